This design comes from an exercise in tuning for small area and a short achievable clock period on the open sky130 flow, not from production work. At most, simulation tests tie the RTL to the original design; equivalence was not proved. Order is by start time. A run may have started before the one above it ended, and the first run may already hold edits. Some runs may be left out. An edit can pass the tests and still lose a function that they never use. The RTL of run 2 was laid out without a check of its function. Power is estimated from default activity; no workload was simulated.

==> flow/design.v <==
module register_wen #(parameter W=8) (clock, rst, enable, reg_in, reg_out);
	input clock, rst, enable;
	input [W-1:0] reg_in;
	output reg [W-1:0] reg_out;
	always @(posedge clock)
	begin
		if (~rst) 
		begin
			if (enable) 
			begin
				reg_out <= reg_in;
			end 
		end
		else 
		begin
			reg_out <= 0;
		end
	end
endmodule
module DECODER4_16(
input wire [3:0] dec_in,
output [15:0] dec_out
);
assign dec_out[15] = dec_in[3] & dec_in[2] & dec_in[1] & dec_in[0],
		 dec_out[14] = dec_in[3] & dec_in[2] & dec_in[1] & ~dec_in[0],
		 dec_out[13] = dec_in[3] & dec_in[2] & ~dec_in[1] & dec_in[0],
		 dec_out[12] = dec_in[3] & dec_in[2] & ~dec_in[1] & ~dec_in[0],
		 dec_out[11] = dec_in[3] & ~dec_in[2] & dec_in[1] & dec_in[0],
		 dec_out[10] = dec_in[3] & ~dec_in[2] & dec_in[1] & ~dec_in[0],
		 dec_out[9] = dec_in[3] & ~dec_in[2] & ~dec_in[1] & dec_in[0],
		 dec_out[8] = dec_in[3] & ~dec_in[2] & ~dec_in[1] & ~dec_in[0],
		 dec_out[7] = ~dec_in[3] & dec_in[2] & dec_in[1] & dec_in[0],
		 dec_out[6] = ~dec_in[3] & dec_in[2] & dec_in[1] & ~dec_in[0],
		 dec_out[5] = ~dec_in[3] & dec_in[2] & ~dec_in[1] & dec_in[0],
		 dec_out[4] = ~dec_in[3] & dec_in[2] & ~dec_in[1] & ~dec_in[0],
		 dec_out[3] = ~dec_in[3] & ~dec_in[2] & dec_in[1] & dec_in[0],
		 dec_out[2] = ~dec_in[3] & ~dec_in[2] & dec_in[1] & ~dec_in[0],
		 dec_out[1] = ~dec_in[3] & ~dec_in[2] & ~dec_in[1] & dec_in[0],
		 dec_out[0] = ~dec_in[3] & ~dec_in[2] & ~dec_in[1] & ~dec_in[0];
endmodule
module MUX16to1 #(parameter W = 32)(
input [3:0] select,
input wire [W-1:0] mux_in_0,
input wire [W-1:0] mux_in_1,
input wire [W-1:0] mux_in_2,
input wire [W-1:0] mux_in_3,
input wire [W-1:0] mux_in_4,
input wire [W-1:0] mux_in_5,
input wire [W-1:0] mux_in_6,
input wire [W-1:0] mux_in_7,
input wire [W-1:0] mux_in_8,
input wire [W-1:0] mux_in_9,
input wire [W-1:0] mux_in_10,
input wire [W-1:0] mux_in_11,
input wire [W-1:0] mux_in_12,
input wire [W-1:0] mux_in_13,
input wire [W-1:0] mux_in_14,
input wire [W-1:0] mux_in_15,
output [W-1:0] mux_out
);
reg [W-1:0] mux_sel;
always @*
begin
case(select)
4'b0000: mux_sel = mux_in_0;
4'b0001: mux_sel = mux_in_1;
4'b0010: mux_sel = mux_in_2;
4'b0011: mux_sel = mux_in_3;
4'b0100: mux_sel = mux_in_4;
4'b0101: mux_sel = mux_in_5;
4'b0110: mux_sel = mux_in_6;
4'b0111: mux_sel = mux_in_7;
4'b1000: mux_sel = mux_in_8;
4'b1001: mux_sel = mux_in_9;
4'b1010: mux_sel = mux_in_10;
4'b1011: mux_sel = mux_in_11;
4'b1100: mux_sel = mux_in_12;
4'b1101: mux_sel = mux_in_13;
4'b1110: mux_sel = mux_in_14;
default: mux_sel = mux_in_15;
endcase
end
assign mux_out = mux_sel;
endmodule
module register_file #(parameter W=32)(
input clock,
input rst,
input [3:0] A3,
input [3:0] A2,
input [3:0] A1,
input [W-1:0] WD3,
input [W-1:0] R15,
input enable,
output [W-1:0] RD1,
output [W-1:0] RD2
); 
wire [15:0] decoder_out;
wire wen_0,wen_1,wen_2,wen_3,wen_4,wen_5,wen_6,wen_7,wen_8,wen_9,wen_10,wen_11,wen_12,wen_13,wen_14,wen_15;
wire [W-1:0] register0,register1,register2,register3,register4,register5,register6,register7,register8,register9,register10,register11,register12,register13,register14,register15;
assign wen_0 = decoder_out[0] & enable,
		 wen_1 = decoder_out[1] & enable,
		 wen_2 = decoder_out[2] & enable,
		 wen_3 = decoder_out[3] & enable,
		 wen_4 = decoder_out[4] & enable,
		 wen_5 = decoder_out[5] & enable,
		 wen_6 = decoder_out[6] & enable,
		 wen_7 = decoder_out[7] & enable,
		 wen_8 = decoder_out[8] & enable,
		 wen_9 = decoder_out[9] & enable,
		 wen_10 = decoder_out[10] & enable,
		 wen_11 = decoder_out[11] & enable,
		 wen_12 = decoder_out[12] & enable,
		 wen_13 = decoder_out[13] & enable,
		 wen_14 = decoder_out[14] & enable,
		 wen_15 = decoder_out[15] & enable;
MUX16to1 mux1(A1,register0,register1,register2,register3,register4,register5,register6,register7,register8,register9,register10,register11,register12,register13,register14,register15,RD1);
MUX16to1 mux2(A2,register0,register1,register2,register3,register4,register5,register6,register7,register8,register9,register10,register11,register12,register13,register14,register15,RD2);
register_wen  #(W) register_0(clock,rst,wen_0,WD3,register0);
register_wen  #(W) register_1(clock,rst,wen_1,WD3,register1);
register_wen  #(W) register_2(clock,rst,wen_2,WD3,register2);
register_wen  #(W) register_3(clock,rst,wen_3,WD3,register3);
register_wen  #(W) register_4(clock,rst,wen_4,WD3,register4);
register_wen  #(W) register_5(clock,rst,wen_5,WD3,register5);
register_wen  #(W) register_6(clock,rst,wen_6,WD3,register6);
register_wen  #(W) register_7(clock,rst,wen_7,WD3,register7);
register_wen  #(W) register_8(clock,rst,wen_8,WD3,register8);
register_wen  #(W) register_9(clock,rst,wen_9,WD3,register9);
register_wen  #(W) register_10(clock,rst,wen_10,WD3,register10);
register_wen  #(W) register_11(clock,rst,wen_11,WD3,register11);
register_wen  #(W) register_12(clock,rst,wen_12,WD3,register12);
register_wen  #(W) register_13(clock,rst,wen_13,WD3,register13);
register_wen  #(W) register_14(clock,rst,wen_14,WD3,register14);
assign register15 = R15;  
DECODER4_16 dec(A3,decoder_out);
endmodule
module ADDER_FOUR(
input [31:0] ADDER_FOUR_IN,
output [31:0] ADDER_FOUR_OUT
);
assign  ADDER_FOUR_OUT = ADDER_FOUR_IN + 4;
endmodule
module EXTEND(
input [23:0] ext_in,
input [1:0] imm_src,
output reg [31:0] ext_out
);
always @*
begin
case(imm_src)
2'b00: ext_out = {24'b0, ext_in[7:0]};
2'b01: ext_out = {20'b0, ext_in[11:0]};
default: ext_out = {24'b0, ext_in[7:0]};
endcase
end
endmodule
module ALU #(parameter W = 3)(A, B, I, F, C_out, OVF, Z, N);
	input [W-1:0] A;
	input [W-1:0] B;
	input [2:0] I;
	output reg C_out, OVF, Z, N;
	output reg [W-1:0] F;
always @(A, B, I)
	begin
	case(I)
		3'b000:	begin						 
					{C_out, F} = A + B;
					if (A[W-1] ~^ B[W-1])
						OVF = F[W-1] ^ A[W-1];
					else
						OVF = 0;
					end
		3'b001:	begin						 
					{C_out, F} = A - B;
					if ((A[W-1] ^ B[W-1]))
						OVF = F[W-1] ^ A[W-1];
					else
						OVF = 0;
					end
		3'b010:	begin						 
					{C_out, F} = B - A;
					if ((A[W-1] ^ B[W-1]))
						OVF = F[W-1] ^ B[W-1];
					else
						OVF = 0;
					end
		3'b011:	begin					 
					F = A & ~B;
					C_out = 0;
					OVF = 0;
					end
		3'b100:	begin					 
					F = A & B;
					C_out = 0;
					OVF = 0;
					end
		3'b101:	begin					 
					F = A | B;
					C_out = 0;
					OVF = 0;
					end
		3'b110:	begin					 
					F = A ^ B;
					C_out = 0;
					OVF = 0;				
					end
		3'b111:	begin					 
					F = A ~^ B;
					C_out = 0;
					OVF = 0;
					end
	endcase			
	N = F[W-1];
	Z = (F == 0);
	end
endmodule
module MUX2to1 #(parameter W = 2)(
input wire [W-1:0] mux_in_1,
input select,
input wire [W-1:0] mux_in_0,
output reg [W-1:0] mux_out
);
always@(mux_in_1 or mux_in_0 or select)
begin
	if(select)
		mux_out[W-1:0] = mux_in_1[W-1:0];
	else
		mux_out[W-1:0] = mux_in_0[W-1:0];
end
endmodule
module MUX4to1 #(parameter W = 2)(
input [1:0] select,
input wire [W-1:0] mux_in_0,
input wire [W-1:0] mux_in_1,
input wire [W-1:0] mux_in_2,
input wire [W-1:0] mux_in_3,
output reg [W-1:0] mux_out
);
always @*
begin
	case (select)
	2'b00: mux_out[W-1:0] = mux_in_0[W-1:0];
	2'b01: mux_out[W-1:0] = mux_in_1[W-1:0];
	2'b10: mux_out[W-1:0] = mux_in_2[W-1:0];
	default: mux_out[W-1:0] = mux_in_3[W-1:0];
	endcase
end
endmodule
module SHIFTER(
input [31:0] data_in, 
input [31:0] shift_amount, 
input shift_direction, 
output reg [31:0] shifter_output 
);
always @*
begin
if(shift_direction) 
	shifter_output = data_in >> shift_amount;
else
	shifter_output = data_in << shift_amount;
end
endmodule
module MAIN_DECODER(
input [5:0] FUNCT,
input [1:0] Op,
output reg [1:0] Result_Src,
output reg  Reg_Write, Mem_Write, ALU_Src, Reg_Src, ALU_Op, Shift_Dir
);
always @ (FUNCT, Op)
	begin
		Result_Src = 2'b00;
		Reg_Write = 0;
		Mem_Write = 0;
		ALU_Src = 0;
		Reg_Src = 0;
		ALU_Op = 0;
		Shift_Dir = 0;
		if(Op[1:0] == 2'b00) begin
			if(FUNCT[5] == 0 & (FUNCT[4:1] == 4'b0100 | FUNCT[4:1] == 4'b0010 | FUNCT[4:1] == 4'b0000 | FUNCT[4:1] == 4'b1100)) 
			begin
				Result_Src = 2'b01;
				Mem_Write = 0;
				ALU_Src = 0; 
				Reg_Write = 1;
				Reg_Src = 0;
				ALU_Op = 1;
			end 
			else if(FUNCT[5] == 1 & FUNCT[4:1] == 4'b0001) 
			begin
				Result_Src = 2'b10;
				Mem_Write = 0; 
				Reg_Write = 1;
				ALU_Op = 0;
				Shift_Dir = 1;
			end 
			else if(FUNCT[5] == 1 & FUNCT[4:1] == 4'b0011) 
			begin
				Result_Src = 2'b10;
				Mem_Write = 0; 
				Reg_Write = 1;
				ALU_Op = 0;
				Shift_Dir = 0;
			end else if(FUNCT[5] == 0 & FUNCT[4:1] == 4'b1010) 
			begin
				Mem_Write = 0;
				ALU_Src = 0;
				Reg_Write = 0;
				Reg_Src = 0;
				ALU_Op = 1;
			end
		end 
		else if(Op[1:0] == 2'b01) 
		begin
			if(FUNCT[0] == 1 & FUNCT[5] == 0) 
			begin
				Result_Src = 2'b00;
				Mem_Write = 0;
				ALU_Src = 1; 
				Reg_Write = 1;
				ALU_Op = 0;
			end 
			else if(FUNCT[0] == 0 & FUNCT[5] == 0) 
			begin
				Mem_Write = 1;
				ALU_Src = 1; 
				Reg_Write = 0;
				Reg_Src = 1;
				ALU_Op = 0;
			end
		end
	end
endmodule
module ALU_DECODER(
input [4:0] FUNCT,
input ALU_Op,
output reg [2:0] 	ALU_Ctrl,
output reg [1:0] 	Flag_Write,
output reg 	No_Write
);
always @ (FUNCT or ALU_Op)
	begin
		ALU_Ctrl = 3'b000;
		No_Write = 0;
		Flag_Write = 2'b00;
		if(!ALU_Op)  
		begin
			ALU_Ctrl = 3'b000;
			No_Write = 0;
			Flag_Write = 2'b00;
		end 
		else 
		begin
			if(FUNCT[4:1] == 4'b0100) 
			begin
				ALU_Ctrl = 3'b000;
				No_Write = 0;
				Flag_Write = FUNCT[0] ? 2'b11 : 2'b00;
			end 
			else if(FUNCT[4:1] == 4'b0010) 
			begin
				ALU_Ctrl = 3'b001;
				No_Write = 0;
				Flag_Write = FUNCT[0] ? 2'b11 : 2'b00;
			end 
			else if(FUNCT[4:1] == 4'b0000) 
			begin
				ALU_Ctrl = 3'b100;
				No_Write = 0;
				Flag_Write = FUNCT[0] ? 2'b10 : 2'b00;
			end 
			else if(FUNCT[4:1] == 4'b1100) 
			begin
				ALU_Ctrl = 3'b101;
				No_Write = 0;
				Flag_Write = FUNCT[0] ? 2'b10 : 2'b00;
			end 
			else if(FUNCT[4:1] == 4'b1010) 
			begin
				ALU_Ctrl = 3'b001;
				No_Write = 1;
				Flag_Write = 2'b11;
			end
		end
	end	
endmodule
module CONDITION_LOGIC(
input [3:0] cond, 
input [3:0] ALU_Flags,
input [1:0] FlagW,
input clk, rst, Memory_Wr, NoWrite, PCS, Register_Wr, 
output wire PCSrc, Register_Write, Memory_Write
);
wire [1:0] Flags_NZ, Flags_CV, FW;
reg CondEx;
always @ (cond or Flags_NZ[1]) 
begin
	if(cond[3:0] == 4'b1110) 
	begin
		CondEx = 1;
	end 
	else if((cond[3:0] == 4'b0000) & Flags_NZ[1] == 1) 
	begin
		CondEx = 1;
		end 
		else 
		begin
		CondEx = 0;
	end
end
and a1(FW[1], FlagW[1], CondEx);
and a2(FW[0], FlagW[0], CondEx);
register_wen #(2) Flags_NZ_reg(clk, rst, FW[1], ALU_Flags[3:2], Flags_NZ[1:0]);
register_wen #(2) Flags_CV_reg(clk, rst, FW[0], ALU_Flags[1:0], Flags_CV[1:0]);
and a3(PCSrc, PCS, CondEx);
and a4(Memory_Write, Memory_Wr, CondEx);
and a5(Register_Write, ~NoWrite, Register_Wr, CondEx);
endmodule
module Single_Cycle_Datapath(
input clock,
input reset,
input Reg_Src,
input [2:0] ALU_Ctrl,
input Mem_Write,
input Reg_Write,
input [1:0] Result_Src,
input [1:0] Imm_Src,
input shift_dir,
input ALU_Source,
output [3:0] Cond,
output [1:0] Op,
output [5:0] Funct,
output [3:0] R,
output [31:0] Instr,
output [3:0] ALU_FLAGS,
output [31:0] PC_out,
input [31:0] instr_in,
output [31:0] DataAdr,
output [31:0] WriteData,
output MemWrite,
input [31:0] ReadData
);
wire [31:0] instr;
wire [31:0] pc, pc_plus4, pc_plus8, pc_next;
wire [31:0] rd1, rd2, ext_imm, src_b, alu_result, shift_result, result;
wire [3:0] ra2;
wire [3:0] alu_flag;
assign instr = instr_in;
assign Cond = instr[31:28];
assign Op = instr[27:26];
assign Funct = instr[25:20];
assign R = instr[15:12];
assign Instr = instr;
assign ALU_FLAGS = alu_flag;
assign PC_out = pc;
assign DataAdr = alu_result;
assign WriteData = rd2;
assign MemWrite = Mem_Write;
register_wen #(32) PC(clock, reset, 1'b1, pc_next, pc);
ADDER_FOUR inst2(pc, pc_plus4);
ADDER_FOUR inst3(pc_plus4, pc_plus8);
MUX2to1 #(32) PCMUX(result, 1'b0, pc_plus4, pc_next);
MUX2to1 #(4) inst13(instr[15:12], Reg_Src, instr[3:0], ra2);
register_file #(32) inst9(clock, reset, instr[15:12], ra2, instr[19:16], result, pc_plus8, Reg_Write, rd1, rd2);
EXTEND inst7(instr[23:0], Imm_Src, ext_imm);
MUX2to1 #(32) inst11(ext_imm, ALU_Source, rd2, src_b);
ALU #(32) inst5(rd1, src_b, ALU_Ctrl, alu_result, alu_flag[1], alu_flag[0], alu_flag[3], alu_flag[2]);
SHIFTER inst14(rd1, ext_imm, shift_dir, shift_result);
MUX4to1 #(32) inst15(Result_Src, ReadData, alu_result, shift_result, 32'b0, result);
endmodule
module Single_Cycle_CPU(
input clock,
input reset,
output [31:0] pc,
input [31:0] instr,
output [31:0] dmem_addr,
output [31:0] dmem_wdata,
output dmem_we,
input [31:0] dmem_rdata
);
wire [3:0] cond;
wire [1:0] op;
wire [5:0] funct;
wire [3:0] r;
wire [31:0] instr_unused;
wire [3:0] alu_flags;
wire alu_op, no_write, reg_write_d, mem_write_d, alu_src, reg_src, shift_dir;
wire [2:0] alu_ctrl;
wire [1:0] flag_write, result_src;
wire pc_src, register_write, memory_write;
ALU_DECODER inst(funct[4:0], alu_op, alu_ctrl, flag_write, no_write);
CONDITION_LOGIC inst1(cond, alu_flags, flag_write, clock, reset, mem_write_d, no_write, 1'b0, reg_write_d,
                      pc_src, register_write, memory_write);
MAIN_DECODER inst2(funct, op, result_src, reg_write_d, mem_write_d, alu_src, reg_src, alu_op, shift_dir);
Single_Cycle_Datapath inst4(clock, reset, reg_src, alu_ctrl, memory_write, register_write, result_src, 2'b00,
                            shift_dir, alu_src, cond, op, funct, r, instr_unused, alu_flags,
                            pc, instr, dmem_addr, dmem_wdata, dmem_we, dmem_rdata);
endmodule
==> flow/run.sh <==
#!/bin/bash
# synth_recipe.tcl (not shown) runs the flow's synth.tcl, then flattens the netlist and writes it again
# the make line also repeats each setting of config.mk as NAME=value (left out here)
make -C /OpenROAD-flow-scripts/flow DESIGN_CONFIG=/design/flow/config.mk WORK_HOME=/design/flow/orfs CLKGATE_MAP_FILE= SYNTH_SCRIPT=/design/flow/synth_recipe.tcl finish
==> flow/config.mk <==
export PLATFORM = sky130hd
export DESIGN_NAME = Single_Cycle_CPU
export DESIGN_NICKNAME = Single_Cycle_CPU
export VERILOG_FILES = /design/flow/design.v
export SDC_FILE = /design/flow/constraint.sdc
export NUM_CORES = 4
export LEC_CHECK = 0
export CAP_MARGIN = 20
export CORE_MARGIN = 2
export CORE_UTILIZATION = 30
export SLEW_MARGIN = 20
==> flow/constraint.sdc <==
create_clock -name core_clock -period 14.0 [get_ports {clock}]
set_input_delay 2.8000 -clock core_clock [delete_from_list [all_inputs] [get_ports {clock}]]
set_output_delay 2.8000 -clock core_clock [all_outputs]
set_load 0.01 [all_outputs]
==> results.sh, run 1 <==
export IMPL_clock_sinks=511
export IMPL_seq_power_share_pct=33.3
export IMPL_track_usage_pct=36.8
export IMPL_drc_errors=0
export IMPL_core_mm2=0.131
export IMPL_tritoncts="built"
export IMPL_die_area_mm2=0.135
export IMPL_ir_drop_uv=113
export IMPL_arrival_ns=10.82
export IMPL_clk_path_buf_depth=3
export IMPL_hold_viol=0
export IMPL_p_leak_nw=16.5
export IMPL_power_per_cell_area_mw_per_mm2=92.1
export IMPL_die_w_um=367
export IMPL_io_buffers=156
export IMPL_min_period_over_period_pct=97.3
export IMPL_gp_congestion=1.10
export IMPL_ctsRootBufferMaster="clkbuf_16"
export IMPL_min_from="inst4.inst9.register_4.reg_out[24]"
export IMPL_finalSetupViolations=0
export IMPL_path_max_fanout=18
export IMPL_critPathRequiredTime_ns=11.20
export IMPL_p_clk_share_pct=44.1
export IMPL_switchingPower_mw=1.44
export IMPL_grt_pass1_wl_um=356000
export IMPL_worstSetupStartpointType="primary input"
export IMPL_avgSynthCellArea_um2=7.56
export IMPL_p_int_mw=2.94
export IMPL_critPathKind="in -> out"
export IMPL_synth_cells=5236
export IMPL_final_nets=5546
export IMPL_drive_above_1_share_pct=14.7
export IMPL_num_rows=133
export IMPL_synth_async_reset_ratio_pct=0
export IMPL_cts_max_level=2
export IMPL_worstSkewPairLatency_ns=0.75
export IMPL_cap_violations=0
export IMPL_finClkSkew_ns=0.0792
export IMPL_fillers=13900
export IMPL_overflow=0
export IMPL_drt_vias_per_instance=6.77
export IMPL_ys_ff_latch=511
export IMPL_drt_iter0_markers=8830
export IMPL_fin_area_mm2=0.0475
export IMPL_antenna_found_initial=17
export IMPL_switching_share_pct=32.8
export IMPL_min_path_type="reg -> reg"
export IMPL_start_util_pct=30.2
export IMPL_dp_hpwl_um=190000
export IMPL_wl_per_cell_um=36.2
export IMPL_wirelength_um=261000
export IMPL_reg2reg_from="inst4.PC.reg_out[4]"
export IMPL_ant_nets=0
export IMPL_r2r_slack_ns=4.90
export IMPL_maxSlewHeadroom_pct=11.0
export IMPL_max_freq_mhz=73.4
export IMPL_status="timing/DRC/antenna clean"
export IMPL_worst_slew_pin_slew_ns=1.33
export IMPL_min_path_cells=2
export IMPL_synth_area_mm2=0.0396
export IMPL_ys_warn_count=12
export IMPL_timing_rr_end="inst4.inst9.register_3.reg_out[25]"
export IMPL_grt_pass1_vias=44200
export IMPL_cts_hold_buf=0
export IMPL_crit_path_end_kind="output port"
export IMPL_synth_main_ff_cell="dfxtp_1"
export IMPL_clk_pin_slew_ns=0.06
export IMPL_io_pins=163
export IMPL_final_cell_mix="nor2_1 (651), dfxtp_1 (511), nand2_1 (439)"
export IMPL_grt_max_degree=168
export IMPL_rsz0062_at_grt="no"
export IMPL_place_area_mm2=0.0450
export IMPL_synth_seq_area_share_pct=25.9
export IMPL_min_period_ns=13.62
export IMPL_tns_ns=0
export IMPL_hold_end="inst4.inst9.register_4.reg_out[24]"
export IMPL_tritoncts_num_buffers=61
export IMPL_synthDistinctLibCells=115
export IMPL_r2r_cells=27
export IMPL_drtPass1Iterations=12
export IMPL_synth_edf_count=0
export IMPL_vias=48800
export IMPL_syn_to_final_growth_pct=20.1
export IMPL_die_height_um=367
export IMPL_final_common_cell="nor2_1"
export IMPL_maxSlewViolCount=0
export IMPL_combPwrFrac_pct=22.6
## cell families after synthesis
kind of cell | share of synthesized area, %
AO/OA/AOI/OAI | 31.2
XOR/XNOR | 2.43
adder cells (fa/ha/maj) | 3.20
buffers and inverters | 6.29
flip-flops | 25.9
multiplexers | 5.98
other | 0.00948
AND/OR/NAND/NOR | 25.0
## power by group through the flow
| stage | Combinational (mW) | Sequential, mW | Clock [mW] |
|---|---|---|---|
| finish | 0.987 | 1.46 | 1.93 |
| global route | 0.987 | 1.46 | 1.98 |
| CTS | 0.922 | 1.46 | 1.92 |
| detailed placement | 0.918 | 1.49 | 0 |
| global placement | 0.920 | 1.49 | 0 |
| floorplan | 0.451 | 1.49 | 0 |
## synthesized netlist by cell type, types with 70 or more instances
cell type / count / share of area [%]
nor2_1: 670 / 6.4
dfxtp_1: 511 / 26
nand2_1: 440 / 4.2
clkbuf_1: 357 / 3.4
a211oi_1: 293 / 5.6
a21oi_1: 260 / 3.3
o21ai_0: 234 / 3.0
a22oi_1: 174 / 3.3
nand3_1: 157 / 2.0
nand3b_1: 124 / 2.4
inv_1: 103 / 0.98
ha_1: 98 / 3.1
mux2i_1: 98 / 2.5
nor3_1: 90 / 1.1
xnor2_1: 78 / 1.7
buf_2: 75 / 0.95
o31ai_1: 74 / 1.4
a221oi_1: 71 / 1.6
mux2_2: 70 / 2.0
## how the worst max path moves through the flow
stage                          from            end  slack [ns]  cells after the start
after floorplan           instr[19]  dmem_addr[31]        2.73                     32
after global placement    instr[27]  dmem_addr[31]        0.05                     29
after detailed placement  instr[27]  dmem_addr[31]        0.31                     29
after CTS                 instr[27]  dmem_addr[31]        0.26                     29
after global routing      instr[14]  dmem_addr[31]        0.28                     28
final                     instr[14]  dmem_addr[31]        0.38                     28
## area by class of cell
cell class	instances	area, um^2	area share, %
flip-flops and latches	511	10200	21.5
clock buffers	80	1760	3.70
well taps	1755	2200	4.62
diodes	20	50.0	0.105
repair buffers	584	4910	10.3
clock inverters	36	662	1.39
inverters	109	409	0.861
multi-input cells	4113	27300	57.5
## routing by layer
layer | GRT usage, % | wire length, um | share of wire (%) | vias to the layer above
met5 | 1.53 | 356 | 0.14 | -
met4 | 28.4 | 25300 | 9.7 | 10
met3 | 16.6 | 39300 | 15 | 1328
met2 | 51.7 | 103000 | 39 | 4142
met1 | 43.3 | 93300 | 36 | 23200
li1 | - | - | - | 20100
## worst max-delay path, cell delays in order
cell and delay (ns):
clkdlybuf4s50_1 1.03, buf_4 0.47, nor2b_1 0.43, nand2_1 0.18, o21ai_1 0.70, a222oi_1 0.33, a31oi_1 0.61, buf_4 0.25
nand2_1 0.05, a21boi_0 0.18, inv_1 0.11, ha_1 0.28, o21a_1 0.19, o21ai_0 0.22, a211o_1 0.22, a211oi_1 0.10
buf_4 0.17, o311ai_0 0.33, buf_4 0.18, nand3_1 0.11, o31ai_1 0.22, buf_4 0.16, o21ai_0 0.14, nand2_1 0.13
nor2_1 0.05, mux2i_1 0.33, and3_1 0.27, clkdlybuf4s50_1 0.55
## metrics by stage
step                std cells  util (%)  setup slack [ns]  power, mW  hold slack, ns
floorplan                5237         -              2.73       1.94           0.437
global placement         7069      34.3            0.0507       2.41           0.453
detailed placement       7070      34.3             0.313       2.41           0.459
CTS                      7186      36.1             0.258       4.30           0.467
global route             7188      36.2             0.280       4.43           0.489
finish                   7208      36.2             0.381       4.38           0.474
## timing repair
item / 4_1_cts / 5_1_grt
endpoints found under the setup margin: 0 / 2
gates resized for setup: 0 / 2
setup buffers: 0 / 0
==> run 2: changes to the inputs <==
==> flow/design.v (replaced) <==
module Single_Cycle_CPU(
input clock,
input reset,
output [31:0] pc,
input [31:0] instr,
output [31:0] dmem_addr,
output [31:0] dmem_wdata,
output dmem_we,
input [31:0] dmem_rdata
);
wire [3:0] cond = instr[31:28];
wire [1:0] op   = instr[27:26];
wire       I    = instr[25];
wire [3:0] cmd  = instr[24:21];
wire       S    = instr[20];
wire [3:0] rn   = instr[19:16];
wire [3:0] rd   = instr[15:12];
wire [3:0] rm   = instr[3:0];
wire [7:0] imm8 = instr[7:0];
reg [31:2] pcr;
reg z;
wire [32*15-1:0] rf;
assign pc = {pcr, 2'b00};
wire [31:0] pc8 = {pcr[31:3] + 29'd1, pcr[2], 2'b00};
wire dp     = (op == 2'b00);
wire mem    = (op == 2'b01);
wire is_add = dp & ~I & (cmd == 4'b0100);
wire is_sub = dp & ~I & (cmd == 4'b0010);
wire is_and = dp & ~I & (cmd == 4'b0000);
wire is_orr = dp & ~I & (cmd == 4'b1100);
wire is_cmp = dp & ~I & (cmd == 4'b1010);
wire is_lsr = dp &  I & (cmd == 4'b0001);
wire is_lsl = dp &  I & (cmd == 4'b0011);
wire is_ldr = mem & ~I &  S;
wire is_str = mem & ~I & ~S;
wire cond_ok = (cond == 4'b1110) | ((cond == 4'b0000) & z);
wire [3:0] ra2 = op[0] ? rd : rm;
reg [31:0] rd1, rd2;
integer k;
always @* begin
  rd1 = pc8 & {32{rn == 4'd15}};
  rd2 = pc8 & {32{ra2 == 4'd15}};
  for (k = 0; k < 15; k = k + 1) begin
    rd1 = rd1 | (rf[32*k +: 32] & {32{rn == k}});
    rd2 = rd2 | (rf[32*k +: 32] & {32{ra2 == k}});
  end
end
wire sub = is_sub | is_cmp;
wire [31:0] sum = rd1 + (rd2 ^ {32{sub}}) + {31'd0, sub};
wire [31:0] alu = is_and ? (rd1 & rd2) : is_orr ? (rd1 | rd2) : sum;
wire [31:0] sh_in;
wire [31:0] sh_r = (imm8[7:5] != 3'd0) ? 32'd0 : (sh_in >> imm8[4:0]);
wire [31:0] shres;
genvar g;
generate
  for (g = 0; g < 32; g = g + 1) begin : rev
    assign sh_in[g] = is_lsr ? rd1[g] : rd1[31-g];
    assign shres[g] = is_lsr ? sh_r[g] : sh_r[31-g];
  end
endgenerate
wire [31:0] result = is_ldr ? dmem_rdata : (is_lsr | is_lsl) ? shres : alu;
wire wr = cond_ok & (is_add | is_sub | is_and | is_orr | is_lsr | is_lsl | is_ldr);
wire [31:0] wdata = result & {32{~reset}};
generate
  for (g = 0; g < 15; g = g + 1) begin : regs
    reg [31:0] q;
    always @(posedge clock)
      if (reset | (wr & (rd == g))) q <= wdata;
    assign rf[32*g +: 32] = q;
  end
endgenerate
wire zw = cond_ok & ((S & (is_add | is_sub | is_and | is_orr)) | is_cmp);
always @(posedge clock) begin
  if (reset) begin
    pcr <= 30'd0;
    z <= 1'b0;
  end else begin
    pcr <= pcr + 30'd1;
    if (zw) z <= (alu == 32'd0);
  end
end
assign dmem_addr  = rd1 + {24'd0, imm8};
assign dmem_wdata = rd2;
assign dmem_we    = cond_ok & is_str;
endmodule
==> run 2 against run 1 <==
- still clean on timing, DRC and antenna
- global-route usage shrank 4.7 points
- clock-buffer cell count decreased by 13
- sequential share of layout area up 17 points
- die area shrank 17%
- clock power shrank 26%
- setup slack improved by 1.6 ns
- fmax rose by 13%
- hold slack improved by 0.062 ns
- critical path depth shrank 9
- clock skew is 0.047 ns lower
- non-clock buffer count is 251 lower
- flip-flop and latch count unchanged
- largest cell class unchanged
==> results.sh, run 2 <==
export IMPL_crit_path_end_kind="output port"
export IMPL_grtUsageMet2_pct=46.9
export IMPL_status="timing/DRC/antenna clean"
export IMPL_dp_cells=4643
export IMPL_min_period_over_period_pct=86.1
export IMPL_tns_ns=0
export IMPL_ys_warn_count=1
export IMPL_endpoint="dmem_addr[21]"
export IMPL_fin_total_pwr_mw=6.19
export IMPL_critPathRequiredTime_ns=11.20
export IMPL_synth_most_common_cell="edfxtp_1"
export IMPL_die_height_um=335
export IMPL_min_from="z"
export IMPL_cts_resized=0
export IMPL_synth_main_ff_cell="edfxtp_1"
export IMPL_p_leak_nw=13.1
export IMPL_cts_setup_buffers=0
export IMPL_timing_rr_end="regs[12].q[31]"
export IMPL_hold_slack_ns=0.536
export IMPL_largest_register="regs.q"
export IMPL_cp_common_cell="a21oi_1"
export IMPL_cts_hold_buf=0
export IMPL_clock_sinks=511
export IMPL_synth_area_mm2=0.0328
export IMPL_vias=33000
export IMPL_worstSetupStartpointType="primary input"
export IMPL_overflow=0
export IMPL_slowest_delay_ns=1.05
export IMPL_drt_iter0_markers=6278
export IMPL_synth_async_reset_ratio_pct=0
export IMPL_fin_ws_ns=1.94
export IMPL_r2r_cells=18
export IMPL_drive_above_1_share_pct=14.8
export IMPL_synth_commonest_cells="edfxtp_1 (480), nor2_1 (206), clkbuf_1 (164), nand2_1 (164), a22oi_1 (152)"
export IMPL_gp_congestion=1.04
export IMPL_ys_top_cells_by_area="edfxtp_1 (44%), a22oi_1 (3.5%), mux2i_1 (2.4%), nor2_1 (2.4%), a21oi_1 (2.3%)"
export IMPL_die_w_um=335
export IMPL_maxSlewViolCount=0
export IMPL_use_met3_pct=12.9
export IMPL_worst_slew_pin_slew_ns=1.23
export IMPL_clk_path_buf_depth=3
export IMPL_drc_errors=0
export IMPL_max_freq_mhz=82.9
export IMPL_final_cell_mix="edfxtp_1 (480), nor2_1 (198), buf_4 (177)"
export IMPL_num_rows=121
export IMPL_synth_edf_count=480
export IMPL_grt_pass1_wl_um=251000
export IMPL_worstSkewPairLatency_ns=0.64
export IMPL_min_period_ns=12.06
export IMPL_fin_area_mm2=0.0386
export IMPL_rsz0062_at_grt="no"
export IMPL_synth_top_area_share_pct=43.9
export IMPL_use_met1_pct=37.4
export IMPL_path_max_fanout=54
export IMPL_synth_seq_area_share_pct=45.8
export IMPL_tritoncts_num_buffers=53
export IMPL_finalNonFillerCells=4747
export IMPL_hold_viol=0
export IMPL_power_per_cell_area_mw_per_mm2=160
export IMPL_critPathKind="in -> out"
export IMPL_core_mm2=0.109
export IMPL_worstPathCellList="buf_4 > buf_4 > and3b_1 > a22oi_1 > a31o_2 > nand4_1 > ha_1 > a21oi_1 > o21bai_1 > a21oi_1 > o21bai_1 > a21oi_1 > nor2b_1 > o2111ai_1 > nor3_1 > and2_1 > nand2_1 > xnor2_1 > clkdlybuf4s50_1"
export IMPL_slowest_stage="and3b_1"
export IMPL_syn_to_final_growth_pct=17.5
export IMPL_finClkSkew_ns=0.0326
export IMPL_top_usage_layer="met2"
export IMPL_wl_per_cell_um=39.4
export IMPL_reg2reg_from="pcr[3]"
export IMPL_synth_cells=3162
export IMPL_ctsRootBufferMaster="clkbuf_16"
export IMPL_synth_top_cell_by_area="edfxtp_1"
export IMPL_worstSetupStartpoint="instr[19]"
export IMPL_tritoncts="built"
export IMPL_die_area_mm2=0.112
export IMPL_grt_pass1_vias=30400
export IMPL_ant_nets=0
export IMPL_synthDistinctLibCells=105
export IMPL_drt_vias_per_instance=6.95
export IMPL_io_buffers=156
export IMPL_fin_util_pct=35.5
export IMPL_clk_pin_slew_ns=0.06
export IMPL_largest_reg_flops=480
export IMPL_maxSlewHeadroom_pct=18.0
export IMPL_cts_max_level=2
export IMPL_final_nets=3394
export IMPL_io_pins=163
export IMPL_start_util_pct=30.2
export IMPL_pre_cts_ws_ns=2.32
export IMPL_grt_max_degree=63
export IMPL_antenna_found_initial=13
export IMPL_finalSetupViolations=0
export IMPL_r2r_slack_ns=5.63
export IMPL_min_path_type="reg -> reg"
export IMPL_avgSynthCellArea_um2=10.4
export IMPL_wirelength_um=187000
export IMPL_ir_drop_uv=89.5
export IMPL_dp_hpwl_um=129000
export IMPL_drtPass1Iterations=8
export IMPL_track_usage_pct=32.1
export IMPL_cap_violations=0
export IMPL_arrival_ns=9.26
export IMPL_place_area_mm2=0.0368
export IMPL_top_regs="regs.q (480), pcr (30), z (1)"
export IMPL_ys_ff_latch=511
export IMPL_final_common_cell="edfxtp_1"
-- run 2: cell count changes in the layout (fill, tap and decap cells not counted), moves of 55 or more --
cell,before,now
nor2_1,651,198
ha_1,98,40
nand3b_1,124,19
edfxtp_1,0,480
a21oi_1,260,147
buf_4,421,177
o21ai_0,229,137
dfxtp_1,511,31
a211oi_1,286,27
o31ai_1,73,18
nand2_1,439,158
-- run 2: routing by layer --
metal  share of wire, %  wire length (um)  vias to the layer above
met5              0.041                77                        -
met4                9.4             17600                       12
met3                 15             29000                      799
met2                 41             77200                     3131
met1                 34             63200                    16000
li1                   -                 -                    13000
-- run 2: area by class of cell --
type	count	area (um^2)
Sequential cell	511	15000
Fill cell	10800	70100
Timing Repair Buffer	333	2890
Multi-Input combinational cell	2331	17000
Inverter	56	210
Tap cell	1414	1770
Clock inverter	27	278
Antenna cell	8	20.0
Clock buffer	67	1420
-- run 2: critical path: cells and delay by family --
family | cells | cell delay [ns]
and+or+nand+nor | 6 | 2.22
AOI/OAI and AO/OA | 8 | 1.97
buffers and inverters | 3 | 1.64
adders and majority gates | 1 | 0.39
xor gates and xnor gates | 1 | 0.16
-- run 2: power by group --
part / leakage (nW) / internal [mW] / switching [mW]
Combinational: 7.16 / 0.776 / 1.57
Clock: 0.826 / 0.807 / 0.627
Sequential: 5.15 / 2.19 / 0.224
-- run 2: logic make-up after synthesis --
| kind of cell | Yosys count | synth area share (%) |
|---|---|---|
| AND/OR/NAND/NOR | 929 | 15.2 |
| other | 1 | 0.0114 |
| adder cells (fa/ha/maj) | 42 | 1.65 |
| AO/OA/AOI/OAI | 1093 | 24.5 |
| buffers and inverters | 321 | 4.00 |
| multiplexers | 159 | 6.02 |
| XOR/XNOR | 106 | 2.83 |
| flip-flops | 511 | 45.8 |
-- run 2: worst min-delay path by stage --
stage	to	slack, ns	cells past startpoint
6_report	z	0.54	2
5_1_grt	z	0.56	2
3_5_place_dp	z	0.52	2
2_1_floorplan	z	0.45	2
3_3_place_gp	z	0.51	2
4_1_cts	z	0.53	2
==> run 3: changes to the inputs <==
--- a/flow/design.v
+++ b/flow/design.v
@@ -1,3 +1,54 @@
+module MUX16to1(
+input [15:0] select,
+input [32*15-1:0] regs,
+input [31:0] r15,
+output reg [31:0] mux_out
+);
+integer k;
+always @* begin
+  mux_out = r15 & {32{select[15]}};
+  for (k = 0; k < 15; k = k + 1)
+    mux_out = mux_out | (regs[32*k +: 32] & {32{select[k]}});
+end
+endmodule
+module ADDER_FOUR(
+input [31:0] base,
+input [7:0] offset,
+output [31:0] addr
+);
+assign addr = base + {24'd0, offset};
+endmodule
+module ALU(
+input [31:0] A,
+input [31:0] B,
+input sub,
+input is_and,
+input is_orr,
+output [31:0] F,
+output Z
+);
+wire [31:0] sum = A + (B ^ {32{sub}}) + {31'd0, sub};
+assign F = is_and ? (A & B) : is_orr ? (A | B) : sum;
+assign Z = (F == 32'd0);
+endmodule
+module SHIFTER(
+input [31:0] data_in,
+input [7:0] amount,
+input is_lsr,
+output [31:0] shifter_output
+);
+wire [4:0] n = amount[4:0];
+wire [4:0] ra = is_lsr ? (5'd0 - n) : n;
+wire [63:0] rot2 = {data_in, data_in} << ra;
+wire [31:0] rot = rot2[63:32];
+reg [31:0] keep;
+integer j;
+always @* begin
+  for (j = 0; j < 32; j = j + 1)
+    keep[j] = (amount[7:5] == 3'd0) & (is_lsr ? ({1'b0, n} + j <= 31) : (j >= n));
+end
+assign shifter_output = rot & keep;
+endmodule
 module Single_Cycle_CPU(
 input clock,
 input reset,
@@ -35,30 +86,18 @@
 wire is_str = mem & ~I & ~S;
 wire cond_ok = (cond == 4'b1110) | ((cond == 4'b0000) & z);
 wire [3:0] ra2 = op[0] ? rd : rm;
-reg [31:0] rd1, rd2;
-integer k;
-always @* begin
-  rd1 = pc8 & {32{rn == 4'd15}};
-  rd2 = pc8 & {32{ra2 == 4'd15}};
-  for (k = 0; k < 15; k = k + 1) begin
-    rd1 = rd1 | (rf[32*k +: 32] & {32{rn == k}});
-    rd2 = rd2 | (rf[32*k +: 32] & {32{ra2 == k}});
-  end
-end
-wire sub = is_sub | is_cmp;
-wire [31:0] sum = rd1 + (rd2 ^ {32{sub}}) + {31'd0, sub};
-wire [31:0] alu = is_and ? (rd1 & rd2) : is_orr ? (rd1 | rd2) : sum;
-wire [31:0] sh_in;
-wire [31:0] sh_r = (imm8[7:5] != 3'd0) ? 32'd0 : (sh_in >> imm8[4:0]);
+wire [31:0] rd1, rd2;
+wire [15:0] sel1 = 16'd1 << rn;
+wire [15:0] sel2 = 16'd1 << ra2;
+MUX16to1 read1(sel1, rf, pc8, rd1);
+MUX16to1 read2(sel2, rf, pc8, rd2);
+wire [31:0] alu;
+wire alu_z;
+ALU alu0(rd1, rd2, is_sub | is_cmp, is_and, is_orr, alu, alu_z);
 wire [31:0] shres;
+SHIFTER shift0(rd1, imm8, is_lsr, shres);
+wire [31:0] result = is_ldr ? dmem_rdata : (is_lsr | is_lsl) ? shres : alu;
 genvar g;
-generate
-  for (g = 0; g < 32; g = g + 1) begin : rev
-    assign sh_in[g] = is_lsr ? rd1[g] : rd1[31-g];
-    assign shres[g] = is_lsr ? sh_r[g] : sh_r[31-g];
-  end
-endgenerate
-wire [31:0] result = is_ldr ? dmem_rdata : (is_lsr | is_lsl) ? shres : alu;
 wire wr = cond_ok & (is_add | is_sub | is_and | is_orr | is_lsr | is_lsl | is_ldr);
 wire [31:0] wdata = result & {32{~reset}};
 generate
@@ -76,10 +115,10 @@
     z <= 1'b0;
   end else begin
     pcr <= pcr + 30'd1;
-    if (zw) z <= (alu == 32'd0);
+    if (zw) z <= alu_z;
   end
 end
-assign dmem_addr  = rd1 + {24'd0, imm8};
+ADDER_FOUR agu(rd1, imm8, dmem_addr);
 assign dmem_wdata = rd2;
 assign dmem_we    = cond_ok & is_str;
 endmodule
==> flow/flow/run.sh (new file) <==
#!/bin/bash
set -euo pipefail
bash standard.sh \
  SETUP_SLACK_MARGIN=6.5 \
  MATCH_CELL_FOOTPRINT=0 \
  'BUFFER_PORTS_ARGS=-buffer_cell sky130_fd_sc_hd__buf_2' \
  finish > standard_flow.log 2>&1
==> flow/standard.sh (new file) <==
#!/bin/bash
# synth_recipe.tcl (not shown) runs the flow's synth.tcl, then flattens the netlist and writes it again
# the make line also repeats each setting of config.mk as NAME=value (left out here)
make -C /OpenROAD-flow-scripts/flow DESIGN_CONFIG=/design/flow/config.mk WORK_HOME=/design/flow/orfs CLKGATE_MAP_FILE= SYNTH_SCRIPT=/design/flow/synth_recipe.tcl "${@:-finish}"
--- a/flow/config.mk
+++ b/flow/config.mk
@@ -7,5 +7,6 @@
 export LEC_CHECK = 0
 export CAP_MARGIN = 20
 export CORE_MARGIN = 2
-export CORE_UTILIZATION = 30
+export CORE_UTILIZATION = 50
 export SLEW_MARGIN = 20
+export SYNTH_HIERARCHICAL = 1
removed: flow/run.sh
==> run 3 against run 2 <==
- still clean on timing, DRC and antenna
- hold slack got worse by 0.043 ns
- cell count fell by 20%
- clock power barely moved
- clock-buffer cell count rose by 3
- flip-flop and latch count did not move
- core utilization rose by 30 points
- routed wire length fell by 24%
- die area fell by 44%
- via count fell by 13%
- setup slack improved by 3.3 ns
- first-iteration DRC count fell by 32%
- critical path type unchanged
- highest routed layer unchanged
==> results.sh, run 3 <==
export IMPL_synth_seq_area_share_pct=49.5
export IMPL_ctsRootBufferMaster="clkbuf_16"
export IMPL_clock_sinks=511
export IMPL_avgSynthCellArea_um2=11.6
export IMPL_synth_area_mm2=0.0303
export IMPL_core_mm2=0.0601
export IMPL_rsz0062_at_grt="yes"
export IMPL_maxSlewHeadroom_pct=21.3
export IMPL_p_int_mw=3.93
export IMPL_wirelength_um=142000
export IMPL_synth_commonest_cells="edfxtp_1 (480), a221oi_1 (259), a22o_1 (253)"
export IMPL_vias=28800
export IMPL_finalSetupViolations=0
export IMPL_min_path_type="reg -> reg"
export IMPL_hold_viol=0
export IMPL_final_common_cell="edfxtp_1"
export IMPL_synth_edf_count=480
export IMPL_min_period_over_period_pct=62.3
export IMPL_gp_congestion=1.00
export IMPL_tritoncts_num_buffers=53
export IMPL_fin_total_pwr_mw=6.19
export IMPL_fin_area_mm2=0.0394
export IMPL_die_area_mm2=0.0627
export IMPL_synth_most_common_cell="edfxtp_1"
export IMPL_critPathRequiredTime_ns=11.20
export IMPL_final_nets=3095
export IMPL_crit_path_end_kind="output port"
export IMPL_ys_ff_latch=511
export IMPL_top_regs="regs.q (480), pcr (30), z (1)"
export IMPL_synth_main_ff_cell="edfxtp_1"
export IMPL_worstSetupStartpointType="primary input"
export IMPL_power_per_cell_area_mw_per_mm2=157
export IMPL_synth_async_reset_ratio_pct=0
export IMPL_multiInputGateArea_mm2=0.0165
export IMPL_drt_vias_per_instance=7.59
export IMPL_switching_share_pct=36.5
export IMPL_path_max_fanout=32
export IMPL_antenna_found_initial=2
export IMPL_min_path_cells=2
export IMPL_grt_max_degree=66
export IMPL_arrival_ns=5.93
export IMPL_syn_to_final_growth_pct=29.9
export IMPL_cts_hold_buf=0
export IMPL_synthDistinctLibCells=106
export IMPL_combPwrFrac_pct=37.2
export IMPL_overflow=0
export IMPL_synth_top_area_share_pct=47.5
export IMPL_min_period_ns=8.73
export IMPL_switchingPower_mw=2.26
export IMPL_critPathKind="in -> out"
export IMPL_max_freq_mhz=115
export IMPL_clk_pin_slew_ns=0.06
export IMPL_seq_power_share_pct=39.4
export IMPL_cp_common_cell="buf_6"
export IMPL_ys_top_cells_by_area="edfxtp_1 (47%), a221oi_1 (7.5%), a22o_1 (7.3%), ha_1 (2.3%), mux2i_1 (2.3%)"
export IMPL_clk_path_buf_depth=3
export IMPL_die_height_um=250
export IMPL_slowest_stage="buf_6"
export IMPL_start_util_pct=50.5
export IMPL_r2r_cells=20
export IMPL_track_usage_pct=43.8
export IMPL_fillers=4452
export IMPL_final_cell_mix="edfxtp_1 (480), a22o_1 (253), buf_4 (216)"
export IMPL_tns_ns=0
export IMPL_cap_violations=0
export IMPL_cts_max_level=2
export IMPL_p_clk_share_pct=23.4
export IMPL_grt_pass1_vias=26800
export IMPL_ys_warn_count=9
export IMPL_die_w_um=250
export IMPL_finClkSkew_ns=0.0714
export IMPL_regArea_mm2=0.0150
export IMPL_tritoncts="built"
export IMPL_place_area_mm2=0.0327
export IMPL_p_leak_nw=14.6
export IMPL_num_rows=90
export IMPL_wl_per_cell_um=37.5
export IMPL_synth_top_cell_by_area="edfxtp_1"
export IMPL_drt_iter0_markers=4249
export IMPL_drc_errors=0
export IMPL_grt_pass1_wl_um=195000
export IMPL_worstSkewPairLatency_ns=0.66
export IMPL_io_pins=163
export IMPL_worst_slew_pin_slew_ns=1.18
export IMPL_largest_reg_flops=480
export IMPL_worstPathCellList="buf_12 > buf_4 > nor3_4 > buf_6 > a221oi_2 > nand4_1 > buf_6 > ha_4 > a21o_1 > a221oi_4 > o31ai_4 > buf_4 > buf_6 > clkbuf_16 > nand4_1 > xnor2_2 > buf_2"
export IMPL_maxSlewViolCount=0
export IMPL_drtPass1Iterations=9
export IMPL_largest_register="regs.q"
export IMPL_synth_cells=2612
export IMPL_status="timing/DRC/antenna clean"
export IMPL_slowest_delay_ns=0.46
export IMPL_drive_above_1_share_pct=32.9
export IMPL_dp_hpwl_um=76800
export IMPL_ant_nets=0
export IMPL_io_buffers=156
export IMPL_ir_drop_uv=141
-- run 3: timing repair --
item                                    in CTS  in global routing
gates resized for setup                    376                122
setup buffers                              192                 45
cloned                                      22                  2
endpoints found under the setup margin     515                394
pin swaps                                   92                 64
-- run 3: final timing paths --
path	start	to	slack [ns]
max	instr[19]	dmem_addr[14]	5.27
min	z	z	0.49
max reg2reg	pcr[5]	z	6.72
min reg2reg	z	z	0.49
-- run 3: cell families after synthesis --
| logic type | after synthesis | share of synthesized area, % |
|---|---|---|
| compound gates | 974 | 25.4 |
| simple gates | 601 | 10.5 |
| flops | 511 | 49.5 |
| buf+inv | 264 | 5.13 |
| xor+xnor | 114 | 3.35 |
| mux | 89 | 3.61 |
| fa+ha+maj | 58 | 2.44 |
| other cells | 1 | 0.0124 |
-- run 3: cell type report --
cell class              count  share of cell area, %
diodes                      2                 0.0127
clock buffers              70                   3.73
clock inverters            29                  0.746
inverters                  50                  0.476
multi-input cells        1843                   41.7
flip-flops and latches    511                   38.1
well taps                 782                   2.48
repair buffers            512                   12.7
-- run 3: critical path, delay by kind of cell --
kind                     cells  cell delay (ns)
AO/OA/AOI/OAI                4             0.80
XOR/XNOR                     1             0.12
adder cells (fa/ha/maj)      1             0.23
buffers and inverters        8             1.49
AND/OR/NAND/NOR              3             0.44
-- run 3: power groups by stage --
stage	registers, mW	logic, mW	clock network, mW
floorplan	2.37	1.10	0
detailed placement	2.42	1.74	0
global placement	2.38	1.72	0
CTS	2.41	2.07	1.44
global route	2.47	2.39	1.50
finish	2.44	2.31	1.45
-- run 3: layer usage --
metal | GRT usage (%) | wire [um]
met1 | 56.9 | 51400
met3 | 11.7 | 19200
met2 | 64.5 | 60400
met4 | 28.9 | 11200
met5 | 0 | 115
-- run 3: modules after synthesis, one instance, submodules excluded --
module,cells inside,flip-flops and latches
ADDER_FOUR,109,0
ALU,485,0
MUX16to1,336,0
SHIFTER,405,0
Single_Cycle_CPU,941,511
-- run 3: per-stage QoR --
stage / cells / hold slack, ns / utilization, % / setup WS, ns
after global routing: 3798 / 0.516 / 65.6 / 5.24
after detailed placement: 3437 / 0.478 / 54.4 / 3.52
after floorplan: 2617 / 0.443 / - / 5.79
after global placement: 3437 / 0.469 / 54.4 / 3.59
after CTS: 3750 / 0.487 / 63.6 / 5.37
final: 3799 / 0.493 / 65.6 / 5.27
==> run 4: changes to the inputs <==
--- a/flow/design.v
+++ b/flow/design.v
@@ -1,15 +1,11 @@
 module MUX16to1(
-input [15:0] select,
+input [3:0] select,
 input [32*15-1:0] regs,
 input [31:0] r15,
-output reg [31:0] mux_out
+output [31:0] mux_out
 );
-integer k;
-always @* begin
-  mux_out = r15 & {32{select[15]}};
-  for (k = 0; k < 15; k = k + 1)
-    mux_out = mux_out | (regs[32*k +: 32] & {32{select[k]}});
-end
+wire [32*16-1:0] all = {r15, regs};
+assign mux_out = all[32*select +: 32];
 endmodule
 module ADDER_FOUR(
 input [31:0] base,
@@ -87,10 +83,8 @@
 wire cond_ok = (cond == 4'b1110) | ((cond == 4'b0000) & z);
 wire [3:0] ra2 = op[0] ? rd : rm;
 wire [31:0] rd1, rd2;
-wire [15:0] sel1 = 16'd1 << rn;
-wire [15:0] sel2 = 16'd1 << ra2;
-MUX16to1 read1(sel1, rf, pc8, rd1);
-MUX16to1 read2(sel2, rf, pc8, rd2);
+MUX16to1 read1(rn, rf, pc8, rd1);
+MUX16to1 read2(ra2, rf, pc8, rd2);
 wire [31:0] alu;
 wire alu_z;
 ALU alu0(rd1, rd2, is_sub | is_cmp, is_and, is_orr, alu, alu_z);
==> flow/run.sh (new file) <==
#!/bin/bash
# synth_recipe.tcl (not shown) runs the flow's synth.tcl, then flattens the netlist and writes it again
# the make line also repeats each setting of config.mk as NAME=value (left out here)
make -C /OpenROAD-flow-scripts/flow DESIGN_CONFIG=/design/flow/config.mk WORK_HOME=/design/flow/orfs CLKGATE_MAP_FILE= SYNTH_SCRIPT=/design/flow/synth_recipe.tcl finish
--- a/flow/config.mk
+++ b/flow/config.mk
@@ -8,5 +8,6 @@
 export CAP_MARGIN = 20
 export CORE_MARGIN = 2
 export CORE_UTILIZATION = 50
+export SETUP_SLACK_MARGIN = 5
 export SLEW_MARGIN = 20
 export SYNTH_HIERARCHICAL = 1
removed: flow/flow/run.sh
removed: flow/standard.sh
==> run 4 against run 3 <==
- clock-buffer cell count down 5
- combinational power is 9.1% higher
- global-route usage shrank 8.9 points
- fmax fell by 2.5%
- core utilization down 7.1 points
- first-iteration DRC count decreased by 26%
- synthesized cell count is 6.7% lower
==> results.sh, run 4 <==
export IMPL_status="timing/DRC/antenna clean"
export IMPL_tritoncts_num_buffers=49
export IMPL_synth_top_area_share_pct=45.3
export IMPL_min_path_type="reg -> reg"
export IMPL_fillers=4971
export IMPL_fin_util_pct=58.5
export IMPL_synth_commonest_cells="edfxtp_1 (480), mux4_2 (258), nand2_1 (161)"
export IMPL_final_nets=2664
export IMPL_max_freq_mhz=112
export IMPL_synth_cells=2437
export IMPL_overflow=0
export IMPL_clock_sinks=511
export IMPL_dp_hpwl_um=73400
export IMPL_path_max_fanout=16
export IMPL_die_height_um=256
export IMPL_tns_ns=0
export IMPL_track_usage_pct=34.9
export IMPL_hold_slack_ns=0.524
export IMPL_ir_drop_uv=85.8
export IMPL_cts_hold_buf=0
export IMPL_finClkSkew_ns=0.0345
export IMPL_slowest_stage="clkdlybuf4s50_1"
export IMPL_worst_slew_pin_slew_ns=1.24
export IMPL_ys_ff_latch=511
export IMPL_rsz0062_at_grt="yes"
export IMPL_cts_max_level=2
export IMPL_start_util_pct=50.5
export IMPL_synthDistinctLibCells=96
export IMPL_io_pins=163
export IMPL_critPathKind="in -> out"
export IMPL_cp_common_cell="a21oi_4"
export IMPL_synth_main_ff_cell="edfxtp_1"
export IMPL_synth_top_cell_by_area="edfxtp_1"
export IMPL_power_per_cell_area_mw_per_mm2=171
export IMPL_grt_pass1_wl_um=167000
export IMPL_min_period_over_period_pct=63.9
export IMPL_antenna_found_initial=4
export IMPL_gp_congestion=0.930
export IMPL_min_period_ns=8.95
export IMPL_p_leak_nw=13.2
export IMPL_largest_reg_flops=480
export IMPL_drt_vias_per_instance=7.13
export IMPL_wirelength_um=117000
export IMPL_worstSkewPairLatency_ns=0.59
export IMPL_finalSetupViolations=0
export IMPL_die_area_mm2=0.0656
export IMPL_drc_errors=0
export IMPL_top_regs="regs.q (480), pcr (30), z (1)"
export IMPL_ant_nets=0
export IMPL_die_w_um=256
export IMPL_clk_pin_slew_ns=0.07
export IMPL_tritoncts="built"
export IMPL_drtPass1Iterations=8
export IMPL_core_mm2=0.0630
export IMPL_io_buffers=156
export IMPL_place_area_mm2=0.0342
export IMPL_drt_iter0_markers=3143
export IMPL_drive_above_1_share_pct=22.9
export IMPL_worstSetupStartpointType="primary input"
export IMPL_ys_warn_count=8
export IMPL_synth_area_mm2=0.0318
export IMPL_grt_max_degree=66
export IMPL_num_rows=92
export IMPL_synth_most_common_cell="edfxtp_1"
export IMPL_synth_async_reset_ratio_pct=0
export IMPL_final_common_cell="edfxtp_1"
export IMPL_vias=24400
export IMPL_slowest_delay_ns=0.56
export IMPL_ys_top_cells_by_area="edfxtp_1 (45%), mux4_2 (18%), a22oi_1 (3.2%), mux2i_1 (2.8%), ha_1 (2.2%)"
export IMPL_syn_to_final_growth_pct=15.8
export IMPL_maxSlewViolCount=0
export IMPL_final_cell_mix="edfxtp_1 (480), mux4_2 (258), nand2_1 (143)"
export IMPL_largest_register="regs.q"
export IMPL_cap_violations=0
export IMPL_critPathRequiredTime_ns=11.20
export IMPL_wl_per_cell_um=34.2
export IMPL_maxSlewHeadroom_pct=16.6
export IMPL_avgSynthCellArea_um2=13.1
export IMPL_fin_area_mm2=0.0368
export IMPL_ctsRootBufferMaster="clkbuf_16"
export IMPL_synth_seq_area_share_pct=47.3
export IMPL_grt_pass1_vias=23700
export IMPL_worstPathCellList="clkbuf_16 > buf_16 > mux4_2 > a22oi_1 > nand2_1 > buf_4 > ha_2 > a21o_1 > a21oi_4 > a21oi_4 > buf_12 > o2111ai_1 > xnor2_1 > clkdlybuf4s50_1"
export IMPL_crit_path_end_kind="output port"
export IMPL_hold_viol=0
export IMPL_arrival_ns=6.15
export IMPL_synth_edf_count=480
export IMPL_clk_path_buf_depth=3
## run 4: cells by family (layout without fill, tap and decap cells)
family / count (synthesis) / in the layout / share of synthesized area (%)
buffers and inverters: 264 / 396 / 3.98
AO/OA/AOI/OAI: 580 / 580 / 12.9
AND/OR/NAND/NOR: 538 / 538 / 8.45
XOR/XNOR: 119 / 119 / 3.34
other: 1 / 8 / 0.0118
flip-flops: 511 / 511 / 47.3
adder cells (fa/ha/maj): 58 / 58 / 2.33
multiplexers: 366 / 371 / 21.7
## run 4: Yosys stat by module, one instance, submodules excluded
| module | cell area [um^2] | times used | flip-flops and latches | cells |
|---|---|---|---|---|
| SHIFTER | 2980 | 1 | 0 | 427 |
| Single_Cycle_CPU | 17500 | 1 | 511 | 894 |
| ALU | 3000 | 1 | 0 | 465 |
| MUX16to1 | 3730 | 2 | 0 | 271 |
| ADDER_FOUR | 831 | 1 | 0 | 109 |
## run 4: layout make-up
class | count | area (um^2) | area share [%]
clock buffers | 65 | 1290 | 3.49
diodes | 2 | 5.00 | 0.0136
well taps | 846 | 1060 | 2.88
flip-flops and latches | 511 | 15000 | 40.8
clock inverters | 25 | 279 | 0.758
multi-input cells | 1672 | 16200 | 44.0
repair buffers | 255 | 2750 | 7.48
inverters | 51 | 194 | 0.527
## run 4: report_power, final
part / internal [mW] / switching (mW)
registers: 2.28 / 0.186
clock network: 0.742 / 0.574
logic: 1.02 / 1.50
## run 4: worst max-delay path: cells and delay by family
kind	cells	cell delay (ns)
AOI/OAI and AO/OA	5	0.89
xor gates and xnor gates	1	0.15
adders and majority gates	1	0.33
buffers and inverters	5	1.32
muxes	1	0.52
and+or+nand+nor	1	0.09
## run 4: worst paths after layout
kind	start	end	slack [ns]	cells after the start
max	instr[16]	dmem_addr[27]	5.05	14
min	z	z	0.52	2
max reg2reg	pcr[9]	z	6.72	19
min reg2reg	z	z	0.52	2
## run 4: repair_timing
item,4_1_cts,5_1_grt
endpoints found under the setup margin,296,97
cloned,10,3
endpoints found under the hold margin,0,0
buffers inserted,10,6
pin swaps,4,6
resized for setup,95,58
## run 4: per-stage QoR
step	cells	total power, mW	setup WS [ns]
floorplan	2442	3.89	5.57
global placement	3305	4.76	2.91
detailed placement	3306	4.84	2.82
CTS	3416	6.21	4.97
global route	3426	6.54	4.92
finish	3427	6.31	5.05
## run 4: metal layers
metal / vias to the layer above / track usage (%) / share of wire, %
met3: 248 / 6.22 / 11
met1: 12500 / 47.0 / 37
li1: 10100 / - / -
met4: 2 / 13.8 / 4.5
met2: 1532 / 56.5 / 47
met5: - / 0 / 0.0085
==> run 5: changes to the inputs <==
--- a/flow/design.v
+++ b/flow/design.v
@@ -1,11 +1,15 @@
 module MUX16to1(
-input [3:0] select,
+input [15:0] select,
 input [32*15-1:0] regs,
 input [31:0] r15,
-output [31:0] mux_out
+output reg [31:0] mux_out
 );
-wire [32*16-1:0] all = {r15, regs};
-assign mux_out = all[32*select +: 32];
+integer k;
+always @* begin
+  mux_out = r15 & {32{select[15]}};
+  for (k = 0; k < 15; k = k + 1)
+    mux_out = mux_out | (regs[32*k +: 32] & {32{select[k]}});
+end
 endmodule
 module ADDER_FOUR(
 input [31:0] base,
@@ -83,8 +87,10 @@
 wire cond_ok = (cond == 4'b1110) | ((cond == 4'b0000) & z);
 wire [3:0] ra2 = op[0] ? rd : rm;
 wire [31:0] rd1, rd2;
-MUX16to1 read1(rn, rf, pc8, rd1);
-MUX16to1 read2(ra2, rf, pc8, rd2);
+wire [15:0] sel1 = 16'd1 << rn;
+wire [15:0] sel2 = 16'd1 << ra2;
+MUX16to1 read1(sel1, rf, pc8, rd1);
+MUX16to1 read2(sel2, rf, pc8, rd2);
 wire [31:0] alu;
 wire alu_z;
 ALU alu0(rd1, rd2, is_sub | is_cmp, is_and, is_orr, alu, alu_z);
==> flow/flow/run.sh (new file) <==
#!/bin/bash
set -euo pipefail
bash standard.sh \
  'BUFFER_PORTS_ARGS=-buffer_cell sky130_fd_sc_hd__buf_2' \
  finish > standard_flow.log 2>&1
==> flow/standard.sh (new file) <==
#!/bin/bash
# synth_recipe.tcl (not shown) runs the flow's synth.tcl, then flattens the netlist and writes it again
# the make line also repeats each setting of config.mk as NAME=value (left out here)
make -C /OpenROAD-flow-scripts/flow DESIGN_CONFIG=/design/flow/config.mk WORK_HOME=/design/flow/orfs CLKGATE_MAP_FILE= SYNTH_SCRIPT=/design/flow/synth_recipe.tcl "${@:-finish}"
--- a/flow/config.mk
+++ b/flow/config.mk
@@ -8,6 +8,8 @@
 export CAP_MARGIN = 20
 export CORE_MARGIN = 2
 export CORE_UTILIZATION = 50
+export CTS_BUF_LIST = sky130_fd_sc_hd__clkbuf_8
+export CTS_CLUSTER_SIZE = 20
 export SETUP_SLACK_MARGIN = 5
 export SLEW_MARGIN = 20
 export SYNTH_HIERARCHICAL = 1
removed: flow/run.sh
==> run 5 against run 4 <==
- die area down 4.5%
- clock skew shrank 0.0052 ns
- area after synthesis fell by 4.6%
- sequential share of layout area is 3.0 points higher
- register-to-register slack lost 0.39 ns
- first-iteration DRC count increased by 44%
- hold slack got worse by 0.0040 ns
- synthesized cell count up 7.2%
- critical path depth decreased by 1
- fmax fell by 0.35%
- setup slack got worse by 0.031 ns
- flip-flop and latch count unchanged
- highest routed layer unchanged
==> results.sh, run 5 <==
export IMPL_fillers=5183
export IMPL_fin_util_pct=57.0
export IMPL_p_leak_nw=12.6
export IMPL_synth_most_common_cell="edfxtp_1"
export IMPL_die_height_um=250
export IMPL_r2r_slack_ns=6.33
export IMPL_synth_area_mm2=0.0303
export IMPL_synth_seq_area_share_pct=49.5
export IMPL_min_period_over_period_pct=64.1
export IMPL_slowest_stage="nand4_1"
export IMPL_final_nets=2920
export IMPL_r2r_cells=20
export IMPL_ctsRootBufferMaster="clkbuf_8"
export IMPL_synth_commonest_cells="edfxtp_1 (480), a221oi_1 (259), a22o_1 (253)"
export IMPL_wl_met2_um=54000
export IMPL_drive_above_1_share_pct=20.0
export IMPL_critPathKind="in -> out"
export IMPL_finalNonFillerCells=3647
export IMPL_largest_register="regs.q"
export IMPL_power_per_cell_area_mw_per_mm2=161
export IMPL_drtPass1Iterations=11
export IMPL_timing_rr_end="z"
export IMPL_max_freq_mhz=111
export IMPL_drc_errors=0
export IMPL_synth_async_reset_ratio_pct=0
export IMPL_combPwrFrac_pct=33.7
export IMPL_worstSkewPairLatency_ns=0.70
export IMPL_seq_power_share_pct=43.3
export IMPL_vias=27200
export IMPL_ir_drop_uv=96.9
export IMPL_drt_vias_per_instance=7.46
export IMPL_clk_pin_slew_ns=0.07
export IMPL_crit_path_end_kind="output port"
export IMPL_critPathRequiredTime_ns=11.20
export IMPL_syn_to_final_growth_pct=13.0
export IMPL_avgSynthCellArea_um2=11.6
export IMPL_synth_top_cell_by_area="edfxtp_1"
export IMPL_tritoncts="built"
export IMPL_drt_iter0_markers=4515
export IMPL_pre_cts_ws_ns=3.43
export IMPL_ys_ff_latch=511
export IMPL_die_area_mm2=0.0627
export IMPL_met3_length_um=18800
export IMPL_ys_warn_count=9
export IMPL_ant_nets=0
export IMPL_grt_max_degree=65
export IMPL_final_common_cell="edfxtp_1"
export IMPL_dp_hpwl_um=79000
export IMPL_clock_sinks=511
export IMPL_synth_top_area_share_pct=47.5
export IMPL_fin_ws_ns=5.02
export IMPL_io_pins=163
export IMPL_worst_slew_pin_slew_ns=1.16
export IMPL_ys_top_cells_by_area="edfxtp_1 (47%), a221oi_1 (7.5%), a22o_1 (7.3%), ha_1 (2.3%), mux2i_1 (2.3%)"
export IMPL_path_max_fanout=32
export IMPL_rsz0062_at_grt="yes"
export IMPL_cp_common_cell="and3_1"
export IMPL_worstPathCellList="clkbuf_4 > nand2_2 > nor2_2 > buf_6 > a22o_1 > a221oi_1 > nand4_1 > and4_1 > and3_1 > and3_1 > o211ai_1 > xnor2_1 > buf_2"
export IMPL_top_regs="regs.q (480), pcr (30), z (1)"
export IMPL_finalSetupViolations=0
export IMPL_p_int_mw=3.45
export IMPL_tns_ns=0
export IMPL_start_util_pct=50.5
export IMPL_endpoint="dmem_addr[31]"
export IMPL_io_buffers=156
export IMPL_p_clk_share_pct=23.0
export IMPL_die_w_um=250
export IMPL_reg2reg_from="pcr[4]"
export IMPL_finClkSkew_ns=0.0292
export IMPL_slowest_delay_ns=0.82
export IMPL_status="timing/DRC/antenna clean"
export IMPL_switchingPower_mw=2.08
export IMPL_worstSetupStartpoint="instr[16]"
export IMPL_maxSlewViolCount=0
export IMPL_synth_edf_count=480
export IMPL_tritoncts_num_buffers=85
export IMPL_track_usage_pct=39.3
export IMPL_num_rows=90
export IMPL_maxSlewHeadroom_pct=22.6
export IMPL_cts_max_level=3
export IMPL_dp_cells=3432
export IMPL_arrival_ns=6.18
export IMPL_switching_share_pct=37.6
export IMPL_antenna_found_initial=2
export IMPL_final_cell_mix="edfxtp_1 (480), a221oi_1 (255), a22o_1 (253)"
export IMPL_largest_reg_flops=480
export IMPL_core_mm2=0.0601
export IMPL_synth_cells=2612
export IMPL_min_period_ns=8.98
export IMPL_grt_pass1_wl_um=178000
export IMPL_wl_met1_um=47900
export IMPL_clk_path_buf_depth=3
export IMPL_synthDistinctLibCells=106
export IMPL_worstSetupStartpointType="primary input"
export IMPL_hold_viol=0
export IMPL_cap_violations=0
export IMPL_min_path_cells=2
export IMPL_gp_congestion=0.986
export IMPL_synth_main_ff_cell="edfxtp_1"
export IMPL_grt_pass1_vias=25300
export IMPL_wl_per_cell_um=34.7
export IMPL_top_layer_used="met5"
export IMPL_wirelength_um=127000
export IMPL_min_path_type="reg -> reg"
export IMPL_overflow=0
export IMPL_cts_hold_buf=0
## run 5: cell count changes after synthesis, moves of 39 or more
cell      delta
a22oi_1    -129
nand2_1     -39
buf_6       +51
a221oi_1   +245
nand4_1     +67
mux4_2     -242
a22o_1     +242
## run 5: worst min path at each step
stage	slack, ns	from	end
after floorplan	0.44	z	z
after global placement	0.49	z	z
after detailed placement	0.51	pcr[26]	pcr[26]
after CTS	0.52	z	z
after global routing	0.55	z	z
final	0.52	z	z
## run 5: routing by layer
layer / vias up / global-route usage [%]
met5: - / 0
met3: 315 / 13.6
li1: 11200 / -
met1: 13500 / 53.1
met4: 2 / 16.2
met2: 2131 / 57.8
## run 5: final cells by class
type                            instances  area (um^2)  share of cell area [%]
Inverter                               50          188                   0.547
Sequential cell                       511        15000                    43.8
Antenna cell                            3         7.51                  0.0219
Clock inverter                         64          369                    1.08
Multi-Input combinational cell       1843        14400                    42.1
Tap cell                              782          978                    2.85
Clock buffer                           89         1220                    3.57
Timing Repair Buffer                  305         2070                    6.02
## run 5: critical path, delay by kind of cell
| family | cells | cell delay, ns |
|---|---|---|
| compound gates | 3 | 0.61 |
| simple gates | 6 | 2.01 |
| xor+xnor | 1 | 0.15 |
| buf+inv | 3 | 0.58 |
## run 5: power by group through the flow
stage / sequential (mW) / clock (mW) / combinational, mW
detailed placement: 2.41 / 0 / 1.72
finish: 2.39 / 1.27 / 1.86
global placement: 2.38 / 0 / 1.69
CTS: 2.38 / 1.27 / 1.77
global route: 2.43 / 1.34 / 1.95
floorplan: 2.36 / 0 / 1.02
## run 5: kinds of logic (layout without fill, tap and decap cells)
family,after synthesis,after routing,share of synthesized area (%)
compound gates,974,974,25.4
simple gates,601,602,10.5
flops,511,511,49.5
buf+inv,264,508,5.13
xor+xnor,114,114,3.35
mux,89,89,3.61
fa+ha+maj,58,58,2.44
other cells,1,9,0.0124
## run 5: metrics by stage
stage          hold WS (ns)  cell area (um^2)  power [mW]
2_1_floorplan         0.443             30400        3.39
3_3_place_gp          0.490             31800        4.07
3_5_place_dp          0.508             31800        4.13
4_1_cts               0.519             33800        5.42
5_1_grt               0.547             34300        5.71
6_report              0.520             34300        5.53
## run 5: what timing repair did
action	CTS	global route
cloned	1	0
resized for setup	38	45
endpoints found under the setup margin	123	58
setup buffers	28	29
pin swaps	15	16
## run 5: Yosys stat by module (local to each module, per instance)
module | area (um^2) | copies in the design
SHIFTER | 2840 | 1
MUX16to1 | 2830 | 2
Single_Cycle_CPU | 17800 | 1
ADDER_FOUR | 831 | 1
ALU | 3230 | 1
==> run 6: changes to the inputs <==
--- a/flow/config.mk
+++ b/flow/config.mk
@@ -7,9 +7,10 @@
 export LEC_CHECK = 0
 export CAP_MARGIN = 20
 export CORE_MARGIN = 2
-export CORE_UTILIZATION = 50
-export CTS_BUF_LIST = sky130_fd_sc_hd__clkbuf_8
-export CTS_CLUSTER_SIZE = 20
+export CORE_UTILIZATION = 60
+export CTS_BUF_LIST = sky130_fd_sc_hd__clkbuf_16
+export CTS_CLUSTER_DIAMETER = 80
+export CTS_CLUSTER_SIZE = 24
 export SETUP_SLACK_MARGIN = 5
 export SLEW_MARGIN = 20
 export SYNTH_HIERARCHICAL = 1
==> run 6 against run 5 <==
- fmax about the same
- register-to-register slack got worse by 0.31 ns
- routed wire length decreased by 5.2%
- cell area decreased by 3.0%
- global-route usage increased by 4.8 points
- clock-buffer cell count decreased by 64
- combinational power increased by 3%
- synthesized cell count unchanged
- non-clock buffer count decreased by 28
- cell count decreased by 6.8%
- flip-flop and latch count unchanged
- critical path type unchanged
- critical endpoint is now dmem_addr[11]
- highest routed layer unchanged
==> results.sh, run 6 <==
export IMPL_tritoncts="built"
export IMPL_start_util_pct=60.6
export IMPL_hold_viol=0
export IMPL_largest_reg_flops=480
export IMPL_drc_errors=0
export IMPL_power_per_cell_area_mw_per_mm2=154
export IMPL_grt_pass1_vias=24600
export IMPL_min_period_ns=8.98
export IMPL_ys_warn_count=9
export IMPL_final_nets=2831
export IMPL_synth_async_reset_ratio_pct=0
export IMPL_cts_hold_buf=0
export IMPL_tritoncts_num_buffers=25
export IMPL_wirelength_um=120000
export IMPL_worst_slew_pin_slew_ns=1.21
export IMPL_ys_ff_latch=511
export IMPL_drive_above_1_share_pct=17.6
export IMPL_min_period_over_period_pct=64.2
export IMPL_avgSynthCellArea_um2=11.6
export IMPL_io_buffers=156
export IMPL_track_usage_pct=44.2
export IMPL_synth_top_area_share_pct=47.5
export IMPL_worstSkewPairLatency_ns=0.62
export IMPL_maxSlewHeadroom_pct=19.6
export IMPL_grt_max_degree=65
export IMPL_path_max_fanout=32
export IMPL_finClkSkew_ns=0.0396
export IMPL_maxSlewViolCount=0
export IMPL_die_w_um=229
export IMPL_worstSetupStartpoint="instr[18]"
export IMPL_reg2reg_from="pcr[4]"
export IMPL_largest_register="regs.q"
export IMPL_antenna_found_initial=6
export IMPL_synth_edf_count=480
export IMPL_worstPathCellList="clkbuf_4 > nand2b_4 > nor3_2 > buf_4 > a221oi_1 > nand4_1 > buf_4 > ha_1 > a21o_1 > a21oi_2 > a21oi_4 > buf_12 > o2111ai_1 > xnor2_1 > buf_2"
export IMPL_min_from="pcr[26]"
export IMPL_critPathKind="in -> out"
export IMPL_synth_commonest_cells="edfxtp_1 (480), a221oi_1 (259), a22o_1 (253)"
export IMPL_hold_end="pcr[26]"
export IMPL_drtPass1Iterations=9
export IMPL_min_path_type="reg -> reg"
export IMPL_ctsRootBufferMaster="clkbuf_16"
export IMPL_p_leak_nw=12.0
export IMPL_min_path_cells=2
export IMPL_final_common_cell="edfxtp_1"
export IMPL_io_pins=163
export IMPL_slowest_stage="buf_4"
export IMPL_gp_congestion=0.959
export IMPL_final_cell_mix="edfxtp_1 (480), a221oi_1 (254), a22o_1 (253)"
export IMPL_syn_to_final_growth_pct=9.58
export IMPL_num_rows=82
export IMPL_finalSetupViolations=0
export IMPL_crit_path_end_kind="output port"
export IMPL_synth_cells=2612
export IMPL_ys_top_cells_by_area="edfxtp_1 (47%), a221oi_1 (7.5%), a22o_1 (7.3%), ha_1 (2.3%), mux2i_1 (2.3%)"
export IMPL_synth_seq_area_share_pct=49.5
export IMPL_synth_area_mm2=0.0303
export IMPL_cap_violations=0
export IMPL_drt_vias_per_instance=7.96
export IMPL_clk_pin_slew_ns=0.10
export IMPL_max_freq_mhz=111
export IMPL_cts_max_level=1
export IMPL_overflow=0
export IMPL_worstSetupStartpointType="primary input"
export IMPL_clock_sinks=511
export IMPL_dp_hpwl_um=75300
export IMPL_die_area_mm2=0.0524
export IMPL_top_regs="regs.q (480), pcr (30), z (1)"
export IMPL_fin_total_pwr_mw=5.12
export IMPL_status="timing/DRC/antenna clean"
export IMPL_synthDistinctLibCells=106
export IMPL_synth_most_common_cell="edfxtp_1"
export IMPL_rsz0062_at_grt="no"
export IMPL_synth_main_ff_cell="edfxtp_1"
export IMPL_wl_per_cell_um=35.3
export IMPL_ant_nets=0
export IMPL_timing_rr_end="z"
export IMPL_r2r_slack_ns=6.02
export IMPL_fin_util_pct=66.4
export IMPL_critPathRequiredTime_ns=11.20
export IMPL_clk_path_buf_depth=3
export IMPL_r2r_cells=21
export IMPL_vias=27000
export IMPL_arrival_ns=6.18
export IMPL_hold_slack_ns=0.548
export IMPL_ir_drop_uv=142
export IMPL_core_mm2=0.0501
export IMPL_cp_common_cell="buf_4"
export IMPL_slowest_delay_ns=0.52
export IMPL_die_height_um=229
export IMPL_grt_pass1_wl_um=169000
export IMPL_tns_ns=0
export IMPL_drt_iter0_markers=5115
export IMPL_synth_top_cell_by_area="edfxtp_1"
run 6: cell counts after synthesis:
Identical to the previous run, type by type.
run 6: logic make-up after synthesis:
kind of cell	count (synthesis)	share of synthesized area, %
xor gates and xnor gates	114	3.35
and+or+nand+nor	601	10.5
other	1	0.0124
DFF	511	49.5
muxes	89	3.61
AOI/OAI and AO/OA	974	25.4
adders and majority gates	58	2.44
buffers and inverters	264	5.13
run 6: how the worst max path moves through the flow:
stage / endpoint / slack (ns) / cells past startpoint
CTS: dmem_addr[22] / 5.00 / 17
finish: dmem_addr[11] / 5.02 / 15
global route: dmem_addr[22] / 4.95 / 15
detailed placement: regs[14].q[31] / 3.28 / 22
global placement: z / 3.41 / 24
floorplan: z / 5.27 / 24
run 6: layout make-up:
class | instances | area, um^2
clock buffers | 25 | 626
fillers | 3894 | 16800
diodes | 1 | 2.50
repair buffers | 277 | 1920
well taps | 672 | 841
flip-flops and latches | 511 | 15000
multi-input cells | 1842 | 14500
inverters | 50 | 188
clock inverters | 21 | 98.8
run 6: per-layer routing:
layer,wire (um),track usage [%]
met3,19000,14.2
met1,43100,60.2
met5,101,0
met4,7870,25.0
met2,49900,62.3
run 6: through the flow:
| step | instances | setup WS, ns | instance area, um^2 |
|---|---|---|---|
| 6_report | 3399 | 5.02 | 33300 |
| 5_1_grt | 3398 | 4.95 | 33300 |
| 3_3_place_gp | 3308 | 3.41 | 31600 |
| 2_1_floorplan | 2617 | 5.27 | 30400 |
| 3_5_place_dp | 3308 | 3.28 | 31600 |
| 4_1_cts | 3377 | 5.00 | 32700 |
run 6: what timing repair did:
action | 4_1_cts | 5_1_grt
setup buffers | 23 | 19
pin swaps | 11 | 15
setup endpoints to repair | 229 | 72
cloned | 0 | 1
gates resized for setup | 39 | 53
run 6: per-module statistics from Yosys (local to each module, per instance):
module,cells inside,flops+latches,area (um^2),copies in the design
MUX16to1,336,0,2830,2
ALU,485,0,3230,1
Single_Cycle_CPU,941,511,17800,1
SHIFTER,405,0,2840,1
ADDER_FOUR,109,0,831,1
run 6: power breakdown:
group | switching, mW | internal [mW]
Clock | 0.480 | 0.331
Combinational | 1.31 | 0.605
Sequential | 0.191 | 2.21
run 6: worst max-delay path, delay by kind of cell:
family                   cells  cell delay (ns)
AO/OA/AOI/OAI                5             1.01
buffers and inverters        5             1.29
AND/OR/NAND/NOR              3             0.48
XOR/XNOR                     1             0.18
adder cells (fa/ha/maj)      1             0.37
==> run 7: changes to the inputs <==
--- a/flow/config.mk
+++ b/flow/config.mk
@@ -7,10 +7,11 @@
 export LEC_CHECK = 0
 export CAP_MARGIN = 20
 export CORE_MARGIN = 2
-export CORE_UTILIZATION = 60
+export CORE_UTILIZATION = 65
 export CTS_BUF_LIST = sky130_fd_sc_hd__clkbuf_16
 export CTS_CLUSTER_DIAMETER = 80
 export CTS_CLUSTER_SIZE = 24
+export PLACE_DENSITY = 0.75
 export SETUP_SLACK_MARGIN = 5
 export SLEW_MARGIN = 20
 export SYNTH_HIERARCHICAL = 1
==> run 7 against run 6 <==
- core utilization is 4.8 points higher
- cell area is 0.66% lower
- via count is 1.4% higher
- fmax shrank 1.8%
- area after synthesis unchanged
- setup slack got worse by 0.16 ns
- hold slack worse by 0.028 ns
- total power down 0.90%
- clock skew shrank 0.019 ns
- critical path type is now in -> reg
- critical endpoint is now z
==> results.sh, run 7 <==
export IMPL_power_per_cell_area_mw_per_mm2=154
export IMPL_ys_ff_latch=511
export IMPL_final_common_cell="edfxtp_1"
export IMPL_status="timing/DRC/antenna clean"
export IMPL_grtUsageMet2_pct=69.4
export IMPL_critPathRequiredTime_ns=14.52
export IMPL_clk_pin_slew_ns=0.10
export IMPL_drt_vias_per_instance=8.23
export IMPL_min_path_type="reg -> reg"
export IMPL_drt_iter0_markers=5084
export IMPL_path_max_fanout=24
export IMPL_synth_commonest_cells="edfxtp_1 (480), a221oi_1 (259), a22o_1 (253)"
export IMPL_antenna_found_initial=5
export IMPL_drtPass1Iterations=10
export IMPL_vias=27400
export IMPL_cts_max_level=1
export IMPL_io_pins=163
export IMPL_synth_async_reset_ratio_pct=0
export IMPL_wirelength_um=119000
export IMPL_ys_top_cells_by_area="edfxtp_1 (47%), a221oi_1 (7.5%), a22o_1 (7.3%), ha_1 (2.3%), mux2i_1 (2.3%)"
export IMPL_dp_hpwl_um=73200
export IMPL_critPathKind="in -> reg"
export IMPL_clock_sinks=511
export IMPL_ctsRootBufferMaster="clkbuf_16"
export IMPL_gp_congestion=0.971
export IMPL_rsz0062_at_grt="yes"
export IMPL_die_height_um=220
export IMPL_use_met1_pct=61.8
export IMPL_crit_path_end_kind="flop"
export IMPL_synth_cells=2612
export IMPL_tritoncts="built"
export IMPL_core_mm2=0.0464
export IMPL_switchingPower_mw=1.94
export IMPL_synth_top_cell_by_area="edfxtp_1"
export IMPL_p_clk_share_pct=15.9
export IMPL_finalSetupViolations=0
export IMPL_grt_pass1_vias=25200
export IMPL_start_util_pct=65.5
export IMPL_maxSlewViolCount=0
export IMPL_arrival_ns=9.66
export IMPL_min_period_over_period_pct=65.3
export IMPL_min_period_ns=9.14
export IMPL_synth_area_mm2=0.0303
export IMPL_tritoncts_num_buffers=25
export IMPL_num_rows=79
export IMPL_synth_main_ff_cell="edfxtp_1"
export IMPL_clk_path_buf_depth=3
export IMPL_fin_total_pwr_mw=5.08
export IMPL_hold_slack_ns=0.520
export IMPL_syn_to_final_growth_pct=8.86
export IMPL_ys_warn_count=9
export IMPL_largest_reg_flops=480
export IMPL_worst_slew_pin_slew_ns=1.24
export IMPL_use_met3_pct=16.1
export IMPL_wl_per_cell_um=35.8
export IMPL_worstSkewPairLatency_ns=0.59
export IMPL_synth_edf_count=480
export IMPL_hold_viol=0
export IMPL_avgSynthCellArea_um2=11.6
export IMPL_die_w_um=220
export IMPL_finClkSkew_ns=0.0206
export IMPL_max_freq_mhz=109
export IMPL_synthDistinctLibCells=106
export IMPL_top_usage_layer="met2"
export IMPL_place_area_mm2=0.0315
export IMPL_p_leak_nw=11.9
export IMPL_synth_most_common_cell="edfxtp_1"
export IMPL_grt_pass1_wl_um=167000
export IMPL_ir_drop_uv=167
export IMPL_synth_seq_area_share_pct=49.5
export IMPL_drc_errors=0
export IMPL_track_usage_pct=48.0
export IMPL_combPwrFrac_pct=36.7
export IMPL_switching_share_pct=38.3
export IMPL_overflow=0
export IMPL_grt_max_degree=66
export IMPL_maxSlewHeadroom_pct=17.4
export IMPL_die_area_mm2=0.0484
export IMPL_ant_nets=0
export IMPL_worstSetupStartpointType="primary input"
export IMPL_largest_register="regs.q"
export IMPL_final_cell_mix="edfxtp_1 (480), a221oi_1 (256), a22o_1 (253)"
export IMPL_seq_power_share_pct=47.4
export IMPL_tns_ns=0
export IMPL_p_int_mw=3.13
export IMPL_top_regs="regs.q (480), pcr (30), z (1)"
export IMPL_drive_above_1_share_pct=17.3
export IMPL_synth_top_area_share_pct=47.5
export IMPL_cap_violations=0
export IMPL_final_nets=2825
export IMPL_fin_area_mm2=0.0330
export IMPL_io_buffers=156
[run 7: cell counts after synthesis]
Identical to the previous run, type by type.
[run 7: routing by layer]
layer	wire length, um	part of all wire [%]
met1	40600	34
met2	49700	42
met3	19200	16
met4	9710	8.1
met5	15	0.013
[run 7: final timing paths]
check / cells after the start / endpoint / startpoint / slack [ns]
max: 25 / z / instr[0] / 4.86
min: 2 / z / z / 0.52
max reg2reg: 22 / z / pcr[4] / 5.95
min reg2reg: 2 / z / z / 0.52
[run 7: timing repair]
item                       4_1_cts  5_1_grt
hold buffers                     0        0
pin swaps                       13        9
resized for setup               39       41
setup endpoints to repair      164       72
gates cloned                     0        1
setup buffers                   24       13
[run 7: metrics by stage]
step,instances,utilization (%),setup WS [ns]
6_report,3332,71.3,4.86
3_3_place_gp,3242,68.0,3.66
3_5_place_dp,3242,68.0,3.51
2_1_floorplan,2617,-,5.27
5_1_grt,3328,71.2,4.77
4_1_cts,3312,70.4,5.01
[run 7: cells by family after synthesis]
logic type                 count (synthesis)  synth area share, %
AOI/OAI and AO/OA                        974                 25.4
xor gates and xnor gates                 114                 3.35
adders and majority gates                 58                 2.44
buffers and inverters                    264                 5.13
DFF                                      511                 49.5
muxes                                     89                 3.61
other                                      1               0.0124
and+or+nand+nor                          601                 10.5
[run 7: power groups by stage]
stage	logic (mW)	registers, mW	clock network [mW]
floorplan	1.02	2.36	0
global placement	1.64	2.38	0
detailed placement	1.67	2.42	0
CTS	1.72	2.39	0.796
global route	1.92	2.44	0.846
finish	1.86	2.41	0.806
[run 7: modules after synthesis (local to each module, per instance)]
module	cell area (um^2)	cells inside
MUX16to1	2830	336
SHIFTER	2840	405
ALU	3230	485
Single_Cycle_CPU	17800	941
ADDER_FOUR	831	109
[run 7: worst max-delay path, stage by stage]
cell	delay, ns
buf_2	0.17
buf_12	0.23
nand2_1	0.07
nor2_1	0.19
a31oi_4	0.10
nor2_4	0.37
buf_4	0.49
a221oi_1	0.19
nand4_1	0.14
buf_4	0.17
xor2_1	0.22
inv_1	0.09
fa_1	0.42
nand2b_1	0.22
a21oi_4	0.24
o211a_1	0.20
nor3_2	0.06
or4_1	0.54
or4_1	0.40
or4b_1	0.54
or4_1	0.64
nor4_2	0.27
nor4b_2	0.27
or4b_1	0.47
a21oi_1	0.13
[run 7: cell type report]
| cell class | count | area (um^2) |
|---|---|---|
| sequential | 511 | 15000 |
| multi-input combinational | 1842 | 14500 |
| fill | 3292 | 13300 |
| timing repair buffer | 271 | 1810 |
| tap | 607 | 759 |
| clock buffer | 25 | 626 |
| inverter | 50 | 188 |
| clock inverter | 21 | 97.6 |
| antenna | 5 | 12.5 |
==> run 8: changes to the inputs <==
--- a/flow/design.v
+++ b/flow/design.v
@@ -29,7 +29,7 @@
 );
 wire [31:0] sum = A + (B ^ {32{sub}}) + {31'd0, sub};
 assign F = is_and ? (A & B) : is_orr ? (A | B) : sum;
-assign Z = (F == 32'd0);
+ALU_DECODER zero(F, Z);
 endmodule
 module SHIFTER(
 input [31:0] data_in,
@@ -48,6 +48,12 @@
     keep[j] = (amount[7:5] == 3'd0) & (is_lsr ? ({1'b0, n} + j <= 31) : (j >= n));
 end
 assign shifter_output = rot & keep;
+endmodule
+module ALU_DECODER(
+input [31:0] value,
+output is_zero
+);
+assign is_zero = (value == 32'd0);
 endmodule
 module Single_Cycle_CPU(
 input clock,
--- a/flow/config.mk
+++ b/flow/config.mk
@@ -7,11 +7,10 @@
 export LEC_CHECK = 0
 export CAP_MARGIN = 20
 export CORE_MARGIN = 2
-export CORE_UTILIZATION = 65
+export CORE_UTILIZATION = 60
 export CTS_BUF_LIST = sky130_fd_sc_hd__clkbuf_16
 export CTS_CLUSTER_DIAMETER = 80
 export CTS_CLUSTER_SIZE = 24
-export PLACE_DENSITY = 0.75
 export SETUP_SLACK_MARGIN = 5
 export SLEW_MARGIN = 20
 export SYNTH_HIERARCHICAL = 1
==> run 8 against run 7 <==
- synthesized cell count fell by 1.5%
- setup slack improved by 0.20 ns
- die area rose by 7.1%
- non-clock buffer count fell by 7
- cell count rose by 0.33%
- via count fell by 3.9%
- routed wire length fell by 2.9%
==> results.sh, run 8 <==
export IMPL_clk_pin_slew_ns=0.09
export IMPL_num_rows=82
export IMPL_largest_register="regs.q"
export IMPL_gp_congestion=0.980
export IMPL_drt_vias_per_instance=7.88
export IMPL_worstSetupStartpoint="instr[0]"
export IMPL_start_util_pct=60.4
export IMPL_avgSynthCellArea_um2=11.7
export IMPL_overflow=0
export IMPL_top_regs="regs.q (480), pcr (30), z (1)"
export IMPL_arrival_ns=9.48
export IMPL_clk_path_buf_depth=3
export IMPL_worstSkewPairLatency_ns=0.61
export IMPL_synth_most_common_cell="edfxtp_1"
export IMPL_max_freq_mhz=112
export IMPL_worstSetupStartpointType="primary input"
export IMPL_tritoncts="built"
export IMPL_antenna_found_initial=2
export IMPL_min_period_over_period_pct=63.9
export IMPL_syn_to_final_growth_pct=9.03
export IMPL_largest_reg_flops=480
export IMPL_synth_async_reset_ratio_pct=0
export IMPL_status="timing/DRC/antenna clean"
export IMPL_dp_cells=3284
export IMPL_slowest_delay_ns=0.63
export IMPL_maxSlewViolCount=0
export IMPL_finalNonFillerCells=3343
export IMPL_hold_viol=0
export IMPL_synth_commonest_cells="edfxtp_1 (480), a221oi_1 (256), a22o_1 (253)"
export IMPL_cap_violations=0
export IMPL_drt_iter0_markers=4614
export IMPL_fin_area_mm2=0.0328
export IMPL_final_cell_mix="edfxtp_1 (480), a221oi_1 (254), a22o_1 (253)"
export IMPL_ctsRootBufferMaster="clkbuf_16"
export IMPL_maxSlewHeadroom_pct=16.6
export IMPL_synth_area_mm2=0.0301
export IMPL_io_pins=163
export IMPL_final_nets=2780
export IMPL_critPathRequiredTime_ns=14.53
export IMPL_drtPass1Iterations=8
export IMPL_synth_cells=2574
export IMPL_pre_cts_ws_ns=3.98
export IMPL_crit_path_end_kind="flop"
export IMPL_vias=26400
export IMPL_synth_main_ff_cell="edfxtp_1"
export IMPL_cp_common_cell="nand4_1"
export IMPL_cts_hold_buf=0
export IMPL_grt_pass1_wl_um=166000
export IMPL_track_usage_pct=43.3
export IMPL_ir_drop_uv=137
export IMPL_p_leak_nw=11.8
export IMPL_tns_ns=0
export IMPL_wirelength_um=116000
export IMPL_core_mm2=0.0498
export IMPL_grt_pass1_vias=24800
export IMPL_slowest_stage="nor2_4"
export IMPL_ant_nets=0
export IMPL_clock_sinks=511
export IMPL_synthDistinctLibCells=102
export IMPL_die_w_um=228
export IMPL_worstPathCellList="buf_2 > clkbuf_8 > nor3_1 > a21oi_4 > nor2_4 > buf_4 > a22o_2 > a221oi_2 > nand4_1 > mux2i_2 > fa_1 > nor2b_1 > o31a_1 > o21ai_1 > a21oi_2 > a211oi_4 > o31ai_2 > o41ai_1 > a41oi_1 > nor4_1 > nand4_1 > nor2_1 > or4b_1 > a21oi_1"
export IMPL_power_per_cell_area_mw_per_mm2=154
export IMPL_synth_top_cell_by_area="edfxtp_1"
export IMPL_dp_hpwl_um=72800
export IMPL_io_buffers=156
export IMPL_ys_top_cells_by_area="edfxtp_1 (48%), a221oi_1 (7.5%), a22o_1 (7.4%), a21oi_1 (2.6%), mux2i_1 (2.3%)"
export IMPL_cts_max_level=1
export IMPL_reg2reg_from="pcr[5]"
export IMPL_drive_above_1_share_pct=17.4
export IMPL_final_common_cell="edfxtp_1"
export IMPL_tritoncts_num_buffers=27
export IMPL_diodes=0
export IMPL_worst_slew_pin_slew_ns=1.25
export IMPL_rsz0062_at_grt="no"
export IMPL_min_path_type="reg -> reg"
export IMPL_synth_edf_count=480
export IMPL_hold_slack_ns=0.475
export IMPL_synth_top_area_share_pct=48.0
export IMPL_wl_per_cell_um=34.6
export IMPL_ys_ff_latch=511
export IMPL_ys_warn_count=9
export IMPL_synth_seq_area_share_pct=50.0
export IMPL_grt_max_degree=82
export IMPL_finalSetupViolations=0
export IMPL_finClkSkew_ns=0.0418
export IMPL_die_height_um=228
export IMPL_min_from="z"
export IMPL_fin_ws_ns=5.05
export IMPL_path_max_fanout=48
export IMPL_die_area_mm2=0.0519
export IMPL_critPathKind="in -> reg"
export IMPL_drc_errors=0
export IMPL_place_area_mm2=0.0315
export IMPL_min_period_ns=8.95
run 8: cell types whose count changed after synthesis, moves of 9 or more:
cell	before	now
a21oi_1	124	154
o22ai_1	20	29
clkbuf_1	101	112
o21a_1	23	1
nor2_1	139	113
nand2_1	122	108
o21ai_0	66	57
run 8: final timing paths:
path / to / slack (ns) / depth (start not counted)
hold / removal: z / 0.48 / 2
hold reg to reg: z / 0.48 / 2
setup reg to reg: z / 6.80 / 20
setup / recovery: z / 5.05 / 24
run 8: per-layer routing:
metal	wire length (um)	share of wire (%)	global-route usage [%]	vias up
li1	-	-	-	10800
met1	42100	36	58.4	12900
met2	49800	43	64.7	2151
met3	15600	13	9.73	469
met4	8160	7.1	24.7	6
met5	43	0.037	0.551	-
run 8: timing repair:
item / 4_1_cts / 5_1_grt
setup buffers: 6 / 8
pin swaps: 4 / 7
setup endpoints to repair: 185 / 192
resized for setup: 25 / 32
endpoints found under the hold margin: 0 / 0
run 8: per-stage QoR:
step           utilization, %  power, mW
6_report                 65.8       5.06
5_1_grt                  65.8       5.21
4_1_cts                  65.1       4.93
3_5_place_dp             63.2       4.08
3_3_place_gp             63.2       4.02
2_1_floorplan               -       3.39
run 8: layout make-up:
| type | count | area [um^2] |
|---|---|---|
| Multi-Input combinational cell | 1797 | 14200 |
| Tap cell | 672 | 841 |
| Timing Repair Buffer | 264 | 1690 |
| Clock buffer | 27 | 676 |
| Inverter | 56 | 210 |
| Sequential cell | 511 | 15000 |
| Fill cell | 3868 | 17000 |
| Clock inverter | 16 | 114 |
run 8: where the power goes:
group,total (mW),internal [mW],switching (mW),leakage [nW]
registers,2.42,2.23,0.195,5.15
clock network,0.861,0.361,0.500,0.410
logic,1.77,0.573,1.20,6.25
run 8: critical path, delay by kind of cell:
| kind | cells | cell delay (ns) |
|---|---|---|
| adder cells (fa/ha/maj) | 1 | 0.30 |
| AO/OA/AOI/OAI | 11 | 2.24 |
| AND/OR/NAND/NOR | 8 | 2.77 |
| buffers and inverters | 3 | 0.90 |
| multiplexers | 1 | 0.39 |
run 8: Yosys stat by module (local to each module, per instance):
module | cells inside | area, um^2 | times used | flip-flops and latches
ALU_DECODER | 11 | 72.6 | 1 | 0
Single_Cycle_CPU | 941 | 17800 | 1 | 511
SHIFTER | 405 | 2840 | 1 | 0
ALU | 436 | 2870 | 1 | 0
ADDER_FOUR | 109 | 831 | 1 | 0
MUX16to1 | 336 | 2830 | 2 | 0
run 8: cells by family (layout without fill, tap and decap cells):
logic type / count (synthesis) / in the layout / synth area share [%]
AOI/OAI and AO/OA: 973 / 973 / 25.3
and+or+nand+nor: 549 / 549 / 9.73
buffers and inverters: 271 / 363 / 5.15
DFF: 511 / 511 / 50.0
muxes: 90 / 90 / 3.69
other: 1 / 6 / 0.0125
xor gates and xnor gates: 122 / 122 / 3.62
adders and majority gates: 57 / 57 / 2.42
==> run 9: changes to the inputs <==
==> flow/flow/run.sh (replaced) <==
#!/bin/bash
set -euo pipefail
bash standard.sh \
  'BUFFER_PORTS_ARGS=-buffer_cell sky130_fd_sc_hd__buf_2' \
  SETUP_SLACK_MARGIN=5.3 \
  finish > standard_flow.log 2>&1
--- a/flow/config.mk
+++ b/flow/config.mk
@@ -11,6 +11,5 @@
 export CTS_BUF_LIST = sky130_fd_sc_hd__clkbuf_16
 export CTS_CLUSTER_DIAMETER = 80
 export CTS_CLUSTER_SIZE = 24
-export SETUP_SLACK_MARGIN = 5
 export SLEW_MARGIN = 20
 export SYNTH_HIERARCHICAL = 1
==> run 9 against run 8 <==
- die area unchanged
- via count up 1.1%
- flip-flop and latch count is the same
- routed wire length grew 2.2%
- fmax up 3.0%
- largest cell class unchanged
==> results.sh, run 9 <==
export IMPL_status="timing/DRC/antenna clean"
export IMPL_rsz0062_at_grt="yes"
export IMPL_synth_main_ff_cell="edfxtp_1"
export IMPL_largest_register="regs.q"
export IMPL_antenna_found_initial=3
export IMPL_cap_violations=0
export IMPL_arrival_ns=5.89
export IMPL_die_height_um=228
export IMPL_synth_edf_count=480
export IMPL_synth_most_common_cell="edfxtp_1"
export IMPL_finClkSkew_ns=0.0487
export IMPL_ir_drop_uv=137
export IMPL_ys_ff_latch=511
export IMPL_wirelength_um=118000
export IMPL_top_regs="regs.q (480), pcr (30), z (1)"
export IMPL_cpLargestDelayFamily="buffers and inverters"
export IMPL_clk_pin_slew_ns=0.09
export IMPL_drt_vias_per_instance=7.87
export IMPL_drtPass1Iterations=8
export IMPL_track_usage_pct=43.5
export IMPL_synth_cells=2574
export IMPL_finalSetupViolations=0
export IMPL_vias=26600
export IMPL_final_cell_mix="edfxtp_1 (480), a22o_1 (253), a221oi_1 (243)"
export IMPL_grt_pass1_wl_um=167000
export IMPL_wl_per_cell_um=34.9
export IMPL_power_per_cell_area_mw_per_mm2=153
export IMPL_cts_max_level=1
export IMPL_ys_top_cells_by_area="edfxtp_1 (48%), a221oi_1 (7.5%), a22o_1 (7.4%), a21oi_1 (2.6%), mux2i_1 (2.3%)"
export IMPL_fin_util_pct=67.2
export IMPL_slowest_stage="buf_6"
export IMPL_slowest_delay_ns=0.43
export IMPL_core_mm2=0.0498
export IMPL_worstSkewPairLatency_ns=0.62
export IMPL_maxSlewHeadroom_pct=17.4
export IMPL_synth_seq_area_share_pct=50.0
export IMPL_critPathRequiredTime_ns=11.20
export IMPL_pre_cts_ws_ns=3.98
export IMPL_min_period_ns=8.69
export IMPL_min_period_over_period_pct=62.1
export IMPL_synth_async_reset_ratio_pct=0
export IMPL_synthDistinctLibCells=102
export IMPL_final_nets=2821
export IMPL_ant_nets=0
export IMPL_drive_above_1_share_pct=19.4
export IMPL_synth_top_cell_by_area="edfxtp_1"
export IMPL_tritoncts="built"
export IMPL_min_path_type="reg -> reg"
export IMPL_io_buffers=156
export IMPL_clock_sinks=511
export IMPL_worst_slew_pin_slew_ns=1.24
export IMPL_cts_hold_buf=0
export IMPL_drt_iter0_markers=4641
export IMPL_grt_pass1_vias=24900
export IMPL_overflow=0
export IMPL_worstPathCellList="buf_6 > nand2b_4 > nor3_2 > buf_6 > a221oi_1 > nand4_1 > buf_4 > ha_1 > a21o_1 > a21oi_4 > a21oi_4 > buf_12 > o2111ai_1 > xnor2_1 > buf_2"
export IMPL_worstSetupStartpointType="primary input"
export IMPL_dp_cells=3284
export IMPL_synth_top_area_share_pct=48.0
export IMPL_finalNonFillerCells=3384
export IMPL_die_w_um=228
export IMPL_fin_ws_ns=5.31
export IMPL_gp_congestion=0.980
export IMPL_drc_errors=0
export IMPL_maxSlewViolCount=0
export IMPL_p_leak_nw=12.1
export IMPL_fillers=3780
export IMPL_grt_max_degree=82
export IMPL_clk_path_buf_depth=3
export IMPL_path_max_fanout=32
export IMPL_synth_commonest_cells="edfxtp_1 (480), a221oi_1 (256), a22o_1 (253)"
export IMPL_diodes=0
export IMPL_ys_warn_count=9
export IMPL_max_freq_mhz=115
export IMPL_tns_ns=0
export IMPL_critPathKind="in -> out"
export IMPL_io_pins=163
export IMPL_dp_hpwl_um=72800
export IMPL_largest_reg_flops=480
export IMPL_syn_to_final_growth_pct=11.3
export IMPL_start_util_pct=60.4
export IMPL_final_common_cell="edfxtp_1"
export IMPL_crit_path_end_kind="output port"
export IMPL_tritoncts_num_buffers=27
export IMPL_synth_area_mm2=0.0301
export IMPL_ctsRootBufferMaster="clkbuf_16"
export IMPL_hold_viol=0
export IMPL_die_area_mm2=0.0519
export IMPL_crit_buf_inv=5
export IMPL_num_rows=82
export IMPL_avgSynthCellArea_um2=11.7
run 9: worst reg2reg max path, cell delays in order, from the launching register on:
cell and delay (ns):
dfxtp_1 0.59, nand3_2 0.21, or4_1 0.78, nor2_1 0.20, xor2_1 0.23, a22o_1 0.30
a221oi_1 0.25, nand4_1 0.64, ha_1 0.69, nand2_1 0.15, or3_4 0.37, a31oi_1 0.34
nand2_1 0.11, o311ai_0 0.36, a21oi_1 0.11, o31a_1 0.36, nor4_1 0.25, nand4_1 0.14
nor2_1 0.26, or4b_1 0.46, a21oi_1 0.13
run 9: routing by layer:
layer	global-route usage, %	vias to the layer above	part of all wire, %
met2	65.2	2218	43
met1	58.2	13000	36
met4	24.6	8	7.1
li1	-	10900	-
met5	0.551	-	0.063
met3	10.3	499	14
run 9: worst paths after layout:
path                  start            end  slack, ns  cells past startpoint
hold / removal            z              z       0.48                      2
setup / recovery  instr[19]  dmem_addr[21]       5.31                     15
setup reg to reg     pcr[5]              z       7.01                     20
hold reg to reg           z              z       0.48                      2
run 9: layout make-up:
cell class                 count  area, um^2  share of cell area [%]
multi-input combinational   1797       14400                    43.0
clock buffer                  27         676                    2.02
clock inverter                16         114                   0.340
inverter                      56         210                   0.628
tap                          672         841                    2.51
sequential                   511       15000                    44.9
timing repair buffer         305        2180                    6.51
run 9: repair_timing:
| action | 4_1_cts | 5_1_grt |
|---|---|---|
| setup buffers | 9 | 41 |
| gates cloned | 1 | 5 |
| resized for setup | 55 | 64 |
| pin swaps | 8 | 32 |
| endpoints found under the setup margin | 343 | 208 |
run 9: logic make-up after synthesis:
family	Yosys count	synth area share (%)
XOR/XNOR	122	3.62
multiplexers	90	3.69
other	1	0.0125
buffers and inverters	271	5.15
flip-flops	511	50.0
AO/OA/AOI/OAI	973	25.3
adder cells (fa/ha/maj)	57	2.42
AND/OR/NAND/NOR	549	9.73
run 9: report_power, final:
part,internal [mW],switching [mW]
combinational,0.618,1.23
sequential,2.23,0.199
clock,0.361,0.498
total,3.21,1.92
run 9: per-stage QoR:
stage	power, mW	instance area (um^2)	hold WS, ns
floorplan	3.39	30100	0.443
global placement	4.02	31400	0.455
detailed placement	4.08	31500	0.463
CTS	4.93	32600	0.476
global route	5.28	33500	0.505
finish	5.13	33500	0.477
run 9: modules after synthesis (local to each module, per instance):
module / area [um^2] / cells / flops+latches
ALU: 2870 / 436 / 0
ALU_DECODER: 72.6 / 11 / 0
MUX16to1: 2830 / 336 / 0
Single_Cycle_CPU: 17800 / 941 / 511
ADDER_FOUR: 831 / 109 / 0
SHIFTER: 2840 / 405 / 0
==> run 10: changes to the inputs <==
==> flow/flow/run.sh (replaced) <==
#!/bin/bash
set -euo pipefail
bash standard.sh \
  'BUFFER_PORTS_ARGS=-buffer_cell sky130_fd_sc_hd__buf_2' \
  SETUP_SLACK_MARGIN=5.6 \
  finish > standard_flow.log 2>&1
==> run 10 against run 9 <==
- still clean on timing, DRC and antenna
- global-route usage is 0.93 points higher
- synthesized cell count stayed put
- sequential power hardly changed
- critical path depth is 1 higher
- flip-flop and latch count stayed put
- die area stayed put
- area after synthesis stayed put
- cell area is 2.3% higher
- critical path type unchanged
- critical endpoint unchanged
==> results.sh, run 10 <==
export IMPL_grt_pass1_vias=25200
export IMPL_synth_top_area_share_pct=48.0
export IMPL_syn_to_final_growth_pct=13.9
export IMPL_final_cell_mix="edfxtp_1 (480), a22o_1 (252), a221oi_1 (235)"
export IMPL_dp_cells=3284
export IMPL_cp_common_cell="buf_6"
export IMPL_wirelength_um=120000
export IMPL_avgSynthCellArea_um2=11.7
export IMPL_fin_util_pct=68.8
export IMPL_synth_most_common_cell="edfxtp_1"
export IMPL_die_area_mm2=0.0519
export IMPL_p_leak_nw=12.4
export IMPL_largest_register="regs.q"
export IMPL_maxSlewHeadroom_pct=18.8
export IMPL_dp_hpwl_um=73100
export IMPL_rsz0062_at_grt="yes"
export IMPL_synth_seq_area_share_pct=50.0
export IMPL_gp_congestion=1.02
export IMPL_grtUsageMet2_pct=65.1
export IMPL_worstSetupStartpointType="primary input"
export IMPL_largest_reg_flops=480
export IMPL_min_path_type="reg -> reg"
export IMPL_worst_slew_pin_slew_ns=1.22
export IMPL_ys_warn_count=9
export IMPL_io_pins=163
export IMPL_synth_edf_count=480
export IMPL_critPathRequiredTime_ns=11.20
export IMPL_hold_viol=0
export IMPL_worstPathCellList="buf_12 > nand2_4 > nor2_2 > buf_8 > a22o_1 > a221oi_1 > nand4_1 > buf_4 > ha_4 > nand4b_1 > buf_6 > a21oi_4 > buf_6 > o2111ai_2 > xnor2_1 > buf_2"
export IMPL_worstSkewPairLatency_ns=0.64
export IMPL_finalNonFillerCells=3409
export IMPL_clock_sinks=511
export IMPL_track_usage_pct=44.4
export IMPL_use_met1_pct=58.6
export IMPL_arrival_ns=5.76
export IMPL_slowest_stage="ha_4"
export IMPL_io_buffers=156
export IMPL_antenna_found_initial=0
export IMPL_ir_drop_uv=168
export IMPL_slowest_delay_ns=0.34
export IMPL_clk_path_buf_depth=3
export IMPL_drc_errors=0
export IMPL_status="timing/DRC/antenna clean"
export IMPL_finalSetupViolations=0
export IMPL_cts_max_level=1
export IMPL_power_per_cell_area_mw_per_mm2=153
export IMPL_tns_ns=0
export IMPL_start_util_pct=60.4
export IMPL_diodes=0
export IMPL_critPathKind="in -> out"
export IMPL_final_nets=2849
export IMPL_min_period_ns=8.56
export IMPL_overflow=0
export IMPL_min_period_over_period_pct=61.2
export IMPL_clk_pin_slew_ns=0.07
export IMPL_synth_commonest_cells="edfxtp_1 (480), a221oi_1 (256), a22o_1 (253)"
export IMPL_die_height_um=228
export IMPL_cts_hold_buf=0
export IMPL_synth_main_ff_cell="edfxtp_1"
export IMPL_ant_nets=0
export IMPL_top_regs="regs.q (480), pcr (30), z (1)"
export IMPL_use_met3_pct=12.7
export IMPL_core_mm2=0.0498
export IMPL_maxSlewViolCount=0
export IMPL_grt_pass1_wl_um=170000
export IMPL_tritoncts_num_buffers=27
export IMPL_ys_top_cells_by_area="edfxtp_1 (48%), a221oi_1 (7.5%), a22o_1 (7.4%), a21oi_1 (2.6%), mux2i_1 (2.3%)"
export IMPL_vias=27100
export IMPL_pre_cts_ws_ns=4.06
export IMPL_grt_max_degree=66
export IMPL_num_rows=82
export IMPL_drive_above_1_share_pct=21.6
export IMPL_max_freq_mhz=117
export IMPL_top_usage_layer="met2"
export IMPL_drt_vias_per_instance=7.95
export IMPL_crit_path_end_kind="output port"
export IMPL_finClkSkew_ns=0.0294
export IMPL_synth_async_reset_ratio_pct=0
export IMPL_synth_top_cell_by_area="edfxtp_1"
export IMPL_fin_ws_ns=5.44
export IMPL_ys_ff_latch=511
export IMPL_synth_cells=2574
export IMPL_die_w_um=228
export IMPL_hold_slack_ns=0.475
export IMPL_tritoncts="built"
export IMPL_cap_violations=0
export IMPL_wl_per_cell_um=35.3
export IMPL_path_max_fanout=32
export IMPL_ctsRootBufferMaster="clkbuf_16"
export IMPL_drt_iter0_markers=4666
export IMPL_synth_area_mm2=0.0301
export IMPL_synthDistinctLibCells=102
export IMPL_drtPass1Iterations=10
export IMPL_final_common_cell="edfxtp_1"
-- run 10: power breakdown --
group | leakage, nW | internal [mW] | switching, mW | total [mW]
registers | 5.15 | 2.23 | 0.202 | 2.43
logic | 6.84 | 0.674 | 1.26 | 1.93
clock network | 0.414 | 0.363 | 0.512 | 0.875
total | 12.4 | 3.26 | 1.97 | 5.24
-- run 10: per-module statistics from Yosys (local to each module, per instance) --
| module | cells | flops+latches | area [um^2] | times used |
|---|---|---|---|---|
| ADDER_FOUR | 109 | 0 | 831 | 1 |
| ALU_DECODER | 11 | 0 | 72.6 | 1 |
| SHIFTER | 405 | 0 | 2840 | 1 |
| Single_Cycle_CPU | 941 | 511 | 17800 | 1 |
| MUX16to1 | 336 | 0 | 2830 | 2 |
| ALU | 436 | 0 | 2870 | 1 |
-- run 10: critical path, delay by kind of cell --
kind            cells  cell delay [ns]
buf+inv             6             1.03
compound gates      4             0.90
simple gates        4             0.46
fa+ha+maj           1             0.34
xor+xnor            1             0.19
-- run 10: layout make-up --
class / instances / area, um^2
multi-input combinational: 1798 / 14700
clock buffer: 27 / 676
sequential: 511 / 15000
clock inverter: 13 / 126
inverter: 56 / 210
fill: 3567 / 15500
tap: 672 / 841
timing repair buffer: 332 / 2640
-- run 10: logic make-up (layout without fill, tap and decap cells) --
group,count (synthesis),in the layout,synth area share (%)
and+or+nand+nor,549,549,9.73
other,1,6,0.0125
adders and majority gates,57,57,2.42
muxes,90,90,3.69
xor gates and xnor gates,122,122,3.62
buffers and inverters,271,428,5.15
DFF,511,511,50.0
AOI/OAI and AO/OA,973,974,25.3
-- run 10: per-layer routing --
layer  up-vias  share of wire (%)
met5         -                  0
met4         0                7.5
met3       518                 16
met2      2478                 42
met1     13200                 35
li1      11000                  -
-- run 10: final timing paths --
kind	endpoint	slack, ns	startpoint	cells past startpoint
worst max-delay path	dmem_addr[21]	5.44	instr[16]	16
worst min-delay path	z	0.47	z	2
worst max register to register	z	6.88	pcr[4]	23
worst min register to register	z	0.47	z	2
-- run 10: timing repair --
action                                  4_1_cts  5_1_grt
endpoints found under the setup margin      364      265
pin swaps                                    26       41
gates cloned                                  7        2
buffers inserted                             35       40
gates resized for setup                     133       77
-- run 10: stage by stage --
step	cell area (um^2)	total power, mW
finish	34200	5.24
detailed placement	31500	4.08
global placement	31500	4.01
CTS	33400	5.01
floorplan	30100	3.39
global route	34200	5.39
==> run 11: changes to the inputs <==
==> flow/flow/run.sh (replaced) <==
#!/bin/bash
set -euo pipefail
bash standard.sh \
  'BUFFER_PORTS_ARGS=-buffer_cell sky130_fd_sc_hd__buf_2' \
  SETUP_SLACK_MARGIN=5.45 \
  finish > standard_flow.log 2>&1
==> run 11 against run 10 <==
- cell count is essentially flat
- fmax shrank 1.6%
- cell area shrank 0.19%
- die area is the same
- still clean on timing, DRC and antenna
- sequential power is essentially flat
- register-to-register slack gained 0.10 ns
- area after synthesis is the same
==> results.sh, run 11 <==
export IMPL_num_rows=82
export IMPL_worstSkewPairLatency_ns=0.61
export IMPL_power_per_cell_area_mw_per_mm2=152
export IMPL_worstSetupStartpoint="instr[0]"
export IMPL_place_area_mm2=0.0315
export IMPL_ys_ff_latch=511
export IMPL_regArea_mm2=0.0150
export IMPL_fin_total_pwr_mw=5.18
export IMPL_r2r_cells=22
export IMPL_final_common_cell="edfxtp_1"
export IMPL_worstPathCellList="buf_2 > buf_8 > nor2_1 > a32oi_4 > nor2_4 > buf_4 > a22o_1 > a221oi_1 > nand4_1 > xor2_1 > ha_1 > nor2b_1 > o31a_1 > o21ai_1 > a21oi_2 > a211oi_4 > o31ai_2 > o41ai_1 > a41oi_1 > nor4_1 > nand4_1 > nor2_1 > or4b_1 > a21oi_1"
export IMPL_worstSetupStartpointType="primary input"
export IMPL_clock_sinks=511
export IMPL_slowest_stage="nor4_1"
export IMPL_drc_errors=0
export IMPL_track_usage_pct=44.1
export IMPL_die_area_mm2=0.0519
export IMPL_vias=26900
export IMPL_ant_nets=0
export IMPL_tritoncts_num_buffers=27
export IMPL_r2r_slack_ns=6.98
export IMPL_avgSynthCellArea_um2=11.7
export IMPL_grt_pass1_vias=25100
export IMPL_finClkSkew_ns=0.0387
export IMPL_synth_edf_count=480
export IMPL_ys_top_cells_by_area="edfxtp_1 (48%), a221oi_1 (7.5%), a22o_1 (7.4%), a21oi_1 (2.6%), mux2i_1 (2.3%)"
export IMPL_drt_vias_per_instance=7.87
export IMPL_synth_area_mm2=0.0301
export IMPL_gp_congestion=0.980
export IMPL_clk_path_buf_depth=3
export IMPL_syn_to_final_growth_pct=13.7
export IMPL_grt_pass1_wl_um=168000
export IMPL_maxSlewHeadroom_pct=17.6
export IMPL_min_path_type="reg -> reg"
export IMPL_use_met1_pct=59.1
export IMPL_endpoint="z"
export IMPL_dp_hpwl_um=72800
export IMPL_io_buffers=156
export IMPL_rsz0062_at_grt="yes"
export IMPL_critPathRequiredTime_ns=14.53
export IMPL_grt_max_degree=82
export IMPL_synth_main_ff_cell="edfxtp_1"
export IMPL_top_regs="regs.q (480), pcr (30), z (1)"
export IMPL_largest_reg_flops=480
export IMPL_use_met3_pct=10.7
export IMPL_min_period_over_period_pct=62.2
export IMPL_synth_top_area_share_pct=48.0
export IMPL_maxSlewViolCount=0
export IMPL_synth_top_cell_by_area="edfxtp_1"
export IMPL_timing_rr_end="z"
export IMPL_overflow=0
export IMPL_synth_seq_area_share_pct=50.0
export IMPL_fillers=3664
export IMPL_p_leak_nw=12.4
export IMPL_synthDistinctLibCells=102
export IMPL_min_period_ns=8.71
export IMPL_cts_max_level=1
export IMPL_final_nets=2847
export IMPL_status="timing/DRC/antenna clean"
export IMPL_arrival_ns=9.24
export IMPL_tritoncts="built"
export IMPL_drtPass1Iterations=9
export IMPL_ys_warn_count=9
export IMPL_max_freq_mhz=115
export IMPL_clk_pin_slew_ns=0.09
export IMPL_io_pins=163
export IMPL_finalSetupViolations=0
export IMPL_fin_area_mm2=0.0342
export IMPL_antenna_found_initial=2
export IMPL_grtUsageMet2_pct=65.2
export IMPL_ctsRootBufferMaster="clkbuf_16"
export IMPL_wirelength_um=120000
export IMPL_wl_per_cell_um=35.3
export IMPL_largest_register="regs.q"
export IMPL_ir_drop_uv=138
export IMPL_crit_path_end_kind="flop"
export IMPL_synth_cells=2574
export IMPL_critPathKind="in -> reg"
export IMPL_drt_iter0_markers=4703
export IMPL_worst_slew_pin_slew_ns=1.23
export IMPL_die_w_um=228
export IMPL_hold_viol=0
export IMPL_cap_violations=0
export IMPL_start_util_pct=60.4
export IMPL_multiInputGateArea_mm2=0.0146
export IMPL_synth_commonest_cells="edfxtp_1 (480), a221oi_1 (256), a22o_1 (253)"
export IMPL_top_usage_layer="met2"
export IMPL_final_cell_mix="edfxtp_1 (480), a22o_1 (252), a221oi_1 (235)"
export IMPL_synth_most_common_cell="edfxtp_1"
export IMPL_synth_async_reset_ratio_pct=0
export IMPL_slowest_delay_ns=0.47
export IMPL_path_max_fanout=48
export IMPL_drive_above_1_share_pct=20.8
export IMPL_core_mm2=0.0498
export IMPL_reg2reg_from="pcr[5]"
export IMPL_die_height_um=228
export IMPL_tns_ns=0
[run 11: Yosys stat by module (local to each module, per instance)]
module,area (um^2),copies in the design,cells,flops+latches
ALU_DECODER,72.6,1,11,0
SHIFTER,2840,1,405,0
ADDER_FOUR,831,1,109,0
Single_Cycle_CPU,17800,1,941,511
ALU,2870,1,436,0
MUX16to1,2830,2,336,0
[run 11: final cells by class]
| class | instances | area share, % |
|---|---|---|
| clock inverter | 16 | 0.333 |
| multi-input combinational | 1797 | 42.7 |
| sequential | 511 | 44.0 |
| tap | 672 | 2.46 |
| clock buffer | 27 | 1.98 |
| inverter | 56 | 0.615 |
| timing repair buffer | 331 | 7.86 |
| antenna | 2 | 0.0146 |
[run 11: stage by stage]
stage / instances / setup WS, ns / hold slack, ns / utilization [%]
floorplan: 2579 / 5.60 / 0.443 / -
global placement: 3284 / 4.14 / 0.455 / 63.2
global route: 3410 / 5.15 / 0.515 / 68.6
finish: 3412 / 5.29 / 0.484 / 68.7
detailed placement: 3284 / 3.98 / 0.463 / 63.2
CTS: 3347 / 5.44 / 0.476 / 66.2
[run 11: critical path: cells and delay by family]
kind | cells | cell delay (ns)
XOR/XNOR | 1 | 0.28
AO/OA/AOI/OAI | 11 | 2.73
adder cells (fa/ha/maj) | 1 | 0.37
AND/OR/NAND/NOR | 8 | 2.15
buffers and inverters | 3 | 0.84
[run 11: layer usage]
metal | wire [um] | up-vias
met5 | 62 | -
met4 | 8980 | 6
met3 | 17600 | 512
met2 | 51600 | 2298
met1 | 42200 | 13100
li1 | - | 11000
[run 11: cells by family (layout without fill, tap and decap cells)]
| logic type | after synthesis | after routing | synth area share [%] |
|---|---|---|---|
| other | 1 | 8 | 0.0125 |
| xor gates and xnor gates | 122 | 122 | 3.62 |
| adders and majority gates | 57 | 57 | 2.42 |
| DFF | 511 | 511 | 50.0 |
| AOI/OAI and AO/OA | 973 | 973 | 25.3 |
| muxes | 90 | 90 | 3.69 |
| buffers and inverters | 271 | 430 | 5.15 |
| and+or+nand+nor | 549 | 549 | 9.73 |
[run 11: what timing repair did]
item,4_1_cts,5_1_grt
buffers inserted,16,55
setup endpoints to repair,364,284
pin swaps,17,36
cloned,4,7
gates resized for setup,93,80
hold buffers,0,0
[run 11: power by group]
| part | internal (mW) | leakage, nW | switching, mW |
|---|---|---|---|
| combinational | 0.646 | 6.82 | 1.25 |
| sequential | 2.23 | 5.15 | 0.202 |
| clock | 0.361 | 0.410 | 0.496 |
| total | 3.23 | 12.4 | 1.95 |
[run 11: how the worst min path moves through the flow]
stage | start | to | depth (start not counted)
detailed placement | z | z | 2
floorplan | z | z | 2
finish | z | z | 2
global placement | z | z | 2
CTS | z | z | 2
global route | z | z | 2

afterwards: timing with drivers on the ports:
How much do the figures lean on ideal ports? The routed layouts below were timed once more, with nothing changed but the port constraints.
Step 1: set_driving_cell puts a clkbuf_16 on clock and a buf_2 on each other input, an assumption about the parent block.
Step 2, shift: input delay + t, output delay - t, t = (earliest + latest rising clock arrival at the registers) / 2. This alone moves slack from input paths to output paths.
a / b / c = ideal / step 1 / step 2; a / b = the first two.
run | shift t [ns] | setup WS [ns] | hold slack, ns | worst slew at a driven data input, ns | pins driven straight from the clock port
run 1 | 0.778 | 0.381 / 0.359 / 0.359 | 0.474 / 0.474 / 0.474 | 0.16 | 1
run 2 | 0.686 | 1.940 / 1.878 / 1.878 | 0.536 / 0.536 / 0.536 | 0.08 | 1
run 3 | 0.691 | 5.271 / 5.224 / 4.955 | 0.493 / 0.493 / 0.493 | 0.17 | 1
run 4 | 0.627 | 5.051 / 4.864 / 4.541 | 0.524 / 0.524 / 0.524 | 0.27 | 1
run 5 | 0.752 | 5.020 / 4.992 / 4.398 | 0.520 / 0.520 / 0.520 | 0.06 | 1
run 6 | 0.665 | 5.017 / 4.995 / 4.525 | 0.548 / 0.548 / 0.548 | 0.10 | 1
run 7 | 0.649 | 4.857 / 4.897 / 4.248 | 0.520 / 0.520 / 0.520 | 0.09 | 1
run 8 | 0.659 | 5.053 / 5.070 / 4.439 | 0.475 / 0.475 / 0.475 | 0.06 | 1
run 9 | 0.657 | 5.310 / 5.272 / 4.882 | 0.477 / 0.477 / 0.477 | 0.06 | 1
run 10 | 0.682 | 5.437 / 5.380 / 4.981 | 0.475 / 0.475 / 0.475 | 0.08 | 1
run 11 | 0.657 | 5.295 / 5.337 / 4.680 | 0.484 / 0.484 / 0.484 | 0.07 | 1
After both steps every run listed still meets setup and hold. The setup slack of run 5, which loses most, moves by -0.028 ns with the drivers and by -0.622 ns with both steps.
